This is an optimization exercise on Yosys and OpenROAD, whose aim is small area, a short achievable clock period and few clock cycles per item, not a production implementation.
Where RTL was checked, it was by simulation tests only, not by an equivalence proof against the original.
The runs stand in the order in which they began. Some may have run side by side, so a run need not build on the results above it, and the first need not be the original design.
Not every run is shown, and edits may drop behaviour that the tests do not exercise.
Only the layout flow was run in runs 1 to 5; the RTL was not checked for function there.
The clock port is modelled as an ideal driver; clocking choices that lean on that would not hold on a real chip.
Power and IR drop assume default switching activity.

==> flow/design.v <==
module OSTop (clk, rstnSys, startSys, MemOutputA0, MemOutputA1, MemOutputA2, MemOutputA3, MemOutputB0, MemOutputB1, MemOutputB2, MemOutputB3, OpC00, OpC01, OpC02, OpC03, OpC10, OpC11, OpC12, OpC13, OpC20, OpC21, OpC22, OpC23, OpC30, OpC31, OpC32, OpC33, BankAddr, start_check);
input clk, rstnSys, startSys;
input [255:0] MemOutputA0, MemOutputA1, MemOutputA2, MemOutputA3;
input [255:0] MemOutputB0, MemOutputB1, MemOutputB2, MemOutputB3;
output [31:0] OpC00, OpC01, OpC02, OpC03;
output [31:0] OpC10, OpC11, OpC12, OpC13;
output [31:0] OpC20, OpC21, OpC22, OpC23;
output [31:0] OpC30, OpC31, OpC32, OpC33;
output [9:0] BankAddr;
output start_check;
wire [15:0] rstnPsum;
wire rstnPipe, rstnAddr, addrInc;
wire [3:0] latCnt;
CTRL ctrl(  clk, rstnSys, startSys,
            rstnPsum,
            rstnPipe, rstnAddr, addrInc,
            latCnt, start_check
        );
DATA data(  clk,  rstnPipe, rstnAddr, addrInc,
            rstnPsum,
            latCnt,
            MemOutputA0, MemOutputA1, MemOutputA2, MemOutputA3,
            MemOutputB0, MemOutputB1, MemOutputB2, MemOutputB3,
            OpC00, OpC01, OpC02, OpC03, OpC10, OpC11, OpC12, OpC13,
            OpC20, OpC21, OpC22, OpC23, OpC30, OpC31, OpC32, OpC33,
            BankAddr
        );
endmodule
module CTRL (clk, rstnSys, startSys, rstnPsum, rstnPipe, rstnAddr, addrInc, latCnt, start_check);
    input clk, rstnSys, startSys;
    output reg [15:0] rstnPsum;
    output reg rstnPipe, rstnAddr, addrInc;
    output reg [3:0] latCnt;
    output reg start_check;
    localparam INIT = 2'd0;
    localparam CAL = 2'd1;
    localparam LOAD_NEXT = 2'd2;
    localparam LOAD_NEXT_IDLE = 2'd3;
    localparam SYSTOLIC_LATENCY = 4'd14;
    reg [1:0] currentState;
    reg [1:0] nextState;
    always @ (posedge clk) begin
        if (!rstnSys) currentState <= INIT;
        else currentState <= nextState;
    end
    always @ (*) begin
        case (currentState)
            INIT: begin
                if (startSys) nextState = CAL;
                else nextState = INIT;
            end
            CAL: begin
                if (latCnt == SYSTOLIC_LATENCY)
                     nextState = LOAD_NEXT;
                else nextState = CAL;
            end
            LOAD_NEXT: begin
                nextState = LOAD_NEXT_IDLE;
            end
            LOAD_NEXT_IDLE: begin
                nextState = CAL;
            end
            default: nextState = INIT;
        endcase
    end
always @ (*) begin
    rstnAddr = currentState == INIT ? 1'b0 : 1'b1;
    rstnPipe = currentState != CAL ? 1'b0 : 1'b1;
    addrInc = currentState == LOAD_NEXT ? 1'b1 : 1'b0;
    start_check = latCnt == SYSTOLIC_LATENCY ? 1'b1 : 1'b0;
end
always @ (posedge clk) begin
    if (!rstnSys) rstnPsum <= 16'h0000;
    else if (currentState == INIT && !startSys) rstnPsum <= rstnPsum;
    else if (currentState == LOAD_NEXT) rstnPsum <= rstnPsum;
    else if (currentState == CAL) begin
        case (latCnt)
            SYSTOLIC_LATENCY - 6: rstnPsum <= 16'hfffe;
            SYSTOLIC_LATENCY - 5: rstnPsum <= 16'hffec;
            SYSTOLIC_LATENCY - 4: rstnPsum <= 16'hfec8;
            SYSTOLIC_LATENCY - 3: rstnPsum <= 16'hec80;
            SYSTOLIC_LATENCY - 2: rstnPsum <= 16'hc800;
            SYSTOLIC_LATENCY - 1: rstnPsum <= 16'h8000;
            SYSTOLIC_LATENCY - 0: rstnPsum <= 16'h0000;
            default: rstnPsum <= 16'hffff;
        endcase
    end
    else rstnPsum <= 16'hffff;
end
always @ (posedge clk) begin
    if (!rstnSys) latCnt <= 4'd0;
    else if (currentState == CAL) latCnt <= latCnt + 4'd1;
    else latCnt <= 4'd0;
end
endmodule
module DATA (clk, rstnPipe, rstnAddr, addrInc, rstnPsum, latCnt, MemOutputA0, MemOutputA1, MemOutputA2, MemOutputA3, MemOutputB0, MemOutputB1, MemOutputB2, MemOutputB3, OpC00, OpC01, OpC02, OpC03, OpC10, OpC11, OpC12, OpC13, OpC20, OpC21, OpC22, OpC23, OpC30, OpC31, OpC32, OpC33, BankAddr);
input clk, rstnPipe, rstnAddr, addrInc;
input [15:0] rstnPsum;
input [3:0] latCnt;
input [255:0] MemOutputA0, MemOutputA1, MemOutputA2, MemOutputA3;
input [255:0] MemOutputB0, MemOutputB1, MemOutputB2, MemOutputB3;
output [31:0] OpC00, OpC01, OpC02, OpC03;
output [31:0] OpC10, OpC11, OpC12, OpC13;
output [31:0] OpC20, OpC21, OpC22, OpC23;
output [31:0] OpC30, OpC31, OpC32, OpC33;
output reg [9:0] BankAddr;
always @(posedge clk) begin
	if (!rstnAddr) BankAddr <= 10'b0;
	else if (addrInc) BankAddr <= BankAddr + 10'b1;
	else BankAddr <= BankAddr;
end
reg [31:0] ipA0, ipA1, ipA2, ipA3;
reg [31:0] ipB0, ipB1, ipB2, ipB3;
always @(*) begin
	case (latCnt)
		4'd0: 
	begin                              
		ipA0 = MemOutputA0[31:0]; 
		ipA1 = MemOutputA1[31:0]; 
		ipA2 = MemOutputA2[31:0]; 
		ipA3 = MemOutputA3[31:0]; 
		ipB0 = MemOutputB0[31:0]; 
		ipB1 = MemOutputB1[31:0]; 
		ipB2 = MemOutputB2[31:0]; 
		ipB3 = MemOutputB3[31:0]; 
	end
		4'd1: 
	begin                              
		ipA0 = MemOutputA0[63:32]; 
		ipA1 = MemOutputA1[63:32]; 
		ipA2 = MemOutputA2[63:32]; 
		ipA3 = MemOutputA3[63:32]; 
		ipB0 = MemOutputB0[63:32]; 
		ipB1 = MemOutputB1[63:32]; 
		ipB2 = MemOutputB2[63:32]; 
		ipB3 = MemOutputB3[63:32]; 
	end
		4'd2: 
	begin                              
		ipA0 = MemOutputA0[95:64]; 
		ipA1 = MemOutputA1[95:64]; 
		ipA2 = MemOutputA2[95:64]; 
		ipA3 = MemOutputA3[95:64]; 
		ipB0 = MemOutputB0[95:64]; 
		ipB1 = MemOutputB1[95:64]; 
		ipB2 = MemOutputB2[95:64]; 
		ipB3 = MemOutputB3[95:64]; 
	end
		4'd3: 
	begin                              
		ipA0 = MemOutputA0[127:96]; 
		ipA1 = MemOutputA1[127:96]; 
		ipA2 = MemOutputA2[127:96]; 
		ipA3 = MemOutputA3[127:96]; 
		ipB0 = MemOutputB0[127:96]; 
		ipB1 = MemOutputB1[127:96]; 
		ipB2 = MemOutputB2[127:96]; 
		ipB3 = MemOutputB3[127:96]; 
	end
		4'd4: 
	begin                              
		ipA0 = MemOutputA0[159:128]; 
		ipA1 = MemOutputA1[159:128]; 
		ipA2 = MemOutputA2[159:128]; 
		ipA3 = MemOutputA3[159:128]; 
		ipB0 = MemOutputB0[159:128]; 
		ipB1 = MemOutputB1[159:128]; 
		ipB2 = MemOutputB2[159:128]; 
		ipB3 = MemOutputB3[159:128]; 
	end
		4'd5: 
	begin                              
		ipA0 = MemOutputA0[191:160]; 
		ipA1 = MemOutputA1[191:160]; 
		ipA2 = MemOutputA2[191:160]; 
		ipA3 = MemOutputA3[191:160]; 
		ipB0 = MemOutputB0[191:160]; 
		ipB1 = MemOutputB1[191:160]; 
		ipB2 = MemOutputB2[191:160]; 
		ipB3 = MemOutputB3[191:160]; 
	end
		4'd6: 
	begin                              
		ipA0 = MemOutputA0[223:192]; 
		ipA1 = MemOutputA1[223:192]; 
		ipA2 = MemOutputA2[223:192]; 
		ipA3 = MemOutputA3[223:192]; 
		ipB0 = MemOutputB0[223:192]; 
		ipB1 = MemOutputB1[223:192]; 
		ipB2 = MemOutputB2[223:192]; 
		ipB3 = MemOutputB3[223:192]; 
	end
		4'd7: 
	begin                              
		ipA0 = MemOutputA0[255:224]; 
		ipA1 = MemOutputA1[255:224]; 
		ipA2 = MemOutputA2[255:224]; 
		ipA3 = MemOutputA3[255:224]; 
		ipB0 = MemOutputB0[255:224]; 
		ipB1 = MemOutputB1[255:224]; 
		ipB2 = MemOutputB2[255:224]; 
		ipB3 = MemOutputB3[255:224]; 
	end
		default: begin
			ipA0 = 32'b0;
			ipA1 = 32'b0;
			ipA2 = 32'b0;
			ipA3 = 32'b0;
			ipB0 = 32'b0;
			ipB1 = 32'b0;
			ipB2 = 32'b0;
			ipB3 = 32'b0;
		end
	endcase
end
wire [31:0] opC00_out, opC01_out, opC02_out, opC03_out,
			opC10_out, opC11_out, opC12_out, opC13_out,
			opC20_out, opC21_out, opC22_out, opC23_out,
			opC30_out, opC31_out, opC32_out, opC33_out;
OSPEArray ospe_array (	clk, rstnPipe, rstnPsum,
						ipA0, ipA1, ipA2, ipA3,
						ipB0, ipB1, ipB2, ipB3,
						opC00_out, opC01_out, opC02_out, opC03_out,
						opC10_out, opC11_out, opC12_out, opC13_out,
						opC20_out, opC21_out, opC22_out, opC23_out,
						opC30_out, opC31_out, opC32_out, OpC33
					);
reg [31:0] opC00_d6, opC00_d5, opC00_d4, opC00_d3, opC00_d2, opC00_d1;
reg [31:0] opC01_d5, opC01_d4, opC01_d3, opC01_d2, opC01_d1;
reg [31:0] opC10_d5, opC10_d4, opC10_d3, opC10_d2, opC10_d1;
reg [31:0] opC02_d4, opC02_d3, opC02_d2, opC02_d1;
reg [31:0] opC11_d4, opC11_d3, opC11_d2, opC11_d1;
reg [31:0] opC20_d4, opC20_d3, opC20_d2, opC20_d1;
reg [31:0] opC03_d3, opC03_d2, opC03_d1;
reg [31:0] opC12_d3, opC12_d2, opC12_d1;
reg [31:0] opC21_d3, opC21_d2, opC21_d1;
reg [31:0] opC30_d3, opC30_d2, opC30_d1;
reg [31:0] opC13_d2, opC13_d1;
reg [31:0] opC22_d2, opC22_d1;
reg [31:0] opC31_d2, opC31_d1;
reg [31:0] opC23_d1;
reg [31:0] opC32_d1;
assign OpC00 = opC00_d1;
assign OpC01 = opC01_d1;
assign OpC02 = opC02_d1;
assign OpC03 = opC03_d1;
assign OpC10 = opC10_d1;
assign OpC11 = opC11_d1;
assign OpC12 = opC12_d1;
assign OpC13 = opC13_d1;
assign OpC20 = opC20_d1;
assign OpC21 = opC21_d1;
assign OpC22 = opC22_d1;
assign OpC23 = opC23_d1;
assign OpC30 = opC30_d1;
assign OpC31 = opC31_d1;
assign OpC32 = opC32_d1;
always @ (posedge clk) begin
	if (rstnPipe) begin
		opC00_d6 <= opC00_out;
		opC00_d5 <= opC00_d6;
		opC00_d4 <= opC00_d5;
		opC00_d3 <= opC00_d4;
		opC00_d2 <= opC00_d3;
		opC00_d1 <= opC00_d2;
		opC01_d5 <= opC01_out;
		opC01_d4 <= opC01_d5;
		opC01_d3 <= opC01_d4;
		opC01_d2 <= opC01_d3;
		opC01_d1 <= opC01_d2;
		opC10_d5 <= opC10_out;
		opC10_d4 <= opC10_d5;
		opC10_d3 <= opC10_d4;
		opC10_d2 <= opC10_d3;
		opC10_d1 <= opC10_d2;
		opC02_d4 <= opC02_out;
		opC02_d3 <= opC02_d4;
		opC02_d2 <= opC02_d3;
		opC02_d1 <= opC02_d2;
		opC11_d4 <= opC11_out;
		opC11_d3 <= opC11_d4;
		opC11_d2 <= opC11_d3;
		opC11_d1 <= opC11_d2;
		opC20_d4 <= opC20_out;
		opC20_d3 <= opC20_d4;
		opC20_d2 <= opC20_d3;
		opC20_d1 <= opC20_d2;
		opC03_d3 <= opC03_out;
		opC03_d2 <= opC03_d3;
		opC03_d1 <= opC03_d2;
		opC12_d3 <= opC12_out;
		opC12_d2 <= opC12_d3;
		opC12_d1 <= opC12_d2;
		opC21_d3 <= opC21_out;
		opC21_d2 <= opC21_d3;
		opC21_d1 <= opC21_d2;
		opC30_d3 <= opC30_out;
		opC30_d2 <= opC30_d3;
		opC30_d1 <= opC30_d2;
		opC13_d2 <= opC13_out;
		opC13_d1 <= opC13_d2;
		opC22_d2 <= opC22_out;
		opC22_d1 <= opC22_d2;
		opC31_d2 <= opC31_out;
		opC31_d1 <= opC31_d2;
		opC23_d1 <= opC23_out;
		opC32_d1 <= opC32_out;
	end
	else begin
		opC00_d5 <= 32'b0;
		opC00_d4 <= 32'b0;
		opC00_d3 <= 32'b0;
		opC00_d2 <= 32'b0;
		opC00_d1 <= 32'b0;
		opC01_d5 <= 32'b0;
		opC01_d4 <= 32'b0;
		opC01_d3 <= 32'b0;
		opC01_d2 <= 32'b0;
		opC01_d1 <= 32'b0;
		opC10_d5 <= 32'b0;
		opC10_d4 <= 32'b0;
		opC10_d3 <= 32'b0;
		opC10_d2 <= 32'b0;
		opC10_d1 <= 32'b0;
		opC02_d4 <= 32'b0;
		opC02_d3 <= 32'b0;
		opC02_d2 <= 32'b0;
		opC02_d1 <= 32'b0;
		opC11_d4 <= 32'b0;
		opC11_d3 <= 32'b0;
		opC11_d2 <= 32'b0;
		opC11_d1 <= 32'b0;
		opC20_d4 <= 32'b0;
		opC20_d3 <= 32'b0;
		opC20_d2 <= 32'b0;
		opC20_d1 <= 32'b0;
		opC03_d3 <= 32'b0;
		opC03_d2 <= 32'b0;
		opC03_d1 <= 32'b0;
		opC12_d3 <= 32'b0;
		opC12_d2 <= 32'b0;
		opC12_d1 <= 32'b0;
		opC21_d3 <= 32'b0;
		opC21_d2 <= 32'b0;
		opC21_d1 <= 32'b0;
		opC30_d3 <= 32'b0;
		opC30_d2 <= 32'b0;
		opC30_d1 <= 32'b0;
		opC13_d2 <= 32'b0;
		opC13_d1 <= 32'b0;
		opC22_d2 <= 32'b0;
		opC22_d1 <= 32'b0;
		opC31_d2 <= 32'b0;
		opC31_d1 <= 32'b0;
		opC23_d1 <= 32'b0;
		opC32_d1 <= 32'b0;
	end
end
endmodule
module OSPEArray (clk, rstnPipe, rstnPsum, ipA0, ipA1, ipA2, ipA3, ipB0, ipB1, ipB2, ipB3, opC00, opC01, opC02, opC03, opC10, opC11, opC12, opC13, opC20, opC21, opC22, opC23, opC30, opC31, opC32, opC33);
input clk, rstnPipe;
input [15:0] rstnPsum;
input [31:0] ipA0, ipA1, ipA2, ipA3, ipB0, ipB1, ipB2, ipB3;
output [31:0] 	opC00, opC01, opC02, opC03, opC10, opC11, opC12, opC13,
				opC20, opC21, opC22, opC23, opC30, opC31, opC32, opC33;
reg [31:0] ipA1_d1, ipB1_d1;
reg [31:0] ipA2_d1, ipA2_d2, ipB2_d1, ipB2_d2;
reg [31:0] ipA3_d1, ipA3_d2, ipA3_d3, ipB3_d1, ipB3_d2, ipB3_d3;
always @(posedge clk) begin
	if (!rstnPipe) begin
		ipA1_d1 <= 32'b0;
		ipB1_d1 <= 32'b0;
		ipA2_d1 <= 32'b0;
		ipA2_d2 <= 32'b0;
		ipB2_d1 <= 32'b0;
		ipB2_d2 <= 32'b0;
		ipA3_d1 <= 32'b0;
		ipA3_d2 <= 32'b0;
		ipA3_d3 <= 32'b0;
		ipB3_d1 <= 32'b0;
		ipB3_d2 <= 32'b0;
		ipB3_d3 <= 32'b0;
	end else begin
		ipA1_d1 <= ipA1;
		ipA2_d1 <= ipA2;
		ipA3_d1 <= ipA3;
		ipB1_d1 <= ipB1;
		ipB2_d1 <= ipB2;
		ipB3_d1 <= ipB3;
		ipA2_d2 <= ipA2_d1;
		ipA3_d2 <= ipA3_d1;
		ipB2_d2 <= ipB2_d1;
		ipB3_d2 <= ipB3_d1;
		ipA3_d3 <= ipA3_d2;
		ipB3_d3 <= ipB3_d2;
	end
end
wire [31:0] opA00, opA01, opA02, opA03, opA10, opA11, opA12, opA13, opA20, opA21, opA22, opA23, opA30, opA31, opA32, opA33;
wire [31:0] opB00, opB01, opB02, opB03, opB10, opB11, opB12, opB13, opB20, opB21, opB22, opB23, opB30, opB31, opB32, opB33;
OSPE ospe00 (clk, rstnPipe, rstnPsum[00], ipA0, ipB0, opA00, opB00, opC00);
OSPE ospe01 (clk, rstnPipe, rstnPsum[01], opA00, ipB1_d1, opA01, opB01, opC01);
OSPE ospe02 (clk, rstnPipe, rstnPsum[02], opA01, ipB2_d2, opA02, opB02, opC02);
OSPE ospe03 (clk, rstnPipe, rstnPsum[03], opA02, ipB3_d3, opA03, opB03, opC03);
OSPE ospe10 (clk, rstnPipe, rstnPsum[04], ipA1_d1, opB00, opA10, opB10, opC10);
OSPE ospe11 (clk, rstnPipe, rstnPsum[05], opA10, opB01, opA11, opB11, opC11);
OSPE ospe12 (clk, rstnPipe, rstnPsum[06], opA11, opB02, opA12, opB12, opC12);
OSPE ospe13 (clk, rstnPipe, rstnPsum[07], opA12, opB03, opA13, opB13, opC13);
OSPE ospe20 (clk, rstnPipe, rstnPsum[08], ipA2_d2, opB10, opA20, opB20, opC20);
OSPE ospe21 (clk, rstnPipe, rstnPsum[09], opA20, opB11, opA21, opB21, opC21);
OSPE ospe22 (clk, rstnPipe, rstnPsum[10], opA21, opB12, opA22, opB22, opC22);
OSPE ospe23 (clk, rstnPipe, rstnPsum[11], opA22, opB13, opA23, opB23, opC23);
OSPE ospe30 (clk, rstnPipe, rstnPsum[12], ipA3_d3, opB20, opA30, opB30, opC30);
OSPE ospe31 (clk, rstnPipe, rstnPsum[13], opA30, opB21, opA31, opB31, opC31);
OSPE ospe32 (clk, rstnPipe, rstnPsum[14], opA31, opB22, opA32, opB32, opC32);
OSPE ospe33 (clk, rstnPipe, rstnPsum[15], opA32, opB23, opA33, opB33, opC33);
endmodule
module OSPE (clk, rstnPipe, rstnPsum, ipA, ipB, opA, opB, opC);
input clk, rstnPipe, rstnPsum;
input [31:0] ipA, ipB;
output reg [31:0] opA, opB, opC;
wire [31:0] opC_wire = ipA * ipB + opC;
always @(posedge clk) begin
	if (!rstnPipe) begin
	opA <= 32'b0;
	opB <= 32'b0;
	end
else begin
	opA <= ipA;
	opB <= ipB;
	end
end
always @(posedge clk) begin
	if (!rstnPsum) opC <= 32'b0;
	else  opC <= opC_wire;
end
endmodule
==> flow/run.sh <==
#!/bin/bash
# synth_recipe.tcl (not shown) runs the flow's synth.tcl, then flattens the netlist and writes it again
# the make line also repeats each setting of config.mk as NAME=value (left out here)
make -C /OpenROAD-flow-scripts/flow DESIGN_CONFIG=/design/flow/config.mk WORK_HOME=/design/flow/orfs CLKGATE_MAP_FILE= SYNTH_SCRIPT=/design/flow/synth_recipe.tcl finish
==> flow/config.mk <==
export PLATFORM = sky130hd
export DESIGN_NAME = OSTop
export DESIGN_NICKNAME = OSTop
export VERILOG_FILES = /design/flow/design.v
export SDC_FILE = /design/flow/constraint.sdc
export NUM_CORES = 8
export LEC_CHECK = 0
export CAP_MARGIN = 20
export CORE_MARGIN = 2
export CORE_UTILIZATION = 40
export SLEW_MARGIN = 20
==> flow/constraint.sdc <==
create_clock -name core_clock -period 11.0 [get_ports {clk}]
set_input_delay 2.2000 -clock core_clock [delete_from_list [all_inputs] [get_ports {clk}]]
set_output_delay 2.2000 -clock core_clock [all_outputs]
set_load 0.01 [all_outputs]
==> results.sh, run 1 <==
export IMPL_drc_errors=0
export IMPL_first_iter_violations=21700
export IMPL_hold_buffers=0
export IMPL_pwr_share_seq=0.212
export IMPL_post_dp_cell_area_mm2=0.397
export IMPL_clk_latency_ns=1.13
export IMPL_fin_nets=51100
export IMPL_dieArea_mm2=0.896
export IMPL_syn_inst=38300
export IMPL_hold_ws_ns=0.376
export IMPL_routed_wl_um=1630000
export IMPL_p_int_w=0.0359
export IMPL_crit_family="adder cells"
export IMPL_relSlewSlack=0.105
export IMPL_initial_utilization=0.401
export IMPL_cp_max_fo=3
export IMPL_fp_row_count=346
export IMPL_fillers=85700
export IMPL_clk_pin_slew_ns=0.08
export IMPL_multiInputGateArea_mm2=0.254
export IMPL_p_comb_frac=0.554
export IMPL_setup_violations_final=0
export IMPL_power_density_mw_per_mm2=145
export IMPL_fp_dieW_um=947
export IMPL_yosysSeqAreaShare=0.182
export IMPL_die_y_um=947
export IMPL_critical_path_class="in2reg"
export IMPL_worst_path_largest_cell_delay_ns=0.62
export IMPL_clkPwrFrac=0.233
export IMPL_cp_end_kind="register"
export IMPL_status="complete, no violations"
export IMPL_seq_area_mm2=0.0650
export IMPL_ant_nets=0
export IMPL_hp_class="reg2reg"
export IMPL_grt_overflow_total=0
export IMPL_cts_buffers_inserted=388
export IMPL_grt_max_degree=238
export IMPL_cp_common_cell="fa_1"
export IMPL_worstPathArrival_ns=11.39
export IMPL_critPathSlowestCell="nor3_1"
export IMPL_vdd_ir_drop_max_mv=1.31
export IMPL_cts_root_buf="clkbuf_16"
export IMPL_cts_setup_buffers=0
export IMPL_drive_above_1_share=0.0492
export IMPL_finalInstanceArea_mm2=0.415
export IMPL_clock_path_buffers=4
export IMPL_async_flop_share=0
export IMPL_required_ns=11.96
export IMPL_syn_avg_cell_area_um2=9.28
export IMPL_hold_violations=0
export IMPL_power_switching_w=0.0243
export IMPL_area_growth_pct=16.6
export IMPL_period_needed_ns=10.42
export IMPL_p_leak_nw=191
export IMPL_port_buffer_count=2573
export IMPL_grt_pass1_wl_um=2280000
export IMPL_drt_pass1_iterations=7
export IMPL_skew_ns=0.110
export IMPL_cts_resized=0
export IMPL_drv_cap=0
export IMPL_ys_ff_latch=3223
export IMPL_max_freq_ghz=0.0960
export IMPL_crit_buf_inv=12
export IMPL_worst_pin_slew_ns=1.34
export IMPL_io_pins=2574
export IMPL_crit_path_start_kind="input pin"
export IMPL_coreArea_mm2=0.887
export IMPL_wire_per_inst_um=30.2
export IMPL_htreeDepth=5
export IMPL_gp_congestion=1.00
export IMPL_synth_cell_types=113
export IMPL_slew_violations=0
export IMPL_routed_via_count=276000
export IMPL_synth_area_mm2=0.356
export IMPL_vias_per_cell=5.13
export IMPL_synth_nets=49400
export IMPL_post_route_period_util=0.947
export IMPL_antenna_found_initial=523
export IMPL_ys_warn_count=4
export IMPL_rsz0062_at_grt="no"
export IMPL_cts_sinks=3223
export IMPL_cts_tree="yes"
export IMPL_hpwl_um=1340000
export IMPL_dominantRegCellSynth="dfxtp_1"
export IMPL_synth_edf_count=32
export IMPL_grt_pass1_vias=296000
export IMPL_p_sw_frac=0.403
export IMPL_grtUsageTotal=0.361
[Yosys cell counts (209+ instances only)]
cell / instances / area (um^2)
clkbuf_1: 2048 / 7690
nor2_1: 813 / 3050
a221oi_1: 209 / 1830
a21o_1: 220 / 1650
a22oi_1: 507 / 3810
nand2_1: 6749 / 25300
and2_1: 4112 / 25700
a22o_1: 224 / 1960
dfxtp_1: 3191 / 63900
a21oi_1: 371 / 1860
xor2_1: 322 / 2820
fa_1: 7008 / 140000
inv_1: 7785 / 29200
a31oi_1: 226 / 1410
xnor2_1: 1052 / 9210
o21ai_0: 218 / 1090
ha_1: 1989 / 24900
[worst reg2reg max path, delay by kind of cell (launching register included)]
| kind | cells | cell delay (ns) |
|---|---|---|
| xor+xnor | 1 | 0.16 |
| simple gates | 5 | 0.96 |
| compound gates | 8 | 2.04 |
| fa+ha+maj | 10 | 4.78 |
| flops | 1 | 0.45 |
| buf+inv | 13 | 1.73 |
[worst paths after layout]
| kind | startpoint | endpoint | slack, ns | cells past startpoint |
|---|---|---|---|---|
| worst max-delay path | MemOutputB0[224] | data.ospe_array.ospe00.opC[31]$_SDFF_PN0_ | 0.58 | 35 |
| worst min register to register | data.opC13_d2[14]$_SDFF_PP0_ | data.opC13_d1[14]$_SDFF_PP0_ | 0.38 | 1 |
| worst min-delay path | data.opC13_d2[14]$_SDFF_PP0_ | data.opC13_d1[14]$_SDFF_PP0_ | 0.38 | 1 |
| worst max register to register | ctrl.latCnt[1]$_SDFF_PN0_ | data.ospe_array.ospe00.opC[31]$_SDFF_PN0_ | 0.81 | 37 |
[routing by layer]
layer  global-route usage  vias to the layer above  wire (um)
li1                     -                   118000          -
met1                0.410                   142000     577000
met2                0.570                    12700     741000
met3                0.108                     3306     152000
met4                0.282                      226     154000
met5                    0                        -       1500
[final cells by class]
| cell class | instances | area share |
|---|---|---|
| sequential | 3223 | 0.157 |
| tap | 11800 | 0.0357 |
| inverter | 7787 | 0.0705 |
| timing repair buffer | 3588 | 0.0823 |
| multi-input combinational | 25100 | 0.612 |
| antenna | 1644 | 0.00992 |
| clock buffer | 502 | 0.0261 |
| clock inverter | 210 | 0.00712 |
[power groups by stage]
stage          clock network [W]  registers (W)  logic [W]
6_report                  0.0140         0.0128     0.0333
5_1_grt                   0.0147         0.0128     0.0372
3_5_place_dp                   0         0.0130     0.0333
2_1_floorplan                  0         0.0125     0.0207
3_3_place_gp                   0         0.0130     0.0340
4_1_cts                   0.0143         0.0128     0.0335
[metrics by stage]
stage	util	setup WS, ns	cells	power, W	setup TNS, ns
2_1_floorplan	-	1.02	38300	0.0333	0
3_3_place_gp	0.447	-0.580	51500	0.0471	-0.870
3_5_place_dp	0.447	-0.474	51500	0.0463	-0.564
4_1_cts	0.463	0.650	52200	0.0606	0
5_1_grt	0.467	0.366	53700	0.0647	0
6_report	0.468	0.578	53900	0.0602	0
[kinds of logic (layout without fill, tap and decap cells)]
group,Yosys count,after routing,share of synthesized area
buffers and inverters,9985,12100,0.106
other,0,1644,0
XOR/XNOR,1378,1378,0.0341
AO/OA/AOI/OAI,2411,2411,0.0489
multiplexers,42,42,0.00125
AND/OR/NAND/NOR,12300,12300,0.163
adder cells (fa/ha/maj),8997,8997,0.465
flip-flops,3223,3223,0.182
[placed cells by master, fill, tap and decap left out, drive strengths merged, types with 45 or more instances in the layout]
master,netlist,layout
inv,7787,7832
fa,7008,7008
nand2,6750,6750
and2,4112,4112
dfxtp,3191,3191
clkdlybuf4s50,0,2570
ha,1989,1989
diode,0,1644
xnor2,1053,1053
buf,150,1016
nor2,815,815
a22oi,507,507
clkbuf,2048,504
a21oi,373,373
xor2,323,323
o21ai,227,227
a31oi,227,227
a22o,224,224
a21o,220,220
a221oi,213,213
nand2b,138,138
nand3,111,111
clkinv,0,94
o21a,76,76
o21bai,73,73
nor3,69,69
or2,57,57
nor2b,51,51
bufinv,0,45
## Run 2: large edit since run 1, in outline
flow/design.v: 436 -> 2347 lines; modules unchanged: 0
  OSTop: edited, 28 -> 17 lines
  CTRL: edited, 67 -> 27 lines
  DATA: edited, 264 -> 97 lines
  OSPEArray: edited, 57 -> 13 lines
  OSDot: new, 2181 lines, shown in part
  OSfa: new, 6 lines
  OSha: new, 6 lines
  removed: OSPE
==> module OSTop as of run 2 <==
module OSTop (clk, rstnSys, startSys, MemOutputA0, MemOutputA1, MemOutputA2, MemOutputA3, MemOutputB0, MemOutputB1, MemOutputB2, MemOutputB3, OpC00, OpC01, OpC02, OpC03, OpC10, OpC11, OpC12, OpC13, OpC20, OpC21, OpC22, OpC23, OpC30, OpC31, OpC32, OpC33, BankAddr, start_check);
input clk, rstnSys, startSys;
input [255:0] MemOutputA0, MemOutputA1, MemOutputA2, MemOutputA3;
input [255:0] MemOutputB0, MemOutputB1, MemOutputB2, MemOutputB3;
output [31:0] OpC00, OpC01, OpC02, OpC03;
output [31:0] OpC10, OpC11, OpC12, OpC13;
output [31:0] OpC20, OpC21, OpC22, OpC23;
output [31:0] OpC30, OpC31, OpC32, OpC33;
output [9:0] BankAddr;
output start_check;
wire phase;
CTRL ctrl (clk, rstnSys, startSys, phase, BankAddr, start_check);
DATA data (clk, phase, MemOutputA0, MemOutputA1, MemOutputA2, MemOutputA3,
           MemOutputB0, MemOutputB1, MemOutputB2, MemOutputB3,
           OpC00, OpC01, OpC02, OpC03, OpC10, OpC11, OpC12, OpC13,
           OpC20, OpC21, OpC22, OpC23, OpC30, OpC31, OpC32, OpC33);
endmodule
==> module CTRL as of run 2 <==
module CTRL (clk, rstnSys, startSys, phase, BankAddr, start_check);
  input clk, rstnSys, startSys;
  output phase;
  output reg [9:0] BankAddr;
  output start_check;
  reg run;                        
  wire go = run | startSys;       
  reg ph;                         
  assign phase = ph;
  always @(posedge clk) begin
    if (!rstnSys) begin
      run <= 1'b0;
      ph <= 1'b0;
      BankAddr <= 10'd0;
    end else if (go) begin
      run <= 1'b1;
      if (run) ph <= ~ph;
      if (run && !ph) BankAddr <= BankAddr + 10'd1;
    end
  end
  reg [3:1] vld;
  always @(posedge clk) begin
    if (!rstnSys) vld <= 3'd0;
    else vld <= {vld[2:1], run & ph};
  end
  assign start_check = vld[3];
endmodule
==> module DATA as of run 2 <==
module DATA (clk, phase, MemOutputA0, MemOutputA1, MemOutputA2, MemOutputA3,
             MemOutputB0, MemOutputB1, MemOutputB2, MemOutputB3,
             OpC00, OpC01, OpC02, OpC03, OpC10, OpC11, OpC12, OpC13,
             OpC20, OpC21, OpC22, OpC23, OpC30, OpC31, OpC32, OpC33);
  input clk, phase;
  input [255:0] MemOutputA0, MemOutputA1, MemOutputA2, MemOutputA3;
  input [255:0] MemOutputB0, MemOutputB1, MemOutputB2, MemOutputB3;
  output [31:0] OpC00, OpC01, OpC02, OpC03, OpC10, OpC11, OpC12, OpC13;
  output [31:0] OpC20, OpC21, OpC22, OpC23, OpC30, OpC31, OpC32, OpC33;
  reg [255:0] ra0;
  reg [255:0] ra1;
  always @(posedge clk) begin
    ra0 <= phase ? MemOutputA2 : MemOutputA0;
    ra1 <= phase ? MemOutputA3 : MemOutputA1;
  end
  wire [127:0] one0, two0, neg0;
  wire [127:0] one1, two1, neg1;
  wire [127:0] one2, two2, neg2;
  wire [127:0] one3, two3, neg3;
  wire [127:0] eone0, etwo0, eneg0;
  reg [127:0] rone0, rtwo0, rneg0;
  wire [127:0] eone1, etwo1, eneg1;
  reg [127:0] rone1, rtwo1, rneg1;
  wire [127:0] eone2, etwo2, eneg2;
  reg [127:0] rone2, rtwo2, rneg2;
  wire [127:0] eone3, etwo3, eneg3;
  reg [127:0] rone3, rtwo3, rneg3;
  genvar k;
  generate
    for (k = 0; k < 8; k = k + 1) begin : ge
      OSPEArray e0 (MemOutputB0[32*k+31:32*k], eone0[16*k+15:16*k], etwo0[16*k+15:16*k], eneg0[16*k+15:16*k]);
      OSPEArray e1 (MemOutputB1[32*k+31:32*k], eone1[16*k+15:16*k], etwo1[16*k+15:16*k], eneg1[16*k+15:16*k]);
      OSPEArray e2 (MemOutputB2[32*k+31:32*k], eone2[16*k+15:16*k], etwo2[16*k+15:16*k], eneg2[16*k+15:16*k]);
      OSPEArray e3 (MemOutputB3[32*k+31:32*k], eone3[16*k+15:16*k], etwo3[16*k+15:16*k], eneg3[16*k+15:16*k]);
    end
  endgenerate
  always @(posedge clk) begin
    rone0 <= eone0; rtwo0 <= etwo0; rneg0 <= eneg0;
    rone1 <= eone1; rtwo1 <= etwo1; rneg1 <= eneg1;
    rone2 <= eone2; rtwo2 <= etwo2; rneg2 <= eneg2;
    rone3 <= eone3; rtwo3 <= etwo3; rneg3 <= eneg3;
  end
  assign one0 = rone0; assign two0 = rtwo0; assign neg0 = rneg0;
  assign one1 = rone1; assign two1 = rtwo1; assign neg1 = rneg1;
  assign one2 = rone2; assign two2 = rtwo2; assign neg2 = rneg2;
  assign one3 = rone3; assign two3 = rtwo3; assign neg3 = rneg3;
  wire [31:0] c00;
  OSDot t00 (clk, ra0, one0, two0, neg0, c00);
  wire [31:0] c01;
  OSDot t01 (clk, ra0, one1, two1, neg1, c01);
  wire [31:0] c02;
  OSDot t02 (clk, ra0, one2, two2, neg2, c02);
  wire [31:0] c03;
  OSDot t03 (clk, ra0, one3, two3, neg3, c03);
  wire [31:0] c10;
  OSDot t10 (clk, ra1, one0, two0, neg0, c10);
  wire [31:0] c11;
  OSDot t11 (clk, ra1, one1, two1, neg1, c11);
  wire [31:0] c12;
  OSDot t12 (clk, ra1, one2, two2, neg2, c12);
  wire [31:0] c13;
  OSDot t13 (clk, ra1, one3, two3, neg3, c13);
  reg [31:0] h00;
  reg [31:0] h01;
  reg [31:0] h02;
  reg [31:0] h03;
  reg [31:0] h10;
  reg [31:0] h11;
  reg [31:0] h12;
  reg [31:0] h13;
  always @(posedge clk) begin
    h00 <= c00;
    h01 <= c01;
    h02 <= c02;
    h03 <= c03;
    h10 <= c10;
    h11 <= c11;
    h12 <= c12;
    h13 <= c13;
  end
  assign OpC00 = h00;
  assign OpC20 = c00;
  assign OpC01 = h01;
  assign OpC21 = c01;
  assign OpC02 = h02;
  assign OpC22 = c02;
  assign OpC03 = h03;
  assign OpC23 = c03;
  assign OpC10 = h10;
  assign OpC30 = c10;
  assign OpC11 = h11;
  assign OpC31 = c11;
  assign OpC12 = h12;
  assign OpC32 = c12;
  assign OpC13 = h13;
  assign OpC33 = c13;
endmodule
==> module OSPEArray as of run 2 <==
module OSPEArray (b, one, two, neg);
  input [31:0] b;
  output [15:0] one, two, neg;
  wire [32:0] bx = {b, 1'b0};
  genvar t;
  generate
    for (t = 0; t < 16; t = t + 1) begin : gt
      assign one[t] = bx[2*t+1] ^ bx[2*t];
      assign two[t] = (bx[2*t+2] ^ bx[2*t+1]) & ~(bx[2*t+1] ^ bx[2*t]);
      assign neg[t] = bx[2*t+2];
    end
  endgenerate
endmodule
==> module OSDot as of run 2, first 44 of 2181 lines <==
module OSDot (clk, a, one, two, neg, c);
  input clk;
  input [255:0] a;                  
  input [127:0] one, two, neg;      
  output reg [31:0] c;
  wire [4095:0] pp;
  wire [127:0] ng = neg;
  genvar k, t, m;
  generate
    for (k = 0; k < 8; k = k + 1) begin : gk
      for (t = 0; t < 16; t = t + 1) begin : gt
        for (m = 0; m < 32 - 2 * t; m = m + 1) begin : gm
          if (m == 0)
            assign pp[(k*16+t)*32+m] = (one[k*16+t] & a[32*k+m]) ^ neg[k*16+t];
          else
            assign pp[(k*16+t)*32+m] = ((one[k*16+t] & a[32*k+m]) | (two[k*16+t] & a[32*k+m-1])) ^ neg[k*16+t];
        end
        for (m = 32 - 2 * t; m < 32; m = m + 1) begin : gz
          assign pp[(k*16+t)*32+m] = 1'b0;
        end
      end
    end
  endgenerate
  wire [4301:0] n;
  reg [412:0] r0;
  OSfa f0(pp[20], pp[50], pp[80], n[0], n[1]);
  OSfa f1(pp[22], pp[52], pp[82], n[2], n[3]);
  OSfa f2(pp[112], pp[142], pp[172], n[4], n[5]);
  OSfa f3(pp[202], pp[232], pp[262], n[6], n[7]);
  OSfa f4(pp[292], pp[322], pp[352], n[8], n[9]);
  OSfa f5(ng[11], pp[534], pp[564], n[10], n[11]);
  OSfa f6(pp[23], pp[53], pp[83], n[12], n[13]);
  OSfa f7(pp[113], pp[143], pp[173], n[14], n[15]);
  OSfa f8(pp[203], pp[233], pp[263], n[16], n[17]);
  OSha h9(pp[293], pp[323], n[18], n[19]);
  OSfa f10(pp[24], pp[54], pp[84], n[20], n[21]);
  OSfa f11(pp[114], pp[144], pp[174], n[22], n[23]);
  OSfa f12(pp[204], pp[234], pp[264], n[24], n[25]);
  OSfa f13(pp[294], pp[324], pp[354], n[26], n[27]);
  OSfa f14(pp[384], ng[12], pp[536], n[28], n[29]);
  OSfa f15(pp[566], pp[596], pp[626], n[30], n[31]);
  OSfa f16(pp[656], pp[686], pp[716], n[32], n[33]);
  OSfa f17(pp[746], pp[776], pp[806], n[34], n[35]);
  OSfa f18(pp[836], pp[866], pp[896], n[36], n[37]);
==> module OSfa as of run 2 <==
module OSfa (a, b, ci, s, co);
  input a, b, ci;
  output s, co;
  assign s = a ^ b ^ ci;
  assign co = (a & b) | (a & ci) | (b & ci);
endmodule
==> module OSha as of run 2 <==
module OSha (a, b, s, co);
  input a, b;
  output s, co;
  assign s = a ^ b;
  assign co = a & b;
endmodule
--- a/flow/config.mk
+++ b/flow/config.mk
@@ -6,4 +6,5 @@
 export NUM_CORES = 8
 export LEC_CHECK = 0
+export ABC_AREA = 1
 export CAP_MARGIN = 20
 export CORE_MARGIN = 2
==> results.sh, run 2 <==
export IMPL_grt_max_degree=134
export IMPL_yosys_top_cells_area="fa_1 (37%), xor2_1 (19%), dfxtp_1 (14%), o22ai_1 (12%), inv_1 (6.8%)"
export IMPL_lastStage="global routing"
export IMPL_port_buffer_count=2573
export IMPL_ys_warn_count=3
export IMPL_status="aborted with a tool error"
export IMPL_cts_buffers_inserted=834
export IMPL_gp_congestion=1.46
export IMPL_fp_row_count=531
export IMPL_yosysSeqAreaShare=0.140
export IMPL_htreeDepth=6
export IMPL_hpwl_um=7170000
export IMPL_initial_utilization=0.401
export IMPL_cts_root_buf="clkbuf_16"
export IMPL_ys_ff_latch=5843
export IMPL_hold_buffers=0
export IMPL_dominantRegCellSynth="dfxtp_1"
export IMPL_async_flop_share=0
export IMPL_syn_avg_cell_area_um2=9.15
export IMPL_synth_nets=110000
export IMPL_cts_setup_buffers=0
export IMPL_post_synth_top_count_cell="xor2_1"
export IMPL_io_pins=2574
export IMPL_fp_dieW_um=1450
export IMPL_synth_cell_types=66
export IMPL_synth_top_area_frac=0.366
export IMPL_synth_largest_area_cell="fa_1"
export IMPL_syn_inst=91600
export IMPL_clock_path_buffers=6
export IMPL_cts_resized=0
export IMPL_synth_area_mm2=0.838
export IMPL_die_y_um=1450
export IMPL_yosys_top_cells_count="xor2_1 (17900), o22ai_1 (15900), fa_1 (15300)"
export IMPL_cts_sinks=5843
export IMPL_synth_edf_count=0
export IMPL_first_error="[ERROR GRT-0116] Global routing finished with congestion. Check the congestion regions in the DRC Viewer."
## run 2: cell count changes after synthesis, sizes merged, moves of 2782 or more
| cell | change |
|---|---|
| o22ai | +15900 |
| xor2 | +17600 |
| fa | +8328 |
| inv | +8115 |
| and2 | -4110 |
| clkbuf | +2782 |
| buf | +3044 |
## run 2: stage by stage
step                      setup slack [ns]  instances  hold slack (ns)  cell area (um^2)  utilization
after floorplan                       5.95      91600            0.326            838000            -
after global placement                3.41     118000            0.337            907000        0.434
after detailed placement              3.55     118000            0.339            907000        0.434
after CTS                             3.54     120000            0.301            937000        0.448
## run 2: how the worst min path moves through the flow
stage,startpoint,to,slack [ns],cells past startpoint
floorplan,data.rneg0[96]$_DFF_P_,data.t00.r0[10]$_DFF_P_,0.33,0
CTS,data.t12.c[3]$_DFF_P_,data.h12[3]$_DFF_P_,0.30,0
global placement,data.t02.c[2]$_DFF_P_,data.h02[2]$_DFF_P_,0.34,0
detailed placement,data.t01.c[1]$_DFF_P_,data.h01[1]$_DFF_P_,0.34,0
## run 2: cells by family after synthesis
| family | Yosys count | synth area share |
|---|---|---|
| DFF | 5843 | 0.140 |
| muxes | 342 | 0.00460 |
| buffers and inverters | 24200 | 0.110 |
| and+or+nand+nor | 9006 | 0.0429 |
| xor gates and xnor gates | 19300 | 0.203 |
| adders and majority gates | 15900 | 0.375 |
| AOI/OAI and AO/OA | 17000 | 0.126 |
==> run 3: too many edits to list; what changed since run 2 <==
flow/design.v: 2347 -> 2349 lines; modules unchanged: 5
  CTRL: edited, 27 -> 27 lines
  OSDot: edited, 2181 -> 2183 lines, shown in part
==> module CTRL, changes in run 3 <==
@@ -19,9 +19,9 @@
     end
   end
-  reg [3:1] vld;
+  reg [4:1] vld;
   always @(posedge clk) begin
-    if (!rstnSys) vld <= 3'd0;
-    else vld <= {vld[2:1], run & ph};
+    if (!rstnSys) vld <= 4'd0;
+    else vld <= {vld[3:1], run & ph};
   end
-  assign start_check = vld[3];
+  assign start_check = vld[4];
 endmodule
==> module OSDot as of run 3, first 45 of 2183 lines <==
module OSDot (clk, a, one, two, neg, c);
  input clk;
  input [255:0] a;                  
  input [127:0] one, two, neg;      
  output reg [31:0] c;
  wire [4095:0] pp;
  wire [127:0] ng = neg;
  genvar k, t, m;
  generate
    for (k = 0; k < 8; k = k + 1) begin : gk
      for (t = 0; t < 16; t = t + 1) begin : gt
        for (m = 0; m < 32 - 2 * t; m = m + 1) begin : gm
          if (m == 0)
            assign pp[(k*16+t)*32+m] = (one[k*16+t] & a[32*k+m]) ^ neg[k*16+t];
          else
            assign pp[(k*16+t)*32+m] = ((one[k*16+t] & a[32*k+m]) | (two[k*16+t] & a[32*k+m-1])) ^ neg[k*16+t];
        end
        for (m = 32 - 2 * t; m < 32; m = m + 1) begin : gz
          assign pp[(k*16+t)*32+m] = 1'b0;
        end
      end
    end
  endgenerate
  wire [4301:0] n;
  reg [845:0] r0;
  reg [191:0] r1;
  OSfa f0(pp[20], pp[50], pp[80], n[0], n[1]);
  OSfa f1(pp[22], pp[52], pp[82], n[2], n[3]);
  OSfa f2(pp[112], pp[142], pp[172], n[4], n[5]);
  OSfa f3(pp[202], pp[232], pp[262], n[6], n[7]);
  OSfa f4(pp[292], pp[322], pp[352], n[8], n[9]);
  OSfa f5(ng[11], pp[534], pp[564], n[10], n[11]);
  OSfa f6(pp[23], pp[53], pp[83], n[12], n[13]);
  OSfa f7(pp[113], pp[143], pp[173], n[14], n[15]);
  OSfa f8(pp[203], pp[233], pp[263], n[16], n[17]);
  OSha h9(pp[293], pp[323], n[18], n[19]);
  OSfa f10(pp[24], pp[54], pp[84], n[20], n[21]);
  OSfa f11(pp[114], pp[144], pp[174], n[22], n[23]);
  OSfa f12(pp[204], pp[234], pp[264], n[24], n[25]);
  OSfa f13(pp[294], pp[324], pp[354], n[26], n[27]);
  OSfa f14(pp[384], ng[12], pp[536], n[28], n[29]);
  OSfa f15(pp[566], pp[596], pp[626], n[30], n[31]);
  OSfa f16(pp[656], pp[686], pp[716], n[32], n[33]);
  OSfa f17(pp[746], pp[776], pp[806], n[34], n[35]);
  OSfa f18(pp[836], pp[866], pp[896], n[36], n[37]);
==> results.sh, run 3 <==
export IMPL_status="aborted with a tool error"
export IMPL_lastStage="global routing"
export IMPL_first_error="[ERROR GRT-0116] Global routing finished with congestion. Check the congestion regions in the DRC Viewer."
export IMPL_synth_area_mm2=0.937
export IMPL_dominantRegCellSynth="dfxtp_1"
export IMPL_syn_avg_cell_area_um2=9.70
export IMPL_yosysSeqAreaShare=0.230
export IMPL_grt_max_degree=104
export IMPL_synth_edf_count=0
export IMPL_cts_root_buf="clkbuf_16"
export IMPL_io_pins=2574
export IMPL_cts_buffers_inserted=1399
export IMPL_clock_path_buffers=6
export IMPL_ys_ff_latch=10800
export IMPL_synth_largest_area_cell="fa_1"
export IMPL_initial_utilization=0.401
export IMPL_fp_row_count=562
export IMPL_post_synth_top_count_cell="xor2_1"
export IMPL_die_y_um=1530
export IMPL_async_flop_share=0
export IMPL_hpwl_um=7730000
export IMPL_fp_dieW_um=1530
export IMPL_synth_cell_types=61
export IMPL_port_buffer_count=2573
export IMPL_synth_nets=115000
export IMPL_yosys_top_cells_area="fa_1 (33%), dfxtp_1 (23%), xor2_1 (17%), o22ai_1 (11%), inv_1 (6.0%)"
export IMPL_cts_setup_buffers=0
export IMPL_syn_inst=96600
export IMPL_htreeDepth=7
export IMPL_ys_warn_count=3
export IMPL_cts_resized=0
export IMPL_yosys_top_cells_count="xor2_1 (18000), o22ai_1 (15800), fa_1 (15400)"
export IMPL_cts_sinks=10800
export IMPL_synth_top_area_frac=0.329
export IMPL_gp_congestion=1.35
export IMPL_post_dp_cell_area_mm2=1.01
export IMPL_hold_buffers=0
run 3: cell types whose count changed after synthesis, sizes merged, moves of 36 or more:
cell | before | now
dfxtp | 5843 | 10760
nand2 | 6999 | 7500
inv | 15902 | 15573
buf | 3194 | 3051
clkbuf | 4830 | 4965
o22ai | 15901 | 15795
fa | 15336 | 15416
nor2 | 718 | 797
o21ai | 557 | 489
mux2 | 342 | 291
xor2 | 17925 | 17961
run 3: metrics by stage:
step,utilization,std cells,setup WS (ns)
after global placement,0.432,127000,4.27
after floorplan,-,96600,7.30
after CTS,0.453,129000,4.85
after detailed placement,0.432,127000,4.84
run 3: worst max path at each step:
stage / endpoint / slack [ns] / from
4_1_cts: data.t00.r0[789]$_DFF_P_ / 4.85 / data.ra0[49]$_DFF_P_
3_5_place_dp: data.t00.r0[789]$_DFF_P_ / 4.84 / data.ra0[49]$_DFF_P_
3_3_place_gp: data.t00.r0[844]$_DFF_P_ / 4.27 / data.ra0[80]$_DFF_P_
2_1_floorplan: data.t03.r0[839]$_DFF_P_ / 7.30 / data.ra0[66]$_DFF_P_
run 3: kinds of logic after synthesis:
group / synth area share
compound gates: 0.111
xor+xnor: 0.181
fa+ha+maj: 0.337
buf+inv: 0.0970
flops: 0.230
mux: 0.00351
simple gates: 0.0404
--- run 4: outline of the changes from run 3 ---
flow/design.v: 2349 -> 2221 lines; modules unchanged: 1
  OSTop: edited, 17 -> 17 lines
  CTRL: edited, 27 -> 28 lines
  DATA: edited, 97 -> 114 lines
  OS3A: new, 5 lines
  OSPEArray: edited, 13 -> 12 lines
  OSDot: edited, 2183 -> 2033 lines, shown in part
  OSha: edited, 6 -> 6 lines
==> module OSTop, changes in run 4 <==
@@ -9,5 +9,5 @@
 output [9:0] BankAddr;
 output start_check;
-wire phase;
+wire [1:0] phase;
 CTRL ctrl (clk, rstnSys, startSys, phase, BankAddr, start_check);
 DATA data (clk, phase, MemOutputA0, MemOutputA1, MemOutputA2, MemOutputA3,
==> module CTRL as of run 4 <==
module CTRL (clk, rstnSys, startSys, phase, BankAddr, start_check);
  input clk, rstnSys, startSys;
  output [1:0] phase;
  output reg [9:0] BankAddr;
  output start_check;
  reg run;                        
  wire go = run | startSys;       
  reg [1:0] ph;
  assign phase = ph;
  wire last = run & (ph == 2'd1);
  always @(posedge clk) begin
    if (!rstnSys) begin
      run <= 1'b0;
      ph <= 2'd0;
      BankAddr <= 10'd0;
    end else if (go) begin
      run <= 1'b1;
      if (run) ph <= last ? 2'd0 : ph + 2'd1;
      if (run && ph == 2'd0) BankAddr <= BankAddr + 10'd1;
    end
  end
  reg [3:1] vld;
  always @(posedge clk) begin
    if (!rstnSys) vld <= 3'd0;
    else vld <= {vld[2:1], last};
  end
  assign start_check = vld[3];
endmodule
==> module DATA as of run 4 <==
module DATA (clk, phase, MemOutputA0, MemOutputA1, MemOutputA2, MemOutputA3,
             MemOutputB0, MemOutputB1, MemOutputB2, MemOutputB3,
             OpC00, OpC01, OpC02, OpC03, OpC10, OpC11, OpC12, OpC13,
             OpC20, OpC21, OpC22, OpC23, OpC30, OpC31, OpC32, OpC33);
  input clk;
  input [1:0] phase;
  input [255:0] MemOutputA0, MemOutputA1, MemOutputA2, MemOutputA3;
  input [255:0] MemOutputB0, MemOutputB1, MemOutputB2, MemOutputB3;
  output [31:0] OpC00, OpC01, OpC02, OpC03, OpC10, OpC11, OpC12, OpC13;
  output [31:0] OpC20, OpC21, OpC22, OpC23, OpC30, OpC31, OpC32, OpC33;
  wire [255:0] sa0 = phase[0] ? MemOutputA2 : MemOutputA0;
  wire [255:0] st0;
  wire [255:0] sa1 = phase[0] ? MemOutputA3 : MemOutputA1;
  wire [255:0] st1;
  genvar k;
  generate
    for (k = 0; k < 8; k = k + 1) begin : gm
      OS3A m0 (sa0[32*k+31:32*k], st0[32*k+31:32*k]);
      OS3A m1 (sa1[32*k+31:32*k], st1[32*k+31:32*k]);
    end
  endgenerate
  reg [255:0] ra0, rt0;
  reg [255:0] ra1, rt1;
  reg [255:0] rb0;
  reg [255:0] rb1;
  reg [255:0] rb2;
  reg [255:0] rb3;
  always @(posedge clk) begin
    ra0 <= sa0;
    rt0 <= st0;
    ra1 <= sa1;
    rt1 <= st1;
    rb0 <= MemOutputB0;
    rb1 <= MemOutputB1;
    rb2 <= MemOutputB2;
    rb3 <= MemOutputB3;
  end
  wire [127:0] s1_0, s2_0, s3_0;
  wire [127:0] s1_1, s2_1, s3_1;
  wire [127:0] s1_2, s2_2, s3_2;
  wire [127:0] s1_3, s2_3, s3_3;
  generate
    for (k = 0; k < 8; k = k + 1) begin : ge
      OSPEArray e0 (rb0[32*k+31:32*k], s1_0[16*k+15:16*k], s2_0[16*k+15:16*k], s3_0[16*k+15:16*k]);
      OSPEArray e1 (rb1[32*k+31:32*k], s1_1[16*k+15:16*k], s2_1[16*k+15:16*k], s3_1[16*k+15:16*k]);
      OSPEArray e2 (rb2[32*k+31:32*k], s1_2[16*k+15:16*k], s2_2[16*k+15:16*k], s3_2[16*k+15:16*k]);
      OSPEArray e3 (rb3[32*k+31:32*k], s1_3[16*k+15:16*k], s2_3[16*k+15:16*k], s3_3[16*k+15:16*k]);
    end
  endgenerate
  wire [31:0] c00;
  OSDot t00 (clk, ra0, rt0, s1_0, s2_0, s3_0, c00);
  wire [31:0] c01;
  OSDot t01 (clk, ra0, rt0, s1_1, s2_1, s3_1, c01);
  wire [31:0] c02;
  OSDot t02 (clk, ra0, rt0, s1_2, s2_2, s3_2, c02);
  wire [31:0] c03;
  OSDot t03 (clk, ra0, rt0, s1_3, s2_3, s3_3, c03);
  wire [31:0] c10;
  OSDot t10 (clk, ra1, rt1, s1_0, s2_0, s3_0, c10);
  wire [31:0] c11;
  OSDot t11 (clk, ra1, rt1, s1_1, s2_1, s3_1, c11);
  wire [31:0] c12;
  OSDot t12 (clk, ra1, rt1, s1_2, s2_2, s3_2, c12);
  wire [31:0] c13;
  OSDot t13 (clk, ra1, rt1, s1_3, s2_3, s3_3, c13);
  reg [31:0] h0_00;
  always @(posedge clk) begin
    h0_00 <= c00;
  end
  reg [31:0] h0_01;
  always @(posedge clk) begin
    h0_01 <= c01;
  end
  reg [31:0] h0_02;
  always @(posedge clk) begin
    h0_02 <= c02;
  end
  reg [31:0] h0_03;
  always @(posedge clk) begin
    h0_03 <= c03;
  end
  reg [31:0] h0_10;
  always @(posedge clk) begin
    h0_10 <= c10;
  end
  reg [31:0] h0_11;
  always @(posedge clk) begin
    h0_11 <= c11;
  end
  reg [31:0] h0_12;
  always @(posedge clk) begin
    h0_12 <= c12;
  end
  reg [31:0] h0_13;
  always @(posedge clk) begin
    h0_13 <= c13;
  end
  assign OpC00 = h0_00;
  assign OpC01 = h0_01;
  assign OpC02 = h0_02;
  assign OpC03 = h0_03;
  assign OpC10 = h0_10;
  assign OpC11 = h0_11;
  assign OpC12 = h0_12;
  assign OpC13 = h0_13;
  assign OpC20 = c00;
  assign OpC21 = c01;
  assign OpC22 = c02;
  assign OpC23 = c03;
  assign OpC30 = c10;
  assign OpC31 = c11;
  assign OpC32 = c12;
  assign OpC33 = c13;
endmodule
==> module OS3A as of run 4 <==
module OS3A (a, t);
  input [31:0] a;
  output [31:0] t;
  assign t = a + {a[30:0], 1'b0};
endmodule
==> module OSPEArray as of run 4 <==
module OSPEArray (b, s1, s2, s3);
  input [31:0] b;
  output [15:0] s1, s2, s3;
  genvar t;
  generate
    for (t = 0; t < 16; t = t + 1) begin : gt
      assign s1[t] = ~b[2*t+1] & b[2*t];
      assign s2[t] = b[2*t+1] & ~b[2*t];
      assign s3[t] = b[2*t+1] & b[2*t];
    end
  endgenerate
endmodule
==> module OSDot, changes in run 4, first 45 of 4199 lines <==
@@ -1,9 +1,8 @@
-module OSDot (clk, a, one, two, neg, c);
+module OSDot (clk, a, m3, s1, s2, s3, c);
   input clk;
-  input [255:0] a;                  
-  input [127:0] one, two, neg;      
+  input [255:0] a, m3;              
+  input [127:0] s1, s2, s3;         
   output reg [31:0] c;
-  wire [4095:0] pp;
-  wire [127:0] ng = neg;
+  wire [4095:0] q;
   genvar k, t, m;
   generate
@@ -12,2172 +11,2023 @@
         for (m = 0; m < 32 - 2 * t; m = m + 1) begin : gm
           if (m == 0)
-            assign pp[(k*16+t)*32+m] = (one[k*16+t] & a[32*k+m]) ^ neg[k*16+t];
+            assign q[(k*16+t)*32+m] = ~((s1[k*16+t] | s3[k*16+t]) & a[32*k]);    
           else
-            assign pp[(k*16+t)*32+m] = ((one[k*16+t] & a[32*k+m]) | (two[k*16+t] & a[32*k+m-1])) ^ neg[k*16+t];
+            assign q[(k*16+t)*32+m] = ~((s1[k*16+t] & a[32*k+m]) | (s2[k*16+t] & a[32*k+m-1]) | (s3[k*16+t] & m3[32*k+m]));
         end
         for (m = 32 - 2 * t; m < 32; m = m + 1) begin : gz
-          assign pp[(k*16+t)*32+m] = 1'b0;
+          assign q[(k*16+t)*32+m] = 1'b1;
         end
       end
     end
   endgenerate
-  wire [4301:0] n;
-  reg [845:0] r0;
-  reg [191:0] r1;
-  OSfa f0(pp[20], pp[50], pp[80], n[0], n[1]);
-  OSfa f1(pp[22], pp[52], pp[82], n[2], n[3]);
-  OSfa f2(pp[112], pp[142], pp[172], n[4], n[5]);
-  OSfa f3(pp[202], pp[232], pp[262], n[6], n[7]);
-  OSfa f4(pp[292], pp[322], pp[352], n[8], n[9]);
-  OSfa f5(ng[11], pp[534], pp[564], n[10], n[11]);
-  OSfa f6(pp[23], pp[53], pp[83], n[12], n[13]);
-  OSfa f7(pp[113], pp[143], pp[173], n[14], n[15]);
-  OSfa f8(pp[203], pp[233], pp[263], n[16], n[17]);
-  OSha h9(pp[293], pp[323], n[18], n[19]);
-  OSfa f10(pp[24], pp[54], pp[84], n[20], n[21]);
-  OSfa f11(pp[114], pp[144], pp[174], n[22], n[23]);
==> module OSha as of run 4 <==
module OSha (a, b, s, co);
  input a, b;
  output s, co;
  assign s = ~(a ^ b);
  assign co = a | b;
endmodule
--- a/flow/config.mk
+++ b/flow/config.mk
@@ -6,7 +6,8 @@
 export NUM_CORES = 8
 export LEC_CHECK = 0
-export ABC_AREA = 1
 export CAP_MARGIN = 20
 export CORE_MARGIN = 2
-export CORE_UTILIZATION = 40
+export CORE_UTILIZATION = 32
+export SETUP_SLACK_MARGIN = 5
 export SLEW_MARGIN = 20
+export SYNTH_HIERARCHICAL = 1
==> results.sh, run 4 <==
export IMPL_fp_dieW_um=1450
export IMPL_initial_utilization=0.321
export IMPL_io_pins=2574
export IMPL_syn_inst=55000
export IMPL_htreeDepth=6
export IMPL_synth_nets=73800
export IMPL_port_buffer_count=2573
export IMPL_post_dp_cell_area_mm2=0.737
export IMPL_synth_area_mm2=0.667
export IMPL_cts_root_buf="clkbuf_16"
export IMPL_ys_warn_count=9
export IMPL_hpwl_um=6440000
export IMPL_die_y_um=1450
export IMPL_post_place_cells=80800
export IMPL_cts_buffers_inserted=589
export IMPL_grt_max_degree=114
export IMPL_lastStage="global routing"
export IMPL_gp_congestion=1.32
export IMPL_hold_buffers=0
export IMPL_syn_avg_cell_area_um2=12.1
export IMPL_fp_row_count=530
export IMPL_status="aborted with a tool error"
export IMPL_first_error="[ERROR GRT-0116] Global routing finished with congestion. Check the congestion regions in the DRC Viewer."
export IMPL_clock_path_buffers=6
==> run 4: worst max-delay path by stage <==
stage / to / cells after the start
after floorplan: data.rt0[125]$_DFF_P_ / 10
after global placement: data.t02.r0[8]$_DFF_P_ / 8
after detailed placement: data.t10.r0[142]$_DFF_P_ / 9
after CTS: data.t10.r0[73]$_DFF_P_ / 10
==> run 4: timing repair <==
action	4_1_cts
cloned	1
endpoints found under the setup margin	118
gates resized for setup	45
buffers inserted	5
hold endpoints to repair	0
pin swaps	7
==> run 4: metrics by stage <==
stage / worst slack (ns) / utilization / hold slack [ns]
after CTS: 5.00 / 0.364 / 0.319
after detailed placement: 4.66 / 0.354 / 0.338
after global placement: 3.36 / 0.354 / 0.336
after floorplan: 6.53 / - / 0.382
==> run 5: changes to the inputs <==
--- a/flow/config.mk
+++ b/flow/config.mk
@@ -8,5 +8,5 @@
 export CAP_MARGIN = 20
 export CORE_MARGIN = 2
-export CORE_UTILIZATION = 32
+export CORE_UTILIZATION = 25
 export SETUP_SLACK_MARGIN = 5
 export SLEW_MARGIN = 20
==> results.sh, run 5 <==
export IMPL_status="aborted with a tool error"
export IMPL_lastStage="global routing"
export IMPL_first_error="[ERROR GRT-0116] Global routing finished with congestion. Check the congestion regions in the DRC Viewer."
export IMPL_synth_nets=73800
export IMPL_ys_warn_count=9
export IMPL_clock_path_buffers=6
export IMPL_htreeDepth=6
export IMPL_cts_root_buf="clkbuf_16"
export IMPL_hpwl_um=8160000
export IMPL_initial_utilization=0.250
export IMPL_synth_area_mm2=0.667
export IMPL_grt_max_degree=115
export IMPL_fp_dieW_um=1640
export IMPL_io_pins=2574
export IMPL_gp_congestion=1.31
export IMPL_die_y_um=1640
export IMPL_port_buffer_count=2573
export IMPL_post_dp_cell_area_mm2=0.761
export IMPL_fp_row_count=600
export IMPL_syn_inst=55000
export IMPL_dp_slack_ns=4.12
export IMPL_syn_avg_cell_area_um2=12.1
export IMPL_cts_buffers_inserted=616
run 5: what timing repair did:
item / 4_1_cts
cloned: 3
hold buffers: 0
setup buffers: 301
gates resized for setup: 604
pin swaps: 69
setup endpoints to repair: 942
run 5: how the worst min path moves through the flow:
stage	from	slack, ns	endpoint	cells after the start
3_5_place_dp	data.t11.c[31]$_DFF_P_	0.34	data.h0_11[31]$_DFF_P_	0
2_1_floorplan	data.t00.c[0]$_DFF_P_	0.38	data.h0_00[0]$_DFF_P_	0
4_1_cts	data.t11.c[8]$_DFF_P_	0.34	data.h0_11[8]$_DFF_P_	0
3_3_place_gp	data.t00.c[26]$_DFF_P_	0.33	data.h0_00[26]$_DFF_P_	0
run 5: metrics by stage:
stage          utilization  hold slack (ns)  std cells
2_1_floorplan            -            0.382      55000
3_3_place_gp         0.285            0.334      90100
3_5_place_dp         0.286            0.335      90300
4_1_cts              0.296            0.339      91700
==> run 6: too many edits to list; what changed since run 5 <==
flow/design.v: 2221 -> 2209 lines; modules unchanged: 5
  CTRL: edited, 28 -> 28 lines
  DATA: edited, 114 -> 100 lines
  OSDot: edited, 2033 -> 2035 lines, shown in part
==> module CTRL as of run 6 <==
module CTRL (clk, rstnSys, startSys, phase, BankAddr, start_check);
  input clk, rstnSys, startSys;
  output [1:0] phase;
  output reg [9:0] BankAddr;
  output start_check;
  reg run;                        
  wire go = run | startSys;       
  reg [1:0] ph;
  assign phase = ph;
  wire last = run & (ph == 2'd3);
  always @(posedge clk) begin
    if (!rstnSys) begin
      run <= 1'b0;
      ph <= 2'd0;
      BankAddr <= 10'd0;
    end else if (go) begin
      run <= 1'b1;
      if (run) ph <= last ? 2'd0 : ph + 2'd1;
      if (run && ph == 2'd2) BankAddr <= BankAddr + 10'd1;
    end
  end
  reg [4:1] vld;
  always @(posedge clk) begin
    if (!rstnSys) vld <= 4'd0;
    else vld <= {vld[3:1], last};
  end
  assign start_check = vld[4];
endmodule
==> module DATA as of run 6 <==
module DATA (clk, phase, MemOutputA0, MemOutputA1, MemOutputA2, MemOutputA3,
             MemOutputB0, MemOutputB1, MemOutputB2, MemOutputB3,
             OpC00, OpC01, OpC02, OpC03, OpC10, OpC11, OpC12, OpC13,
             OpC20, OpC21, OpC22, OpC23, OpC30, OpC31, OpC32, OpC33);
  input clk;
  input [1:0] phase;
  input [255:0] MemOutputA0, MemOutputA1, MemOutputA2, MemOutputA3;
  input [255:0] MemOutputB0, MemOutputB1, MemOutputB2, MemOutputB3;
  output [31:0] OpC00, OpC01, OpC02, OpC03, OpC10, OpC11, OpC12, OpC13;
  output [31:0] OpC20, OpC21, OpC22, OpC23, OpC30, OpC31, OpC32, OpC33;
  wire [255:0] sa0 = phase[1] ? (phase[0] ? MemOutputA3 : MemOutputA2) : (phase[0] ? MemOutputA1 : MemOutputA0);
  wire [255:0] st0;
  genvar k;
  generate
    for (k = 0; k < 8; k = k + 1) begin : gm
      OS3A m0 (sa0[32*k+31:32*k], st0[32*k+31:32*k]);
    end
  endgenerate
  reg [255:0] ra0, rt0;
  reg [255:0] rb0;
  reg [255:0] rb1;
  reg [255:0] rb2;
  reg [255:0] rb3;
  always @(posedge clk) begin
    ra0 <= sa0;
    rt0 <= st0;
    rb0 <= MemOutputB0;
    rb1 <= MemOutputB1;
    rb2 <= MemOutputB2;
    rb3 <= MemOutputB3;
  end
  wire [127:0] s1_0, s2_0, s3_0;
  wire [127:0] s1_1, s2_1, s3_1;
  wire [127:0] s1_2, s2_2, s3_2;
  wire [127:0] s1_3, s2_3, s3_3;
  generate
    for (k = 0; k < 8; k = k + 1) begin : ge
      OSPEArray e0 (rb0[32*k+31:32*k], s1_0[16*k+15:16*k], s2_0[16*k+15:16*k], s3_0[16*k+15:16*k]);
      OSPEArray e1 (rb1[32*k+31:32*k], s1_1[16*k+15:16*k], s2_1[16*k+15:16*k], s3_1[16*k+15:16*k]);
      OSPEArray e2 (rb2[32*k+31:32*k], s1_2[16*k+15:16*k], s2_2[16*k+15:16*k], s3_2[16*k+15:16*k]);
      OSPEArray e3 (rb3[32*k+31:32*k], s1_3[16*k+15:16*k], s2_3[16*k+15:16*k], s3_3[16*k+15:16*k]);
    end
  endgenerate
  wire [31:0] c00;
  OSDot t00 (clk, ra0, rt0, s1_0, s2_0, s3_0, c00);
  wire [31:0] c01;
  OSDot t01 (clk, ra0, rt0, s1_1, s2_1, s3_1, c01);
  wire [31:0] c02;
  OSDot t02 (clk, ra0, rt0, s1_2, s2_2, s3_2, c02);
  wire [31:0] c03;
  OSDot t03 (clk, ra0, rt0, s1_3, s2_3, s3_3, c03);
  reg [31:0] h0_00;
  reg [31:0] h1_00;
  reg [31:0] h2_00;
  always @(posedge clk) begin
    h0_00 <= c00;
    h1_00 <= h0_00;
    h2_00 <= h1_00;
  end
  reg [31:0] h0_01;
  reg [31:0] h1_01;
  reg [31:0] h2_01;
  always @(posedge clk) begin
    h0_01 <= c01;
    h1_01 <= h0_01;
    h2_01 <= h1_01;
  end
  reg [31:0] h0_02;
  reg [31:0] h1_02;
  reg [31:0] h2_02;
  always @(posedge clk) begin
    h0_02 <= c02;
    h1_02 <= h0_02;
    h2_02 <= h1_02;
  end
  reg [31:0] h0_03;
  reg [31:0] h1_03;
  reg [31:0] h2_03;
  always @(posedge clk) begin
    h0_03 <= c03;
    h1_03 <= h0_03;
    h2_03 <= h1_03;
  end
  assign OpC00 = h2_00;
  assign OpC01 = h2_01;
  assign OpC02 = h2_02;
  assign OpC03 = h2_03;
  assign OpC10 = h1_00;
  assign OpC11 = h1_01;
  assign OpC12 = h1_02;
  assign OpC13 = h1_03;
  assign OpC20 = h0_00;
  assign OpC21 = h0_01;
  assign OpC22 = h0_02;
  assign OpC23 = h0_03;
  assign OpC30 = c00;
  assign OpC31 = c01;
  assign OpC32 = c02;
  assign OpC33 = c03;
endmodule
==> module OSDot as of run 6, first 44 of 2035 lines <==
module OSDot (clk, a, m3, s1, s2, s3, c);
  input clk;
  input [255:0] a, m3;              
  input [127:0] s1, s2, s3;         
  output reg [31:0] c;
  wire [4095:0] q;
  genvar k, t, m;
  generate
    for (k = 0; k < 8; k = k + 1) begin : gk
      for (t = 0; t < 16; t = t + 1) begin : gt
        for (m = 0; m < 32 - 2 * t; m = m + 1) begin : gm
          if (m == 0)
            assign q[(k*16+t)*32+m] = ~((s1[k*16+t] | s3[k*16+t]) & a[32*k]);    
          else
            assign q[(k*16+t)*32+m] = ~((s1[k*16+t] & a[32*k+m]) | (s2[k*16+t] & a[32*k+m-1]) | (s3[k*16+t] & m3[32*k+m]));
        end
        for (m = 32 - 2 * t; m < 32; m = m + 1) begin : gz
          assign q[(k*16+t)*32+m] = 1'b1;
        end
      end
    end
  endgenerate
  wire [4007:0] n;
  reg [406:0] r0;
  reg [74:0] r1;
  OSfa f0 (q[0], q[512], q[1024], n[0], n[1]);
  OSfa f1 (q[1536], q[2048], q[2560], n[2], n[3]);
  OSfa f2 (q[1], q[513], q[1025], n[4], n[5]);
  OSfa f3 (q[1537], q[2049], q[2561], n[6], n[7]);
  OSfa f4 (q[2], q[32], q[514], n[8], n[9]);
  OSfa f5 (q[544], q[1026], q[1056], n[10], n[11]);
  OSfa f6 (q[1538], q[1568], q[2050], n[12], n[13]);
  OSfa f7 (q[2080], q[2562], q[2592], n[14], n[15]);
  OSfa f8 (q[3074], q[3104], q[3586], n[16], n[17]);
  OSfa f9 (q[3], q[33], q[515], n[18], n[19]);
  OSfa f10 (q[545], q[1027], q[1057], n[20], n[21]);
  OSfa f11 (q[1539], q[1569], q[2051], n[22], n[23]);
  OSfa f12 (q[2081], q[2563], q[2593], n[24], n[25]);
  OSfa f13 (q[3075], q[3105], q[3587], n[26], n[27]);
  OSfa f14 (q[4], q[34], q[64], n[28], n[29]);
  OSfa f15 (q[516], q[546], q[576], n[30], n[31]);
  OSfa f16 (q[1028], q[1058], q[1088], n[32], n[33]);
  OSfa f17 (q[1540], q[1570], q[1600], n[34], n[35]);
  OSfa f18 (q[2052], q[2082], q[2112], n[36], n[37]);
removed: flow/run.sh
==> flow/flow/run.sh (new file) <==
#!/bin/bash
# Own layout flow: the standard ORFS flow (standard.sh) with two changes to
# how the layout is made:
#  - the timing repair steps run with a larger setup-slack margin
#    (flow/margin.txt), so they aim at a shorter period than constraint.sdc's;
#  - global routing keeps more of the lower metal layers free
#    (flow/fastroute.tcl), which leaves room on met1/met2 for pin access and
#    lets the detailed router finish.
# Every tool's output goes to log files in this work folder (flow_make.log and
# ORFS's own logs under orfs/logs).
set -euo pipefail
cd "$(dirname "$0")/.."
W=$PWD
MARGIN=$(cat flow/margin.txt)
bash standard.sh SETUP_SLACK_MARGIN=$MARGIN FASTROUTE_TCL=$W/flow/fastroute.tcl \
  PRE_GLOBAL_ROUTE_TCL=$W/flow/fastroute.tcl finish > flow_make.log 2>&1 || { tail -50 flow_make.log; exit 1; }
tail -5 flow_make.log
==> flow/flow/fastroute.tcl (new file) <==
# Global routing capacity per layer: keep more of met1/met2 free for pin access.
set_global_routing_layer_adjustment met1 0.7
set_global_routing_layer_adjustment met2 0.5
set_global_routing_layer_adjustment met3 0.15
set_global_routing_layer_adjustment met4 0.15
set_global_routing_layer_adjustment met5 0.15
set_routing_layers -clock met3-met5
set_routing_layers -signal met1-met5
==> flow/flow/margin.txt (new file) <==
6.7
==> flow/standard.sh (new file) <==
#!/bin/bash
# synth_recipe.tcl (not shown) runs the flow's synth.tcl, then flattens the netlist and writes it again
# the make line also repeats each setting of config.mk as NAME=value (left out here)
make -C /OpenROAD-flow-scripts/flow DESIGN_CONFIG=/design/flow/config.mk WORK_HOME=/design/flow/orfs CLKGATE_MAP_FILE= SYNTH_SCRIPT=/design/flow/synth_recipe.tcl "${@:-finish}"
--- a/flow/config.mk
+++ b/flow/config.mk
@@ -8,6 +8,6 @@
 export CAP_MARGIN = 20
 export CORE_MARGIN = 2
-export CORE_UTILIZATION = 25
-export SETUP_SLACK_MARGIN = 5
+export CORE_UTILIZATION = 30
+export PLACE_DENSITY = 0.38
 export SLEW_MARGIN = 20
 export SYNTH_HIERARCHICAL = 1
==> results.sh, run 6 <==
export IMPL_fp_row_count=414
export IMPL_syn_avg_cell_area_um2=12.7
export IMPL_hold_buffers=0
export IMPL_gp_congestion=1.13
export IMPL_cts_buffers_inserted=569
export IMPL_clock_path_buffers=5
export IMPL_htreeDepth=6
export IMPL_cts_root_buf="clkbuf_16"
export IMPL_hpwl_um=2120000
export IMPL_first_error="[ERROR GRT-0232] Routing congestion too high. Check the congestion heatmap in the GUI."
export IMPL_grt_max_degree=87
export IMPL_port_buffer_count=2573
export IMPL_io_pins=2574
export IMPL_synth_area_mm2=0.381
export IMPL_syn_inst=30000
export IMPL_synth_nets=40400
export IMPL_die_y_um=1130
export IMPL_status="aborted with a tool error"
export IMPL_fp_dieW_um=1130
export IMPL_initial_utilization=0.300
export IMPL_ys_warn_count=9
export IMPL_lastStage="global routing"
run 6: metrics by stage:
stage,setup WS (ns),instances,cell area (um^2),utilization,hold WS (ns)
detailed placement,5.13,45900,421000,0.332,0.312
floorplan,6.41,30000,382000,-,0.310
CTS,6.50,47100,443000,0.349,0.289
global placement,5.08,45900,421000,0.332,0.313
run 6: worst min-delay path by stage:
stage | endpoint | cells past startpoint | slack (ns) | from
4_1_cts | data.t01.r1[1]$_DFF_P_ | 0 | 0.29 | data.t01.r0[1]$_DFF_P_
3_5_place_dp | data.t00.r1[1]$_DFF_P_ | 0 | 0.31 | data.t00.r0[1]$_DFF_P_
3_3_place_gp | data.t01.r1[1]$_DFF_P_ | 0 | 0.31 | data.t01.r0[1]$_DFF_P_
2_1_floorplan | data.t00.r1[0]$_DFF_P_ | 0 | 0.31 | data.t00.r0[0]$_DFF_P_
run 6: what timing repair did:
| item | CTS |
|---|---|
| buffers inserted | 77 |
| cloned | 5 |
| pin swaps | 92 |
| resized for setup | 1522 |
| endpoints found under the setup margin | 1516 |
Testbench counts for the RTL of run 6, summed over its fixed seeds: cycles 6,432, items 1,600.
==> run 7: changes to the inputs <==
--- a/flow/design.v
+++ b/flow/design.v
@@ -25,5 +25,5 @@
   reg [1:0] ph;
   assign phase = ph;
-  wire last = run & (ph == 2'd3);
+  wire last = run & (ph == 2'd1);
   always @(posedge clk) begin
     if (!rstnSys) begin
@@ -34,5 +34,5 @@
       run <= 1'b1;
       if (run) ph <= last ? 2'd0 : ph + 2'd1;
-      if (run && ph == 2'd2) BankAddr <= BankAddr + 10'd1;
+      if (run && ph == 2'd0) BankAddr <= BankAddr + 10'd1;
     end
   end
@@ -54,13 +54,17 @@
   output [31:0] OpC00, OpC01, OpC02, OpC03, OpC10, OpC11, OpC12, OpC13;
   output [31:0] OpC20, OpC21, OpC22, OpC23, OpC30, OpC31, OpC32, OpC33;
-  wire [255:0] sa0 = phase[1] ? (phase[0] ? MemOutputA3 : MemOutputA2) : (phase[0] ? MemOutputA1 : MemOutputA0);
+  wire [255:0] sa0 = phase[0] ? MemOutputA2 : MemOutputA0;
   wire [255:0] st0;
+  wire [255:0] sa1 = phase[0] ? MemOutputA3 : MemOutputA1;
+  wire [255:0] st1;
   genvar k;
   generate
     for (k = 0; k < 8; k = k + 1) begin : gm
       OS3A m0 (sa0[32*k+31:32*k], st0[32*k+31:32*k]);
+      OS3A m1 (sa1[32*k+31:32*k], st1[32*k+31:32*k]);
     end
   endgenerate
   reg [255:0] ra0, rt0;
+  reg [255:0] ra1, rt1;
   reg [255:0] rb0;
   reg [255:0] rb1;
@@ -70,4 +74,6 @@
     ra0 <= sa0;
     rt0 <= st0;
+    ra1 <= sa1;
+    rt1 <= st1;
     rb0 <= MemOutputB0;
     rb1 <= MemOutputB1;
@@ -95,52 +101,60 @@
   wire [31:0] c03;
   OSDot t03 (clk, ra0, rt0, s1_3, s2_3, s3_3, c03);
+  wire [31:0] c10;
+  OSDot t10 (clk, ra1, rt1, s1_0, s2_0, s3_0, c10);
+  wire [31:0] c11;
+  OSDot t11 (clk, ra1, rt1, s1_1, s2_1, s3_1, c11);
+  wire [31:0] c12;
+  OSDot t12 (clk, ra1, rt1, s1_2, s2_2, s3_2, c12);
+  wire [31:0] c13;
+  OSDot t13 (clk, ra1, rt1, s1_3, s2_3, s3_3, c13);
   reg [31:0] h0_00;
-  reg [31:0] h1_00;
-  reg [31:0] h2_00;
   always @(posedge clk) begin
     h0_00 <= c00;
-    h1_00 <= h0_00;
-    h2_00 <= h1_00;
   end
   reg [31:0] h0_01;
-  reg [31:0] h1_01;
-  reg [31:0] h2_01;
   always @(posedge clk) begin
     h0_01 <= c01;
-    h1_01 <= h0_01;
-    h2_01 <= h1_01;
   end
   reg [31:0] h0_02;
-  reg [31:0] h1_02;
-  reg [31:0] h2_02;
   always @(posedge clk) begin
     h0_02 <= c02;
-    h1_02 <= h0_02;
-    h2_02 <= h1_02;
   end
   reg [31:0] h0_03;
-  reg [31:0] h1_03;
-  reg [31:0] h2_03;
   always @(posedge clk) begin
     h0_03 <= c03;
-    h1_03 <= h0_03;
-    h2_03 <= h1_03;
   end
-  assign OpC00 = h2_00;
-  assign OpC01 = h2_01;
-  assign OpC02 = h2_02;
-  assign OpC03 = h2_03;
-  assign OpC10 = h1_00;
-  assign OpC11 = h1_01;
-  assign OpC12 = h1_02;
-  assign OpC13 = h1_03;
-  assign OpC20 = h0_00;
-  assign OpC21 = h0_01;
-  assign OpC22 = h0_02;
-  assign OpC23 = h0_03;
-  assign OpC30 = c00;
-  assign OpC31 = c01;
-  assign OpC32 = c02;
-  assign OpC33 = c03;
+  reg [31:0] h0_10;
+  always @(posedge clk) begin
+    h0_10 <= c10;
+  end
+  reg [31:0] h0_11;
+  always @(posedge clk) begin
+    h0_11 <= c11;
+  end
+  reg [31:0] h0_12;
+  always @(posedge clk) begin
+    h0_12 <= c12;
+  end
+  reg [31:0] h0_13;
+  always @(posedge clk) begin
+    h0_13 <= c13;
+  end
+  assign OpC00 = h0_00;
+  assign OpC01 = h0_01;
+  assign OpC02 = h0_02;
+  assign OpC03 = h0_03;
+  assign OpC10 = h0_10;
+  assign OpC11 = h0_11;
+  assign OpC12 = h0_12;
+  assign OpC13 = h0_13;
+  assign OpC20 = c00;
+  assign OpC21 = c01;
+  assign OpC22 = c02;
+  assign OpC23 = c03;
+  assign OpC30 = c10;
+  assign OpC31 = c11;
+  assign OpC32 = c12;
+  assign OpC33 = c13;
 endmodule
 module OS3A (a, t);
==> flow/flow/run.sh (replaced) <==
#!/bin/bash
# Own layout flow: the standard ORFS flow (standard.sh) with these changes to
# how the layout is made:
#  - the timing repair steps run with a larger setup-slack margin
#    (flow/margin.txt), so they aim at a shorter period than constraint.sdc's;
#  - global routing keeps more of met1/met2 free (flow/fastroute.tcl), which
#    leaves room for pin access;
#  - detailed placement keeps empty sites beside the a222oi cells (flow/pad.tcl),
#    whose input pins are hard to reach;
#  - every input and output port gets a buffer as in the standard flow, but
#    the smallest one (buf_1); timing repair resizes it where needed.
# Every tool's output goes to log files in this work folder (flow_make.log and
# ORFS's own logs under orfs/logs).
set -euo pipefail
cd "$(dirname "$0")/.."
W=$PWD
MARGIN=$(cat flow/margin.txt)
bash standard.sh SETUP_SLACK_MARGIN=$MARGIN FASTROUTE_TCL=$W/flow/fastroute.tcl \
  PRE_DETAIL_PLACE_TCL=$W/flow/pad.tcl PRE_CTS_TCL=$W/flow/pad.tcl \
  PRE_GLOBAL_ROUTE_TCL=$W/flow/pregrt.tcl \
  "BUFFER_PORTS_ARGS=-buffer_cell sky130_fd_sc_hd__buf_1" finish > flow_make.log 2>&1 || { tail -50 flow_make.log; exit 1; }
tail -5 flow_make.log
==> flow/flow/fastroute.tcl (replaced) <==
# Global routing capacity per layer: keep more of met1/met2 free for pin access.
set_global_routing_layer_adjustment met1 0.65
set_global_routing_layer_adjustment met2 0.45
set_global_routing_layer_adjustment met3 0.2
set_global_routing_layer_adjustment met4 0.2
set_global_routing_layer_adjustment met5 0.2
set_routing_layers -clock met3-met5
set_routing_layers -signal met1-met5
==> flow/flow/pad.tcl (new file) <==
set_placement_padding -masters sky130_fd_sc_hd__a222oi_1 -left 2 -right 2
==> flow/flow/pregrt.tcl (new file) <==
source [file join [file dirname [info script]] fastroute.tcl]
source [file join [file dirname [info script]] pad.tcl]
--- a/flow/config.mk
+++ b/flow/config.mk
@@ -7,7 +7,8 @@
 export LEC_CHECK = 0
 export CAP_MARGIN = 20
+export CELL_PAD_IN_SITES_GLOBAL_PLACEMENT = 1
 export CORE_MARGIN = 2
 export CORE_UTILIZATION = 30
-export PLACE_DENSITY = 0.38
+export PLACE_DENSITY = 0.4
 export SLEW_MARGIN = 20
 export SYNTH_HIERARCHICAL = 1
==> results.sh, run 7 <==
export IMPL_status="aborted with a tool error"
export IMPL_fp_row_count=566
export IMPL_syn_inst=56800
export IMPL_io_pins=2574
export IMPL_syn_avg_cell_area_um2=12.5
export IMPL_post_place_cells=85000
export IMPL_cts_buffers_inserted=924
export IMPL_gp_congestion=1.25
export IMPL_die_y_um=1540
export IMPL_lastStage="global routing"
export IMPL_hpwl_um=5490000
export IMPL_ys_warn_count=9
export IMPL_grt_max_degree=87
export IMPL_fp_dieW_um=1540
export IMPL_initial_utilization=0.300
export IMPL_post_dp_cell_area_mm2=0.758
export IMPL_first_error="[ERROR GRT-0116] Global routing finished with congestion. Check the congestion regions in the DRC Viewer."
export IMPL_port_buffer_count=2573
export IMPL_synth_nets=75600
export IMPL_synth_area_mm2=0.712
## run 7: what timing repair did
item	in CTS
setup buffers	1244
gates resized for setup	6499
pin swaps	1297
hold endpoints to repair	0
gates cloned	283
hold buffers	0
endpoints found under the setup margin	3787
## run 7: worst min path at each step
stage          slack (ns)  depth (start not counted)                      end                      from
4_1_cts              0.32                          0   data.t01.r1[5]$_DFF_P_    data.t01.r0[7]$_DFF_P_
3_5_place_dp         0.31                          0   data.t12.r1[2]$_DFF_P_    data.t12.r0[2]$_DFF_P_
2_1_floorplan        0.31                          0   data.t00.r1[0]$_DFF_P_    data.t00.r0[0]$_DFF_P_
3_3_place_gp         0.32                          0  data.t01.r1[32]$_DFF_P_  data.t01.r0[143]$_DFF_P_
## run 7: metrics by stage
stage	util	worst slack [ns]	hold slack (ns)
after CTS	0.350	6.14	0.317
after detailed placement	0.320	5.21	0.312
after global placement	0.320	3.45	0.317
after floorplan	-	6.66	0.310
Testbench counts for the RTL of run 7, summed over its fixed seeds: cycles 3,232, items 1,600.
==> run 8: changes to the inputs <==
==> flow/design.v: back to that of run 6 <==
==> flow/flow/margin.txt (replaced) <==
7.2
==> results.sh, run 8 <==
export IMPL_first_error="[ERROR GRT-0232] Routing congestion too high. Check the congestion heatmap in the GUI."
export IMPL_die_y_um=1130
export IMPL_fp_dieW_um=1130
export IMPL_io_pins=2574
export IMPL_post_place_cells=46000
export IMPL_cts_buffers_inserted=564
export IMPL_hpwl_um=2210000
export IMPL_syn_avg_cell_area_um2=12.7
export IMPL_initial_utilization=0.300
export IMPL_post_dp_cell_area_mm2=0.406
export IMPL_synth_nets=40400
export IMPL_synth_area_mm2=0.381
export IMPL_grt_max_degree=77
export IMPL_hold_buffers=0
export IMPL_status="aborted with a tool error"
export IMPL_ys_warn_count=9
export IMPL_port_buffer_count=2573
export IMPL_lastStage="global routing"
export IMPL_gp_congestion=1.10
export IMPL_syn_inst=30000
export IMPL_fp_row_count=414
==> run 8: how the worst min path moves through the flow <==
| stage | startpoint | endpoint | cells after the start |
|---|---|---|---|
| floorplan | data.t00.r0[0]$_DFF_P_ | data.t00.r1[0]$_DFF_P_ | 0 |
| global placement | data.t01.r0[3]$_DFF_P_ | data.t01.r1[3]$_DFF_P_ | 0 |
| detailed placement | data.t01.r0[1]$_DFF_P_ | data.t01.r1[1]$_DFF_P_ | 0 |
| CTS | data.h0_00[9]$_DFF_P_ | data.h1_00[9]$_DFF_P_ | 0 |
==> run 8: through the flow <==
step | setup WS (ns) | hold slack, ns
floorplan | 6.41 | 0.310
CTS | 6.70 | 0.304
detailed placement | 5.35 | 0.312
global placement | 5.39 | 0.313
==> run 8: timing repair <==
action | CTS
hold endpoints to repair | 0
resized for setup | 5753
gates cloned | 306
setup endpoints to repair | 2349
buffers inserted | 1097
pin swaps | 1775
Testbench counts for the RTL of run 8, summed over its fixed seeds: cycles 6,432, items 1,600.
==> run 9: changes to the inputs <==
==> flow/flow/fastroute.tcl (replaced) <==
# Global routing capacity per layer: keep more of met1/met2 free for pin access.
set_global_routing_layer_adjustment met1 0.62
set_global_routing_layer_adjustment met2 0.42
set_global_routing_layer_adjustment met3 0.2
set_global_routing_layer_adjustment met4 0.2
set_global_routing_layer_adjustment met5 0.2
set_routing_layers -clock met3-met5
set_routing_layers -signal met1-met5
==> flow/flow/margin.txt (replaced) <==
7.0
--- a/flow/config.mk
+++ b/flow/config.mk
@@ -9,6 +9,6 @@
 export CELL_PAD_IN_SITES_GLOBAL_PLACEMENT = 1
 export CORE_MARGIN = 2
-export CORE_UTILIZATION = 30
-export PLACE_DENSITY = 0.4
+export CORE_UTILIZATION = 28
+export PLACE_DENSITY = 0.38
 export SLEW_MARGIN = 20
 export SYNTH_HIERARCHICAL = 1
==> results.sh, run 9 <==
export IMPL_status="aborted with a tool error"
export IMPL_lastStage="global routing"
export IMPL_first_error="[ERROR GRT-0232] Routing congestion too high. Check the congestion heatmap in the GUI."
export IMPL_ys_warn_count=9
export IMPL_die_y_um=1170
export IMPL_hpwl_um=2250000
export IMPL_fp_dieW_um=1170
export IMPL_synth_nets=40400
export IMPL_hold_buffers=0
export IMPL_dp_slack_ns=5.37
export IMPL_initial_utilization=0.281
export IMPL_cts_buffers_inserted=578
export IMPL_syn_inst=30000
export IMPL_gp_congestion=1.09
export IMPL_syn_avg_cell_area_um2=12.7
export IMPL_grt_max_degree=85
export IMPL_fp_row_count=428
export IMPL_io_pins=2574
export IMPL_synth_area_mm2=0.381
export IMPL_port_buffer_count=2573
-- run 9: what timing repair did --
action,CTS
setup endpoints to repair,1992
cloned,85
pin swaps,545
setup buffers,380
resized for setup,2673
-- run 9: per-stage QoR --
stage               std cells  area [um^2]
CTS                     48700       441000
detailed placement      47200       407000
floorplan               30000       382000
global placement        47200       407000
-- run 9: worst max path at each step --
stage,slack (ns),to,start,cells after the start
4_1_cts,6.71,OpC03[29],data.h2_03[29]$_DFF_P_,2
3_5_place_dp,5.37,data.rt0[93]$_DFF_P_,MemOutputA0[64],11
3_3_place_gp,5.29,data.rt0[93]$_DFF_P_,MemOutputA0[64],11
2_1_floorplan,6.41,data.rt0[125]$_DFF_P_,MemOutputA3[97],10
==> run 10: changes to the inputs <==
==> flow/design.v: back to that of run 7 <==
==> flow/flow/margin.txt (replaced) <==
6.7
--- a/flow/config.mk
+++ b/flow/config.mk
@@ -9,6 +9,6 @@
 export CELL_PAD_IN_SITES_GLOBAL_PLACEMENT = 1
 export CORE_MARGIN = 2
-export CORE_UTILIZATION = 28
-export PLACE_DENSITY = 0.38
+export CORE_UTILIZATION = 22
+export PLACE_DENSITY = 0.3
 export SLEW_MARGIN = 20
 export SYNTH_HIERARCHICAL = 1
==> results.sh, run 10 <==
export IMPL_status="aborted with a tool error"
export IMPL_lastStage="global routing"
export IMPL_first_error="[ERROR GRT-0232] Routing congestion too high. Check the congestion heatmap in the GUI."
export IMPL_io_pins=2574
export IMPL_syn_avg_cell_area_um2=12.5
export IMPL_fp_row_count=661
export IMPL_die_y_um=1800
export IMPL_hpwl_um=6170000
export IMPL_ys_warn_count=9
export IMPL_fp_dieW_um=1800
export IMPL_cts_buffers_inserted=1053
export IMPL_grt_max_degree=79
export IMPL_port_buffer_count=2573
export IMPL_synth_area_mm2=0.712
export IMPL_synth_nets=75600
export IMPL_syn_inst=56800
export IMPL_initial_utilization=0.220
export IMPL_post_place_cells=97200
export IMPL_hold_buffers=0
export IMPL_gp_congestion=1.16
-- run 10: what timing repair did --
item	CTS
endpoints found under the setup margin	3988
buffers inserted	1738
pin swaps	2102
gates resized for setup	8040
cloned	388
-- run 10: worst max-delay path by stage --
stage / startpoint / to / slack, ns / depth (start not counted)
global placement: data.t00.r0[391]$_DFF_P_ / data.t00.r1[73]$_DFF_P_ / 4.35 / 5
detailed placement: data.ra0[205]$_DFF_P_ / data.t00.r0[173]$_DFF_P_ / 5.09 / 7
CTS: data.t00.r0[402]$_DFF_P_ / data.t00.r1[73]$_DFF_P_ / 5.95 / 6
floorplan: MemOutputA0[161] / data.rt0[189]$_DFF_P_ / 6.66 / 10
-- run 10: metrics by stage --
step,utilization,hold WS [ns],area (um^2),worst slack [ns]
floorplan,-,0.310,714000,6.66
global placement,0.240,0.311,777000,4.35
detailed placement,0.241,0.312,778000,5.09
CTS,0.268,0.295,866000,5.95
Testbench counts for the RTL of run 10, summed over its fixed seeds: cycles 3,232, items 1,600.

## afterwards: timing with drivers on the ports
Ports are ideal in the flow. The routed layout listed here was re-timed in OpenROAD.
Step 1 (the two cells are an assumption about what drives the block):
set clk [get_ports {clk}]
set_driving_cell -lib_cell sky130_fd_sc_hd__clkbuf_16 $clk
set_driving_cell -lib_cell sky130_fd_sc_hd__buf_2 [delete_from_list [all_inputs] $clk]
Step 2, shift: input delay + t, output delay - t, t = (earliest + latest rising clock arrival at the registers) / 2. This alone moves slack from input paths to output paths.
Slacks: ideal / step 1 / step 2; pairs: ideal / step 1.
run: run 1
t (ns): 1.252
setup WS [ns]: 0.578 / 0.712 / -0.540
clock arrival spread, ns: 0.139 / 0.139
With both steps, setup timing fails in run 1, where it was met with ideal ports. For run 1, drivers alone change the setup slack by +0.134 ns; drivers and shift together by -1.118 ns.
